Source: an optimization exercise on an open RTL-to-GDS flow (aim: small area). Production flows keep margins and buffers that such runs may drop. Where RTL was checked, it was by simulation tests only, not by an equivalence proof against the original. Runs are listed by start time; runs that overlapped did not see each other's results, and the first one shown may already differ from the original design. Some runs may be left out. An edit can pass the tests and still lose a function that they never use. No functional check of the RTL was part of run 1.

<file path="flow/config.mk">
export PLATFORM = sky130hd
export DESIGN_NAME = adsb_frontend
export DESIGN_NICKNAME = adsb_frontend
export VERILOG_FILES = /design/flow/design.v
export SDC_FILE = /design/flow/constraint.sdc
export NUM_CORES = 4
export LEC_CHECK = 0
export CAP_MARGIN = 20
export CORE_MARGIN = 2
export CORE_UTILIZATION = 35
export PLACE_DENSITY = 0.45
export SLEW_MARGIN = 20
</file>
<file path="flow/constraint.sdc">
create_clock -name core_clock -period 12.0 [get_ports {clk}]
set_input_delay 2.4000 -clock core_clock [delete_from_list [all_inputs] [get_ports {clk}]]
set_output_delay 2.4000 -clock core_clock [all_outputs]
set_load 0.01 [all_outputs]
</file>
<file path="flow/design.v">
`default_nettype none
`timescale 1 ns / 1 ps
module axis_fir (
    input  wire               clk,
    input  wire               aresetn,
    input  wire               accept,       
    input  wire               upd,          
    input  wire        [75:0] live,         
    input  wire        [15:0] din,
    output logic signed [23:0] acc
);
    logic [15:0] r [0:75];
    always_ff @(posedge clk) begin
        if (accept) begin
            r[0] <= din;
            for (int k = 1; k < 76; k = k + 1) r[k] <= r[k-1];
        end
    end
    wire signed [23:0] m [0:75];
    genvar k;
    generate for (k = 0; k < 76; k = k + 1) begin : mk
        assign m[k] = live[k] ? {{8{r[k][15]}}, r[k]} : 24'sd0;
    end endgenerate
    logic signed [23:0] pos, neg;
    assign pos = m[0] + m[21] + m[23] + m[25] + m[26] + m[27] + m[28] + m[29]
               + m[30] + m[31] + m[33] + m[34] + m[63] + m[67] + m[74];
    assign neg = m[1] + m[8] + m[12] + m[41] + m[42] + m[44] + m[45] + m[46]
               + m[47] + m[48] + m[49] + m[50] + m[52] + m[54] + m[75];
    always_ff @(posedge clk) begin
        if (!aresetn) acc <= 24'sd0;
        else if (upd) acc <= acc + pos - neg;
    end
endmodule
`default_nettype wire
`default_nettype none
`timescale 1 ns / 1 ps
module cordic #(
    parameter integer I = 1
)(
    input  wire               clk,
    input  wire signed [32:0] x,
    input  wire signed [32:0] y,
    output logic signed [32:0] xo,
    output logic signed [32:0] yo
);
    wire s = y[32];
    wire signed [32:0] t = y >>> I;
    wire signed [32:0] u = x >>> I;
    wire nzy = |y[I-1:0];
    wire nzx = |x[I-1:0];
    wire c   = x[32] & nzx;
    always_ff @(posedge clk) begin
        xo <= x + (s ? ~t : t) + {32'd0, s & ~nzy};
        yo <= y + (s ? u : ~u) + {32'd0, s ? c : ~c};
    end
endmodule
`default_nettype wire
`default_nettype none
`timescale 1 ns / 1 ps
module adsb_frontend (
    input  wire         clk,
    input  wire         aresetn,
    input  wire         s_valid,
    input  wire  [31:0] s_data,
    output logic        m_valid,
    output logic [15:0] m_mag
);
    localparam integer NST = 19;    
    wire accept = s_valid & aresetn;
    logic [6:0] cnt;
    always_ff @(posedge clk) begin
        if (!aresetn) cnt <= 7'd0;
        else if (s_valid && cnt != 7'd76) cnt <= cnt + 7'd1;
    end
    wire [75:0] live;
    genvar k;
    generate for (k = 0; k < 76; k = k + 1) begin : lv
        assign live[k] = (cnt > k);
    end endgenerate
    logic [NST:1] vs;
    always_ff @(posedge clk) begin
        if (!aresetn) vs <= '0;
        else vs <= {vs[NST-1:1], s_valid};
    end
    assign m_valid = vs[NST];
    logic signed [23:0] fi, fq;
    axis_fir fir_i (.clk(clk), .aresetn(aresetn), .accept(accept), .upd(vs[1]), .live(live),
                    .din(s_data[31:16]), .acc(fi));
    axis_fir fir_q (.clk(clk), .aresetn(aresetn), .accept(accept), .upd(vs[1]), .live(live),
                    .din(s_data[15:0]), .acc(fq));
    function automatic logic signed [15:0] clip(input logic signed [23:0] v);
        logic signed [16:0] sv;
        sv = v[23:7];
        if (sv > 17'sd32767) clip = 16'sh7fff;
        else if (sv < -17'sd32768) clip = 16'sh8000;
        else clip = sv[15:0];
    endfunction
    wire signed [15:0] si = clip(fi);
    wire signed [15:0] sq = clip(fq);
    wire signed [17:0] ax = (sq[15] && sq != 16'sh8000) ? -{{2{sq[15]}}, sq} : {{2{sq[15]}}, sq};
    wire signed [17:0] ay = si[15] ? -{{2{si[15]}}, si} : {{2{si[15]}}, si};
    logic signed [17:0] sum0, dif0;
    always_ff @(posedge clk) begin
        sum0 <= ay + ax;
        dif0 <= ay - ax;
    end
    function automatic logic signed [32:0] gain(input logic signed [17:0] v);
        logic signed [32:0] w;
        w = v;
        gain = (w <<< 15) + (w <<< 13) - (w <<< 10) - (w <<< 7) - (w <<< 4) + (w <<< 2);
    endfunction
    logic signed [32:0] x1, y1;
    always_ff @(posedge clk) begin
        x1 <= gain(sum0);
        y1 <= gain(dif0);
    end
    wire signed [32:0] xs [1:16];
    wire signed [32:0] ys [1:16];
    assign xs[1] = x1;
    assign ys[1] = y1;
    genvar i;
    generate for (i = 1; i < 16; i = i + 1) begin : it
        cordic #(.I(i)) st (.clk(clk), .x(xs[i]), .y(ys[i]), .xo(xs[i+1]), .yo(ys[i+1]));
    end endgenerate
    assign m_mag = xs[16][31:16];
endmodule
`default_nettype wire
</file>
<file path="flow/run.sh">
#!/bin/bash
# synth_recipe.tcl (not shown) runs the flow's synth.tcl, then flattens the netlist and writes it again
# the make line also repeats each setting of config.mk as NAME=value (left out here)
make -C /OpenROAD-flow-scripts/flow DESIGN_CONFIG=/design/flow/config.mk WORK_HOME=/design/flow/orfs CLKGATE_MAP_FILE= SYNTH_SCRIPT=/design/flow/synth_recipe.tcl finish
</file>
==> flow_summary.toml, run 1 <==
[setup_path]
startpoint = "cnt[2]$_SDFFE_PN0P_"
worstReg2RegEnd = "fir_i.acc[20]$_SDFFE_PN0P_"
cp-end-kind = "register"
r2r_cells = 26
worst_ep_required_time_ns = 12.91
cp_slowest_cell = "dfxtp_1"
slowest_delay_ns = 0.73
crit_fanout = 23
r2r_setup_slack_ns = 2.07
crit_cells = 26
cp-start-kind = "register"
crit_family = "adder cells"
critPathBufInv = 3
worstReg2RegStart = "cnt[2]$_SDFFE_PN0P_"
crit_top_cell = "fa_1"
crit_type = "reg2reg"
worstPathArrival_ns = 10.85
critPathCapture = "fir_i.acc[20]$_SDFFE_PN0P_"

[synthesis]
yosysWarnings = 18
synthesis.area_um2 = 186000
syn_area_per_cell_um2 = 12.4
syn_inst = 15000
synthFlopType = "edfxtp_1"
synth_seq_area_share_pct = 51.1
synth_edf_count = 2432
synth.distinct_cells = 101
synthArstFlopShare_pct = 0
ys_ff_latch = 3539

[grt]
grt_use_met3_pct = 2.04
grt_max_degree = 199
track_usage_pct = 17.4
grt_busiest_layer = "met2"
grt-ovfl-total = 0
use_met1_pct = 24.8
antenna_found_initial = 32
grt_pass1_vias = 112000
grt_pass1_wl_mm = 717
grt.met2_usage_pct = 28.7

[place]
post-place-ws_ns = 1.99
port_buffers = 51
placed_cells = 21900
gp_congestion = 0.814
dp_hpwl_mm = 357

[cts]
cts_buffers = 406
cts-root-buf = "clkbuf_16"
cts_tree = "done"
htree_num_levels = 5
holdBufCountCts = 0
cts_setup_buffers = 0
cts_resized = 0
clk_latency_ns = 1.03
clk_path_buf_depth = 4
clk_pin_slew_ns = 0.06
cts_sinks = 3539

[sta]
final-hold-violation-count = 0
period_needed_ns = 9.93
tightest_slew_ns = 1.30
fmax_ghz = 0.101
period_share_pct = 82.8
layout_setup_ws_ns = 2.07
final_max_slew_viol_count = 0
setup_viol = 0
rsz0062_at_grt = "false"
slew_headroom_pct = 13.2
skew_ns = 0.113
fin_tns_setup_ns = 0

[die]
die_y_um = 733
io_pins = 52
die_w_um = 733
core_area_um2 = 530000
initial_core_util_pct = 35.2
die-area_um2 = 538000
rows = 267

[detailed_routing]
vias_per_cell = 4.85
route.detailed.wl_per_inst_um = 20.9
drtIter0Drc = 7648
ant_nets = 0
drt_wl_total_mm = 473
first_pass_iters = 5
vias = 110000
drc = 0

[finish]
layout.cells.most_common = "edfxtp_1"
final_cell_count_no_fill = 22600
layout_common_cells = "edfxtp_1 (2432), inv_1 (1436), fa_1 (1206)"
area_delta_synth_final_pct = 12.4
nets = 17500
drive_above_1_share_pct = 5.41

[hold_path]
worstHoldPathType = "reg2reg"
worstHoldPathCells = 0

[run_status]
status = "no timing/DRC/antenna violations"

[run]
max_cap_viol_count = 0
## final cells by class
type / count / area (um^2)
clock inverter: 240 / 2850
multi-input combinational: 9747 / 84800
inverter: 1442 / 5410
fill: 50600 / 320000
clock buffer: 507 / 10900
antenna: 7 / 17.5
tap: 6994 / 8750
sequential: 3539 / 95200
timing repair buffer: 148 / 1390
## routing by layer
layer | share of wire [%] | routed length, um | vias up
li1 | - | - | 52700
met1 | 48 | 225000 | 54700
met2 | 47 | 222000 | 1722
met3 | 3.6 | 17100 | 499
met4 | 1.9 | 9130 | 0
met5 | 0 | 0 | -
## Yosys cell counts, types with 213 or more instances
cell      instances  share of area (%)
nand3_1         213               0.57
and2_1          518                1.7
xnor2_1         995                4.7
ha_1           1005                6.8
a21oi_1         754                2.0
nor2_1          696                1.4
nor3_1          220               0.59
a21o_1          332                1.3
edfxtp_1       2432                 39
inv_1          1437                2.9
o21ai_0         292               0.78
xor2_1          600                2.8
clkbuf_1        245               0.49
dfxtp_1        1107                 12
nand2_1         870                1.8
fa_1           1206                 13
## registers in the layout, indices dropped and copies added (netlist names)
register	cells
it.st.yo	461
fir_q.acc	24
y1	31
dif0	18
it.st.xo	476
vs	19
fir_i.r	1216
fir_i.acc	24
x1	30
fir_q.r	1216
sum0	17
cnt	7
## per-stage QoR
stage	cell area (um^2)	hold slack [ns]	utilization [%]
final	209000	0.364	39.5
after global routing	209000	0.378	39.5
after CTS	209000	0.355	39.5
after detailed placement	196000	0.405	36.9
after global placement	196000	0.400	36.9
after floorplan	186000	0.400	-
## worst reg2reg max path: cells and delay by family (launching register included)
| kind | cells | cell delay, ns |
|---|---|---|
| DFF | 1 | 0.73 |
| and+or+nand+nor | 2 | 0.41 |
| muxes | 1 | 0.36 |
| adders and majority gates | 10 | 4.28 |
| AOI/OAI and AO/OA | 10 | 3.45 |
| buffers and inverters | 3 | 0.66 |
## how the worst min path moves through the flow
| stage | from | endpoint | slack [ns] |
|---|---|---|---|
| after floorplan | fir_i.r[9][0]$_DFFE_PP_ | fir_i.r[10][0]$_DFFE_PP_ | 0.40 |
| after global placement | fir_i.r[58][4]$_DFFE_PP_ | fir_i.r[59][4]$_DFFE_PP_ | 0.40 |
| after detailed placement | fir_i.r[9][1]$_DFFE_PP_ | fir_i.r[10][1]$_DFFE_PP_ | 0.40 |
| after CTS | fir_i.r[15][0]$_DFFE_PP_ | fir_i.r[16][0]$_DFFE_PP_ | 0.35 |
| after global routing | fir_i.r[15][0]$_DFFE_PP_ | fir_i.r[16][0]$_DFFE_PP_ | 0.38 |
| final | fir_i.r[15][0]$_DFFE_PP_ | fir_i.r[16][0]$_DFFE_PP_ | 0.36 |
## cell families after synthesis
family          Yosys count  share of synthesized area, %
xor+xnor               1595                          7.50
buf+inv                1741                          3.51
mux                      42                         0.230
other cells               1                       0.00201
simple gates           3325                          8.96
fa+ha+maj              2213                          19.7
flops                  3539                          51.1
compound gates         2570                          8.96
Power of run 1 is not shown: default switching activity piles up to over one toggle a cycle in this logic, so the estimate is an artifact.
==> inputs of run 2 (changes only) <==
==> flow/design.v (replaced) <==
`default_nettype none
`timescale 1 ns / 1 ps
module axis_fir (
    input  wire               clk,
    input  wire               aresetn,
    input  wire               accept,       
    input  wire               upd,          
    input  wire        [75:1] live,         
    input  wire        [15:0] din,
    output logic       [23:0] acc
);
    logic [15:0] r [1:75];
    always_ff @(posedge clk) begin
        if (accept) begin
            r[1] <= din;
            for (int k = 2; k < 76; k = k + 1) r[k] <= r[k-1];
        end
    end
    function automatic [15:0] pm(input logic l, input logic [15:0] v);
        pm = l ? v : 16'd0;
    endfunction
    function automatic [15:0] nm(input logic l, input logic [15:0] v);
        nm = l ? ~v : 16'hffff;
    endfunction
    wire [15:0] p21 = pm(live[21], r[21]), p23 = pm(live[23], r[23]), p25 = pm(live[25], r[25]);
    wire [15:0] p26 = pm(live[26], r[26]), p27 = pm(live[27], r[27]), p28 = pm(live[28], r[28]);
    wire [15:0] p29 = pm(live[29], r[29]), p30 = pm(live[30], r[30]), p31 = pm(live[31], r[31]);
    wire [15:0] p33 = pm(live[33], r[33]), p34 = pm(live[34], r[34]), p63 = pm(live[63], r[63]);
    wire [15:0] p67 = pm(live[67], r[67]), p74 = pm(live[74], r[74]);
    wire [15:0] n1  = nm(live[1],  r[1]),  n8  = nm(live[8],  r[8]),  n12 = nm(live[12], r[12]);
    wire [15:0] n41 = nm(live[41], r[41]), n42 = nm(live[42], r[42]), n44 = nm(live[44], r[44]);
    wire [15:0] n45 = nm(live[45], r[45]), n46 = nm(live[46], r[46]), n47 = nm(live[47], r[47]);
    wire [15:0] n48 = nm(live[48], r[48]), n49 = nm(live[49], r[49]), n50 = nm(live[50], r[50]);
    wire [15:0] n52 = nm(live[52], r[52]), n54 = nm(live[54], r[54]), n75 = nm(live[75], r[75]);
    function automatic [16:0] e17(input logic [15:0] v); e17 = {v[15], v}; endfunction
    function automatic [17:0] e18(input logic [16:0] v); e18 = {v[16], v}; endfunction
    function automatic [18:0] e19(input logic [17:0] v); e19 = {v[17], v}; endfunction
    function automatic [19:0] e20(input logic [18:0] v); e20 = {v[18], v}; endfunction
    function automatic [20:0] e21(input logic [19:0] v); e21 = {v[19], v}; endfunction
    wire [16:0] a1, a2, a3, a4, a5, a6, a7, a8, a9, a10, a11, a12, a13, a14;
    rca #(17) l1a (.a(e17(p21)), .b(e17(n1)),  .ci(1'b1), .s(a1));
    rca #(17) l1b (.a(e17(p23)), .b(e17(n8)),  .ci(1'b1), .s(a2));
    rca #(17) l1c (.a(e17(p25)), .b(e17(n12)), .ci(1'b1), .s(a3));
    rca #(17) l1d (.a(e17(p26)), .b(e17(n41)), .ci(1'b1), .s(a4));
    rca #(17) l1e (.a(e17(p27)), .b(e17(n42)), .ci(1'b1), .s(a5));
    rca #(17) l1f (.a(e17(p28)), .b(e17(n44)), .ci(1'b1), .s(a6));
    rca #(17) l1g (.a(e17(p29)), .b(e17(n45)), .ci(1'b1), .s(a7));
    rca #(17) l1h (.a(e17(p30)), .b(e17(n46)), .ci(1'b1), .s(a8));
    rca #(17) l1i (.a(e17(p31)), .b(e17(n47)), .ci(1'b1), .s(a9));
    rca #(17) l1j (.a(e17(p33)), .b(e17(n48)), .ci(1'b1), .s(a10));
    rca #(17) l1k (.a(e17(p34)), .b(e17(n49)), .ci(1'b1), .s(a11));
    rca #(17) l1l (.a(e17(p63)), .b(e17(n50)), .ci(1'b1), .s(a12));
    rca #(17) l1m (.a(e17(p67)), .b(e17(n52)), .ci(1'b1), .s(a13));
    rca #(17) l1n (.a(e17(p74)), .b(e17(n54)), .ci(1'b1), .s(a14));
    wire [17:0] b1, b2, b3, b4, b5, b6, b7, b8;
    rca #(18) l2a (.a(e18(a1)),  .b(e18(a2)),  .ci(1'b0), .s(b1));
    rca #(18) l2b (.a(e18(a3)),  .b(e18(a4)),  .ci(1'b0), .s(b2));
    rca #(18) l2c (.a(e18(a5)),  .b(e18(a6)),  .ci(1'b0), .s(b3));
    rca #(18) l2d (.a(e18(a7)),  .b(e18(a8)),  .ci(1'b0), .s(b4));
    rca #(18) l2e (.a(e18(a9)),  .b(e18(a10)), .ci(1'b0), .s(b5));
    rca #(18) l2f (.a(e18(a11)), .b(e18(a12)), .ci(1'b0), .s(b6));
    rca #(18) l2g (.a(e18(a13)), .b(e18(a14)), .ci(1'b0), .s(b7));
    assign b8 = {{2{n75[15]}}, n75};
    wire [18:0] c1, c2, c3, c4;
    rca #(19) l3a (.a(e19(b1)), .b(e19(b2)), .ci(1'b0), .s(c1));
    rca #(19) l3b (.a(e19(b3)), .b(e19(b4)), .ci(1'b0), .s(c2));
    rca #(19) l3c (.a(e19(b5)), .b(e19(b6)), .ci(1'b0), .s(c3));
    rca #(19) l3d (.a(e19(b7)), .b(e19(b8)), .ci(1'b1), .s(c4));
    wire [19:0] d1, d2;
    rca #(20) l4a (.a(e20(c1)), .b(e20(c2)), .ci(1'b0), .s(d1));
    rca #(20) l4b (.a(e20(c3)), .b(e20(c4)), .ci(1'b0), .s(d2));
    wire [20:0] f1, dsum;
    rca #(21) l5a (.a(e21(d1)), .b(e21(d2)), .ci(1'b0), .s(f1));
    rca #(21) l6a (.a(f1), .b({{5{din[15]}}, din}), .ci(1'b0), .s(dsum));
    logic [20:0] dreg;
    always_ff @(posedge clk) dreg <= dsum;
    wire [23:0] accn;
    rca #(24) la (.a(acc), .b({{3{dreg[20]}}, dreg}), .ci(1'b0), .s(accn));
    always_ff @(posedge clk) begin
        if (!aresetn) acc <= 24'd0;
        else if (upd) acc <= accn;
    end
endmodule
`default_nettype wire
`default_nettype none
`timescale 1 ns / 1 ps
module rca #(
    parameter integer W = 8
)(
    input  wire [W-1:0] a,
    input  wire [W-1:0] b,
    input  wire         ci,
    output wire [W-1:0] s
);
    wire [W:0] c;
    assign c[0] = ci;
    genvar j;
    generate for (j = 0; j < W; j = j + 1) begin : bit_
        assign s[j]   = a[j] ^ b[j] ^ c[j];
        assign c[j+1] = (a[j] & b[j]) | (c[j] & (a[j] ^ b[j]));
    end endgenerate
endmodule
module cordic #(
    parameter integer I = 2,
    parameter integer W = 33,
    parameter integer WO = W     
)(
    input  wire          clk,
    input  wire [W-1:0]  x,
    input  wire [W-1:0]  y,
    output logic [WO-1:0] xo,
    output logic [WO-1:0] yo
);
    wire s = y[W-1];
    wire [W-1:0] t = $signed(y) >>> I;
    wire [W-1:0] u;
    wire c;
    generate if (W == 33) begin : g_signed
        assign u = $signed(x) >>> I;
        assign c = x[W-1] & (|x[I-1:0]);
    end else begin : g_unsigned
        assign u = x >> I;
        assign c = 1'b0;
    end endgenerate
    wire nzy = |y[I-1:0];
    wire [W-1:0] xn, yn;
    rca #(.W(W)) ax (.a(x), .b(t ^ {W{s}}),  .ci(s & ~nzy),  .s(xn));
    rca #(.W(W)) ay (.a(y), .b(u ^ {W{~s}}), .ci(~(s ^ c)),  .s(yn));
    always_ff @(posedge clk) begin
        xo <= xn[WO-1:0];
        yo <= yn[WO-1:0];
    end
endmodule
`default_nettype wire
`default_nettype none
`timescale 1 ns / 1 ps
module adsb_frontend (
    input  wire         clk,
    input  wire         aresetn,
    input  wire         s_valid,
    input  wire  [31:0] s_data,
    output logic        m_valid,
    output logic [15:0] m_mag
);
    localparam integer NST = 19;    
    wire accept = s_valid & aresetn;
    logic [6:0] cnt;
    always_ff @(posedge clk) begin
        if (!aresetn) cnt <= 7'd0;
        else if (s_valid && cnt != 7'd75) cnt <= cnt + 7'd1;
    end
    wire [75:1] live;
    genvar k;
    generate for (k = 1; k < 76; k = k + 1) begin : lv
        assign live[k] = (cnt >= k);
    end endgenerate
    logic [NST:1] vs;
    always_ff @(posedge clk) begin
        if (!aresetn) vs <= '0;
        else vs <= {vs[NST-1:1], s_valid};
    end
    assign m_valid = vs[NST];
    wire [23:0] fi, fq;
    axis_fir fir_i (.clk(clk), .aresetn(aresetn), .accept(accept), .upd(vs[1]), .live(live),
                    .din(s_data[31:16]), .acc(fi));
    axis_fir fir_q (.clk(clk), .aresetn(aresetn), .accept(accept), .upd(vs[1]), .live(live),
                    .din(s_data[15:0]), .acc(fq));
    function automatic [15:0] clip(input logic [23:0] v);
        if (!v[23] && v[22]) clip = 16'h7fff;
        else if (v[23] && !v[22]) clip = 16'h8000;
        else clip = v[22:7];
    endfunction
    wire [15:0] si = clip(fi);
    wire [15:0] sq = clip(fq);
    wire ni = si[15];
    wire nq = sq[15] & (sq != 16'h8000);
    wire [16:0] ay;
    rca #(17) u_ay (.a({1'b0, si ^ {16{ni}}}), .b(17'd0), .ci(ni), .s(ay));
    wire [17:0] axo = {{2{sq[15]}}, sq} ^ {18{nq}};    
    wire [17:0] s0n, d0n;
    rca #(18) u_s0 (.a({1'b0, ay}), .b(axo),  .ci(nq),  .s(s0n));
    rca #(18) u_d0 (.a({1'b0, ay}), .b(~axo), .ci(~nq), .s(d0n));
    logic [17:0] s0, d0;
    always_ff @(posedge clk) begin
        s0 <= s0n;
        d0 <= d0n;
    end
    wire nd = d0[17];
    wire [18:0] x2n, y2n;
    rca #(19) u_x2 (.a({s0, 1'b0}), .b({1'b0, d0 ^ {18{nd}}}), .ci(nd),  .s(x2n));
    rca #(19) u_y2 (.a({d0, 1'b0}), .b({s0[17], s0} ^ {19{~nd}}),           .ci(~nd), .s(y2n));
    logic [18:0] x2s, y2s;
    always_ff @(posedge clk) begin
        x2s <= x2n;
        y2s <= y2n;
    end
    function automatic signed [32:0] gain(input logic signed [18:0] v);
        logic signed [32:0] w;
        w = v;
        gain = (w <<< 14) + (w <<< 12) - (w <<< 9) - (w <<< 6) - (w <<< 3) + (w <<< 1);
    endfunction
    logic [32:0] x2, y2;
    always_ff @(posedge clk) begin
        x2 <= gain(x2s);
        y2 <= gain(y2s);
    end
    wire [32:0] x3, y3;
    wire [31:0] xs [4:16];
    wire [31:0] ys [4:16];
    cordic #(.I(2), .W(33), .WO(33)) st2 (.clk(clk), .x(x2), .y(y2), .xo(x3), .yo(y3));
    cordic #(.I(3), .W(33), .WO(32)) st3 (.clk(clk), .x(x3), .y(y3), .xo(xs[4]), .yo(ys[4]));
    genvar i;
    generate for (i = 4; i < 16; i = i + 1) begin : it
        cordic #(.I(i), .W(32), .WO(32)) st (.clk(clk), .x(xs[i]), .y(ys[i]), .xo(xs[i+1]), .yo(ys[i+1]));
    end endgenerate
    assign m_mag = xs[16][31:16];
endmodule
`default_nettype wire
==> run 2 against run 1 <==
  * The layout now fails its checks (negative setup slack)
  * Final cell count fell by 24%
  * Flip-flop and latch count decreased by 35
  * Critical path type unchanged
  * Maximum frequency decreased by 17%
  * Worst setup slack got worse by 2.1 ns
  * Global-route usage fell by 2.8 points
  * Non-clock buffer count up 295
  * Synthesized cell count decreased by 32%
  * Sequential share of layout area is 4.6 points higher
  * Routed wire length fell by 30%
  * Register-to-register slack worse by 2.1 ns
  * First-iteration DRC count shrank 44%
  * Area after synthesis is 14% lower
  * Critical endpoint is now st3.yo[31]$_DFF_P_
==> flow_summary.toml, run 2 <==
[setup_path]
worstPathArrival_ns = 12.84
crit_family = "adder cells"
cp-end-kind = "register"
cp_slowest_cell = "dfxtp_4"
worst_ep_required_time_ns = 12.82
crit_type = "reg2reg"
crit_top_cell = "fa_2"
crit_fanout = 2
slowest_delay_ns = 0.37
cp-start-kind = "register"
critPathBufInv = 2

[place]
post-place-ws_ns = -2.63
port_buffers = 51
gp_congestion = 0.782
dp_hpwl_mm = 246

[synthesis]
yosysMostFrequentCell = "edfxtp_1"
synth_top_area_share_pct = 45.2
yosysWarnings = 17
synth_seq_area_share_pct = 59.1
synthesis.area_um2 = 159000
synth.area.mux_share_pct = 0.317
synthArstFlopShare_pct = 0
synth_top_cell_by_area = "edfxtp_1"
syn_inst = 10200
synth_fa_ha_area_share_pct = 26.7
synthTopCellsByCount = "edfxtp_1 (2400), inv_1 (1922), fa_1 (1862), dfxtp_1 (1104), nand2_1 (502)"
synth_edf_count = 2400
ys_ff_latch = 3504
syn_area_per_cell_um2 = 15.7
synth.distinct_cells = 65
synth.top_cells.by_area = "edfxtp_1 (45%), fa_1 (23%), dfxtp_1 (14%)"
synthFlopType = "edfxtp_1"
synth-simple-area-share_pct = 4.16
synth_top_family_by_area = "adder cells"
synth_compound_area_share_pct = 0.976
synth_xor_area_share_pct = 3.73

[cts]
clk_path_buf_depth = 4
clk_pin_slew_ns = 0.06
holdBufCountCts = 0
cts_sinks = 3504
cts-root-buf = "clkbuf_16"
clk_latency_ns = 0.98
cts_buffers = 398
cts_tree = "done"
htree_num_levels = 5

[run_status]
violations = "negative setup slack"
status = "complete, but fails checks"

[detailed_routing]
route.detailed.wl_per_inst_um = 19.4
vias = 73100
ant_nets = 0
first_pass_iters = 5
drtIter0Drc = 4275
drc = 0
drt_wl_total_mm = 333
vias_per_cell = 4.27

[finish]
final-seq-area_um2 = 94300
multi_input_comb_area_um2 = 61000
nets = 13100
layout.cells.most_common = "edfxtp_1"
top_regs = "fir_i.r x1200, fir_q.r x1200, it.st.xo x368"
area_delta_synth_final_pct = 18.0
nFillCells = 40800
drive_above_1_share_pct = 21.4
layout_common_cells = "edfxtp_1 (2400), inv_1 (1890), fa_2 (1172)"

[grt]
grt_pass1_wl_mm = 515
grt_max_degree = 189
antenna_found_initial = 16
track_usage_pct = 14.6
grt_pass1_vias = 82900
grt-ovfl-total = 0

[die]
initial_core_util_pct = 35.2
rows = 247
die_y_um = 679
core_area_um2 = 453000
die_w_um = 679
die-area_um2 = 461000
io_pins = 52

[sta]
fmax_ghz = 0.0832
period_needed_ns = 12.02
hold_slack_ns = 0.368
setup_viol = 2
final_max_slew_viol_count = 0
tightest_slew_ns = 1.12
period_share_pct = 100
skew_ns = 0.0708
slew_headroom_pct = 25.6
layout_setup_ws_ns = -0.0160
final-hold-violation-count = 0
rsz0062_at_grt = "true"
fin_tns_setup_ns = -0.0263

[run]
max_cap_viol_count = 0

[hold_path]
worstHoldPathType = "reg2reg"
run 2: cell count changes in the layout (fill, tap and decap cells not counted), sizes merged, moves of 199 or more:
cell	change
a21o	-305
a21oi	-683
nand2	-368
xnor2	-718
fa	+656
inv	+480
xor2	-199
ha	-581
o21ai	-410
nor2	-620
and2	-318
buf	+289
run 2: final cells by class:
| cell class | count | area share (%) |
|---|---|---|
| inverters | 1923 | 3.84 |
| multi-input cells | 4544 | 32.4 |
| clock buffers | 477 | 5.61 |
| clock inverters | 267 | 1.78 |
| flip-flops and latches | 3504 | 50.1 |
| diodes | 7 | 0.00932 |
| repair buffers | 443 | 2.19 |
| well taps | 5976 | 3.98 |
run 2: routing by layer:
metal  wire [um]  part of all wire (%)  up-vias  track usage, %
li1            -                     -    33500               -
met1      156000                    47    38200            20.9
met2      158000                    47      902            23.7
met3       10300                   3.1      505            1.78
met4        8300                   2.5        4            3.65
met5          22                0.0066        -               0
run 2: final timing paths:
check	slack (ns)	startpoint	cells after the start	to
max	-0.02	st2.yo[32]$_DFF_P_	36	st3.yo[31]$_DFF_P_
min	0.37	fir_q.r[11][12]$_DFFE_PP_	0	fir_q.r[12][12]$_DFFE_PP_
max reg2reg	-0.02	st2.yo[32]$_DFF_P_	36	st3.yo[31]$_DFF_P_
min reg2reg	0.37	fir_q.r[11][12]$_DFFE_PP_	0	fir_q.r[12][12]$_DFFE_PP_
run 2: cells by family after synthesis:
kind of cell	count (synthesis)
XOR/XNOR	678
buffers and inverters	2111
AO/OA/AOI/OAI	236
adder cells (fa/ha/maj)	2287
multiplexers	50
flip-flops	3504
AND/OR/NAND/NOR	1293
run 2: repair_timing:
action	CTS	global route
pin swaps	492	327
gates resized for setup	1191	237
gates cloned	6	0
buffers inserted	46	20
setup endpoints to repair	166	69
run 2: metrics by stage:
stage / util, % / area (um^2) / instances
final: 41.5 / 188000 / 17100
after global routing: 41.5 / 188000 / 17100
after CTS: 41.3 / 187000 / 17100
after detailed placement: 37.4 / 169000 / 16300
after global placement: 37.4 / 169000 / 16300
after floorplan: - / 159000 / 10200
Power of run 2 is left out for the same reason.
==> inputs of run 3 (changes only) <==
==> flow/design.v (replaced) <==
`default_nettype none
`timescale 1 ns / 1 ps
module axis_fir (
    input  wire               clk,
    input  wire               aresetn,
    input  wire               accept,       
    input  wire               upd,          
    input  wire        [75:1] live,         
    input  wire        [15:0] din,
    output logic       [23:0] acc
);
    logic [15:0] r [1:75];
    always_ff @(posedge clk) begin
        if (accept) begin
            r[1] <= din;
            for (int k = 2; k < 76; k = k + 1) r[k] <= r[k-1];
        end
    end
    function automatic [15:0] ob(input logic l, input logic [15:0] v);
        ob = {~(l & v[15]), v[14:0] & {15{l}}};
    endfunction
    wire [15:0] p21 = ob(live[21], r[21]);
    wire [15:0] p23 = ob(live[23], r[23]);
    wire [15:0] p25 = ob(live[25], r[25]);
    wire [15:0] p26 = ob(live[26], r[26]);
    wire [15:0] p27 = ob(live[27], r[27]);
    wire [15:0] p28 = ob(live[28], r[28]);
    wire [15:0] p29 = ob(live[29], r[29]);
    wire [15:0] p30 = ob(live[30], r[30]);
    wire [15:0] p31 = ob(live[31], r[31]);
    wire [15:0] p33 = ob(live[33], r[33]);
    wire [15:0] p34 = ob(live[34], r[34]);
    wire [15:0] p63 = ob(live[63], r[63]);
    wire [15:0] p67 = ob(live[67], r[67]);
    wire [15:0] p74 = ob(live[74], r[74]);
    wire [15:0] n1 = ob(live[1], r[1]);
    wire [15:0] n8 = ob(live[8], r[8]);
    wire [15:0] n12 = ob(live[12], r[12]);
    wire [15:0] n41 = ob(live[41], r[41]);
    wire [15:0] n42 = ob(live[42], r[42]);
    wire [15:0] n44 = ob(live[44], r[44]);
    wire [15:0] n45 = ob(live[45], r[45]);
    wire [15:0] n46 = ob(live[46], r[46]);
    wire [15:0] n47 = ob(live[47], r[47]);
    wire [15:0] n48 = ob(live[48], r[48]);
    wire [15:0] n49 = ob(live[49], r[49]);
    wire [15:0] n50 = ob(live[50], r[50]);
    wire [15:0] n52 = ob(live[52], r[52]);
    wire [15:0] n54 = ob(live[54], r[54]);
    wire [15:0] n75 = ob(live[75], r[75]);
    wire [16:0] tp1_0;
    rca #(16) u_tp1_0 (.a(p21), .b(p23), .ci(1'b0), .s(tp1_0[15:0]), .co(tp1_0[16]));
    wire [16:0] tp1_1;
    rca #(16) u_tp1_1 (.a(p25), .b(p26), .ci(1'b0), .s(tp1_1[15:0]), .co(tp1_1[16]));
    wire [16:0] tp1_2;
    rca #(16) u_tp1_2 (.a(p27), .b(p28), .ci(1'b0), .s(tp1_2[15:0]), .co(tp1_2[16]));
    wire [16:0] tp1_3;
    rca #(16) u_tp1_3 (.a(p29), .b(p30), .ci(1'b0), .s(tp1_3[15:0]), .co(tp1_3[16]));
    wire [16:0] tp1_4;
    rca #(16) u_tp1_4 (.a(p31), .b(p33), .ci(1'b0), .s(tp1_4[15:0]), .co(tp1_4[16]));
    wire [16:0] tp1_5;
    rca #(16) u_tp1_5 (.a(p34), .b(p63), .ci(1'b0), .s(tp1_5[15:0]), .co(tp1_5[16]));
    wire [16:0] tp1_6;
    rca #(16) u_tp1_6 (.a(p67), .b(p74), .ci(1'b0), .s(tp1_6[15:0]), .co(tp1_6[16]));
    wire [17:0] tp2_0;
    rca #(17) u_tp2_0 (.a(tp1_0), .b(tp1_1), .ci(1'b0), .s(tp2_0[16:0]), .co(tp2_0[17]));
    wire [17:0] tp2_1;
    rca #(17) u_tp2_1 (.a(tp1_2), .b(tp1_3), .ci(1'b0), .s(tp2_1[16:0]), .co(tp2_1[17]));
    wire [17:0] tp2_2;
    rca #(17) u_tp2_2 (.a(tp1_4), .b(tp1_5), .ci(1'b0), .s(tp2_2[16:0]), .co(tp2_2[17]));
    wire [18:0] tp3_0;
    rca #(18) u_tp3_0 (.a(tp2_0), .b(tp2_1), .ci(1'b0), .s(tp3_0[17:0]), .co(tp3_0[18]));
    wire [18:0] tp3_1;
    rca #(18) u_tp3_1 (.a(tp2_2), .b({1'd0, tp1_6}), .ci(1'b0), .s(tp3_1[17:0]), .co(tp3_1[18]));
    wire [19:0] tp4_0;
    rca #(19) u_tp4_0 (.a(tp3_0), .b(tp3_1), .ci(1'b0), .s(tp4_0[18:0]), .co(tp4_0[19]));
    wire [16:0] tn1_0;
    rca #(16) u_tn1_0 (.a(n1), .b(n8), .ci(1'b0), .s(tn1_0[15:0]), .co(tn1_0[16]));
    wire [16:0] tn1_1;
    rca #(16) u_tn1_1 (.a(n12), .b(n41), .ci(1'b0), .s(tn1_1[15:0]), .co(tn1_1[16]));
    wire [16:0] tn1_2;
    rca #(16) u_tn1_2 (.a(n42), .b(n44), .ci(1'b0), .s(tn1_2[15:0]), .co(tn1_2[16]));
    wire [16:0] tn1_3;
    rca #(16) u_tn1_3 (.a(n45), .b(n46), .ci(1'b0), .s(tn1_3[15:0]), .co(tn1_3[16]));
    wire [16:0] tn1_4;
    rca #(16) u_tn1_4 (.a(n47), .b(n48), .ci(1'b0), .s(tn1_4[15:0]), .co(tn1_4[16]));
    wire [16:0] tn1_5;
    rca #(16) u_tn1_5 (.a(n49), .b(n50), .ci(1'b0), .s(tn1_5[15:0]), .co(tn1_5[16]));
    wire [16:0] tn1_6;
    rca #(16) u_tn1_6 (.a(n52), .b(n54), .ci(1'b0), .s(tn1_6[15:0]), .co(tn1_6[16]));
    wire [17:0] tn2_0;
    rca #(17) u_tn2_0 (.a(tn1_0), .b(tn1_1), .ci(1'b0), .s(tn2_0[16:0]), .co(tn2_0[17]));
    wire [17:0] tn2_1;
    rca #(17) u_tn2_1 (.a(tn1_2), .b(tn1_3), .ci(1'b0), .s(tn2_1[16:0]), .co(tn2_1[17]));
    wire [17:0] tn2_2;
    rca #(17) u_tn2_2 (.a(tn1_4), .b(tn1_5), .ci(1'b0), .s(tn2_2[16:0]), .co(tn2_2[17]));
    wire [17:0] tn2_3;
    rca #(17) u_tn2_3 (.a(tn1_6), .b({1'd0, n75}), .ci(1'b0), .s(tn2_3[16:0]), .co(tn2_3[17]));
    wire [18:0] tn3_0;
    rca #(18) u_tn3_0 (.a(tn2_0), .b(tn2_1), .ci(1'b0), .s(tn3_0[17:0]), .co(tn3_0[18]));
    wire [18:0] tn3_1;
    rca #(18) u_tn3_1 (.a(tn2_2), .b(tn2_3), .ci(1'b0), .s(tn3_1[17:0]), .co(tn3_1[18]));
    wire [19:0] tn4_0;
    rca #(19) u_tn4_0 (.a(tn3_0), .b(tn3_1), .ci(1'b0), .s(tn4_0[18:0]), .co(tn4_0[19]));
    wire [20:0] dsum;
    rca #(21) u_d (.a({1'b0, tp4_0}), .b(~{1'b0, tn4_0}), .ci(1'b1), .s(dsum), .co());
    logic [20:0] dreg;
    always_ff @(posedge clk) dreg <= dsum;
    wire [23:0] t, accn;
    rca #(24) lt (.a({{3{dreg[20]}}, dreg}), .b({8'd0, ~r[1][15], r[1][14:0]}), .ci(1'b0), .s(t), .co());
    rca #(24) la (.a(acc), .b(t), .ci(1'b0), .s(accn), .co());
    always_ff @(posedge clk) begin
        if (!aresetn) acc <= 24'd0;
        else if (upd) acc <= accn;
    end
endmodule
`default_nettype wire
`default_nettype none
`timescale 1 ns / 1 ps
module rca #(
    parameter integer W = 8
)(
    input  wire [W-1:0] a,
    input  wire [W-1:0] b,
    input  wire         ci,
    output wire [W-1:0] s,
    output wire         co
);
    wire [W:0] c;
    assign c[0] = ci;
    genvar j;
    generate for (j = 0; j < W; j = j + 1) begin : bit_
        assign s[j]   = a[j] ^ b[j] ^ c[j];
        assign c[j+1] = (a[j] & b[j]) | (c[j] & (a[j] ^ b[j]));
    end endgenerate
    assign co = c[W];
endmodule
module cordic #(
    parameter integer I = 2,
    parameter integer W = 33,
    parameter integer WO = W     
)(
    input  wire            clk,
    input  wire [W-1:0]    x,
    input  wire [W-2:0]    m,
    input  wire            s,
    output logic [WO-1:0]  xo,
    output logic [WO-2:0]  mo,
    output logic           so
);
    wire [W-1:0] xn;
    generate if (W == 33) begin : g_xcs
        assign xn = x + ({1'b0, m} >> I) + {32'd0, s & (&m[I-1:0])};
    end else begin : g_xrc
        rca #(.W(W)) ax (.a(x), .b({1'b0, m} >> I), .ci(s & (&m[I-1:0])), .s(xn), .co());
    end endgenerate
    wire [W-1:0] xs;
    wire c;
    generate if (W == 33) begin : g_signed
        assign xs = $signed(x) >>> I;
        assign c  = x[W-1] & (|x[I-1:0]);
    end else begin : g_unsigned
        assign xs = x >> I;
        assign c  = 1'b0;
    end endgenerate
    wire [W-1:0] r;
    generate if (W == 33) begin : g_ycs
        assign r = {1'b0, m} + ~xs + {32'd0, ~c};
    end else begin : g_yrc
        rca #(.W(W)) ay (.a({1'b0, m}), .b(~xs), .ci(~c), .s(r), .co());
    end endgenerate
    wire rs = r[W-1];
    always_ff @(posedge clk) begin
        xo <= xn[WO-1:0];
        mo <= r[WO-2:0] ^ {(WO-1){rs}};
        so <= s ^ rs;
    end
endmodule
`default_nettype wire
`default_nettype none
`timescale 1 ns / 1 ps
module adsb_frontend (
    input  wire         clk,
    input  wire         aresetn,
    input  wire         s_valid,
    input  wire  [31:0] s_data,
    output logic        m_valid,
    output logic [15:0] m_mag
);
    localparam integer NST = 18;    
    wire accept = s_valid & aresetn;
    logic [6:0] cnt;
    wire  [6:0] cnt_n = !aresetn ? 7'd0 : ((s_valid && cnt != 7'd75) ? cnt + 7'd1 : cnt);
    always_ff @(posedge clk) cnt <= cnt_n;
    wire  [75:1] live;
    genvar k;
    generate for (k = 1; k < 76; k = k + 1) begin : lv
        if (k == 1 || k == 8 || k == 12 || k == 21 || k == 23 || (k >= 25 && k <= 31) ||
            k == 33 || k == 34 || k == 41 || k == 42 || (k >= 44 && k <= 50) || k == 52 ||
            k == 54 || k == 63 || k == 67 || k == 74 || k == 75) begin : used
            logic q;
            always_ff @(posedge clk) q <= (cnt_n >= k);
            assign live[k] = q;
        end else begin : unused
            assign live[k] = 1'b0;
        end
    end endgenerate
    logic [NST:1] vs;
    always_ff @(posedge clk) begin
        if (!aresetn) vs <= '0;
        else vs <= {vs[NST-1:1], s_valid};
    end
    assign m_valid = vs[NST];
    wire [23:0] fi, fq;
    axis_fir fir_i (.clk(clk), .aresetn(aresetn), .accept(accept), .upd(vs[1]), .live(live),
                    .din(s_data[31:16]), .acc(fi));
    axis_fir fir_q (.clk(clk), .aresetn(aresetn), .accept(accept), .upd(vs[1]), .live(live),
                    .din(s_data[15:0]), .acc(fq));
    function automatic [15:0] clip(input logic [23:0] v);
        if (!v[23] && v[22]) clip = 16'h7fff;
        else if (v[23] && !v[22]) clip = 16'h8000;
        else clip = v[22:7];
    endfunction
    wire [15:0] si = clip(fi);
    wire [15:0] sq = clip(fq);
    wire ni = si[15];
    wire nq = sq[15] & (sq != 16'h8000);
    wire [16:0] ay;
    rca #(17) u_ay (.a({1'b0, si ^ {16{ni}}}), .b(17'd0), .ci(ni), .s(ay), .co());
    wire [17:0] axo = {{2{sq[15]}}, sq} ^ {18{nq}};    
    wire [17:0] s0n, d0n;
    rca #(18) u_s0 (.a({1'b0, ay}), .b(axo),  .ci(nq),  .s(s0n), .co());
    rca #(18) u_d0 (.a({1'b0, ay}), .b(~axo), .ci(~nq), .s(d0n), .co());
    logic [17:0] s0, d0;
    always_ff @(posedge clk) begin
        s0 <= s0n;
        d0 <= d0n;
    end
    wire nd = d0[17];
    wire [18:0] x2n, y2n;
    rca #(19) u_x2 (.a({s0, 1'b0}), .b({1'b0, d0 ^ {18{nd}}}), .ci(nd),  .s(x2n), .co());
    rca #(19) u_y2 (.a({d0, 1'b0}), .b({s0[17], s0} ^ {19{~nd}}),           .ci(~nd), .s(y2n), .co());
    logic [18:0] x2s, y2s;
    always_ff @(posedge clk) begin
        x2s <= x2n;
        y2s <= y2n;
    end
    function automatic signed [32:0] gain(input logic signed [18:0] v);
        logic signed [32:0] w;
        w = v;
        gain = (w <<< 14) + (w <<< 12) - (w <<< 9) - (w <<< 6) - (w <<< 3) + (w <<< 1);
    endfunction
    wire [32:0] x2 = gain(x2s);
    wire [32:0] y2 = gain(y2s);
    wire        s2 = y2[32];
    wire [31:0] m2 = y2[31:0] ^ {32{s2}};
    wire [32:0] x3n = x2 + ({1'b0, m2} >> 2) + {32'd0, s2 & (&m2[1:0])};
    wire [32:0] xs2 = $signed(x2) >>> 2;
    wire [32:0] r2  = {1'b0, m2} + ~xs2 + {32'd0, ~(x2[32] & (|x2[1:0]))};
    logic [32:0] x3;
    logic [31:0] m3;
    logic        s3;
    always_ff @(posedge clk) begin
        x3 <= x3n;
        m3 <= r2[31:0] ^ {32{r2[32]}};
        s3 <= s2 ^ r2[32];
    end
    wire [31:0] xs [4:16];
    wire [30:0] ms [4:16];
    wire        ss [4:16];
    cordic #(.I(3), .W(33), .WO(32)) st3 (.clk(clk), .x(x3), .m(m3), .s(s3), .xo(xs[4]), .mo(ms[4]), .so(ss[4]));
    genvar i;
    generate for (i = 4; i < 16; i = i + 1) begin : it
        cordic #(.I(i), .W(32), .WO(32)) st (.clk(clk), .x(xs[i]), .m(ms[i]), .s(ss[i]),
                                             .xo(xs[i+1]), .mo(ms[i+1]), .so(ss[i+1]));
    end endgenerate
    assign m_mag = xs[16][31:16];
endmodule
`default_nettype wire
--- a/flow/config.mk
+++ b/flow/config.mk
@@ -8,5 +8,9 @@
 export CAP_MARGIN = 20
 export CORE_MARGIN = 2
-export CORE_UTILIZATION = 35
-export PLACE_DENSITY = 0.45
+export CORE_UTILIZATION = 55
+export CTS_BUF_LIST = sky130_fd_sc_hd__clkbuf_16
+export CTS_CLUSTER_DIAMETER = 80
+export CTS_CLUSTER_SIZE = 25
+export PLACE_DENSITY = 0.65
+export SETUP_SLACK_MARGIN = 0.1
 export SLEW_MARGIN = 20
==> run 3 against run 2 <==
  * The run now finishes clean
  * Flip-flop and latch count shrank 36
  * Final cell count decreased by 20%
  * Core utilization rose by 18 points
  * Critical path depth down 2
  * Global-route usage grew 6.4 points
  * Maximum frequency is 2.8% higher
  * Worst setup slack better by 0.33 ns
  * Non-clock buffer count down 261
  * First-iteration DRC count up 24%
  * Sequential share of layout area is 5.9 points higher
  * Die area down 38%
  * Via count fell by 3.7%
  * Critical path type unchanged
  * Critical endpoint is now it[4].st.xo[31]$_DFF_P_
  * Largest cell class unchanged
==> flow_summary.toml, run 3 <==
[sta]
setup_viol = 0
final_max_slew_viol_count = 0
period_needed_ns = 11.68
period_share_pct = 97.4
fmax_ghz = 0.0856
slew_headroom_pct = 16.2
skew_ns = 0.0583
final-hold-violation-count = 0
tightest_slew_ns = 1.26
rsz0062_at_grt = "true"

[synthesis]
synthArstFlopShare_pct = 0
synth.distinct_cells = 82
yosysMostFrequentCell = "edfxtp_1"
synth.top_cells.by_area = "edfxtp_1 (47%), fa_1 (21%), dfxtp_1 (14%)"
synth_edf_count = 2400
synthTopCellsByCount = "edfxtp_1 (2400), fa_1 (1650), inv_1 (1088), dfxtp_1 (1068), nand2_1 (883)"
synth_top_cell_by_area = "edfxtp_1"
yosysWarnings = 16
syn_area_per_cell_um2 = 16.0
synthesis.area_um2 = 155000
ys_ff_latch = 3468
syn_inst = 9657
synthFlopType = "edfxtp_1"
synth_seq_area_share_pct = 60.4
synth_top_area_share_pct = 46.6

[cts]
holdBufCountCts = 0
cts_buffers = 177
htree_num_levels = 4
cts_sinks = 3468
clk_path_buf_depth = 4
clk_pin_slew_ns = 0.10
clk_latency_ns = 0.90
cts-root-buf = "clkbuf_16"
cts_tree = "done"

[hold_path]
worstHoldPathType = "reg2reg"
worstHoldPathCells = 0
hold_start = "fir_q.r[61][15]$_DFFE_PP_"

[finish]
area_delta_synth_final_pct = 7.87
layout.cells.most_common = "edfxtp_1"
final_cell_count_no_fill = 13700
top_regs = "fir_i.r x1200, fir_q.r x1200, it.st.xo x368"
layout_common_cells = "edfxtp_1 (2400), fa_1 (1425), inv_1 (1150)"
nets = 12100
drive_above_1_share_pct = 6.77

[setup_path]
crit_family = "adder cells"
crit_cells = 34
crit_top_cell = "fa_2"
cp-end-kind = "register"
cp-start-kind = "register"
startpoint = "st3.mo[3]$_DFF_P_"
worstPathArrival_ns = 12.44
r2r_cells = 34
critPathBufInv = 0
crit_fanout = 2
cp_slowest_cell = "fa_2"
crit_type = "reg2reg"
slowest_delay_ns = 0.42
worst_ep_required_time_ns = 12.76
worstReg2RegStart = "st3.mo[3]$_DFF_P_"

[detailed_routing]
drc = 0
vias_per_cell = 5.13
drt_wl_total_mm = 290
first_pass_iters = 5
vias = 70400
route.detailed.wl_per_inst_um = 21.1
drtIter0Drc = 5284
ant_nets = 0

[die]
core_area_um2 = 280000
die_y_um = 534
die_w_um = 534
initial_core_util_pct = 55.3
die-area_um2 = 285000
io_pins = 52
rows = 194

[grt]
antenna_found_initial = 25
track_usage_pct = 21.0
grt_max_degree = 186
grt_pass1_wl_mm = 453
grt-ovfl-total = 0
grt_pass1_vias = 76600

[run]
max_cap_viol_count = 0

[run_status]
status = "no timing/DRC/antenna violations"

[place]
gp_congestion = 0.864
dp_hpwl_mm = 222
port_buffers = 51
placed_cells = 13400
==> run 3: cell types whose count changed in the layout (fill, tap and decap cells not counted), sizes merged, moves of 212 or more <==
| cell | delta |
|---|---|
| xnor2 | +277 |
| inv | -756 |
| nand2 | +381 |
| xor2 | -283 |
| clkbuf | -293 |
| buf | -255 |
| nor2b | -310 |
| fa | -212 |
==> run 3: worst register-to-register path, delay by kind of cell (launching register included) <==
family                     cells  cell delay, ns
and+or+nand+nor                2            0.18
DFF                            1            0.33
xor gates and xnor gates       1            0.15
adders and majority gates     31           10.93
==> run 3: per-layer routing <==
metal  wire (um)  vias to the layer above  GRT usage [%]  part of all wire (%)
met5          23                        -              0                0.0079
met2      140000                     1072           34.4                    48
met4        6150                        4           4.45                   2.1
li1            -                    32400              -                     -
met3       11400                      310           2.54                   3.9
met1      132000                    36700           30.5                    46
==> run 3: layout make-up <==
class                   count  area (um^2)
fillers                 21100       113000
flip-flops and latches   3468        93500
multi-input cells        4933        57400
well taps                3724         4660
clock buffers             184         4600
inverters                1088         4080
repair buffers            182         1720
clock inverters           122          917
diodes                     12         30.0
==> run 3: stage by stage <==
| stage | setup WS [ns] | TNS (ns) | utilization [%] | cell area, um^2 | hold slack (ns) |
|---|---|---|---|---|---|
| 2_1_floorplan | -7.62 | - | - | 155000 | 0.400 |
| 3_3_place_gp | -2.16 | -51.27 | 57.3 | 160000 | 0.400 |
| 3_5_place_dp | -2.18 | -58.64 | 57.3 | 160000 | 0.405 |
| 4_1_cts | 0.0523 | 0 | 59.5 | 166000 | 0.401 |
| 5_1_grt | 0.0464 | 0 | 59.7 | 167000 | 0.408 |
| 6_report | 0.315 | 0 | 59.7 | 167000 | 0.401 |
==> run 3: kinds of logic (layout without fill, tap and decap cells) <==
group	count (synthesis)	after routing	synth area share (%)
buffers and inverters	1269	1576	3.12
other	0	12	0
AND/OR/NAND/NOR	1449	1462	4.19
flip-flops	3468	3468	60.4
adder cells (fa/ha/maj)	2203	2203	25.8
XOR/XNOR	673	673	3.86
AO/OA/AOI/OAI	585	585	2.52
multiplexers	10	10	0.0679
==> run 3: path summary, 6_finish.rpt <==
check | end | slack (ns)
min | fir_q.r[62][15]$_DFFE_PP_ | 0.40
max reg2reg | it[4].st.xo[31]$_DFF_P_ | 0.32
max | it[4].st.xo[31]$_DFF_P_ | 0.32
min reg2reg | fir_q.r[62][15]$_DFFE_PP_ | 0.40
==> run 3: timing repair <==
item / 4_1_cts / 5_1_grt
resized for setup: 183 / 80
gates cloned: 9 / 4
endpoints found under the setup margin: 150 / 170
pin swaps: 37 / 98
setup buffers: 0 / 3
Power of run 3 is left out for the same reason.
==> inputs of run 4 (changes only) <==
--- a/flow/design.v
+++ b/flow/design.v
@@ -11,4 +11,5 @@
 );
     logic [15:0] r [1:75];
+    logic [19:0] q;
     always_ff @(posedge clk) begin
         if (accept) begin
@@ -20,13 +21,18 @@
         ob = {~(l & v[15]), v[14:0] & {15{l}}};
     endfunction
+    wire [15:0] q24 = ob(live[24], r[24]), q31 = ob(live[31], r[31]);
+    wire [15:0] q43 = ob(live[43], r[43]), q50 = ob(live[50], r[50]);
+    wire [16:0] qa, qb;
+    wire [19:0] qt, qn;
+    rca #(16) u_qa (.a(q24), .b(q50), .ci(1'b0), .s(qa[15:0]), .co(qa[16]));
+    rca #(16) u_qb (.a(q31), .b(q43), .ci(1'b0), .s(qb[15:0]), .co(qb[16]));
+    rca #(20) u_qt (.a(q), .b({3'd0, qa}), .ci(1'b0), .s(qt), .co());
+    rca #(20) u_qn (.a(qt), .b(~{3'd0, qb}), .ci(1'b1), .s(qn), .co());
+    always_ff @(posedge clk) begin
+        if (!aresetn) q <= 20'd0;
+        else if (accept) q <= qn;
+    end
     wire [15:0] p21 = ob(live[21], r[21]);
     wire [15:0] p23 = ob(live[23], r[23]);
-    wire [15:0] p25 = ob(live[25], r[25]);
-    wire [15:0] p26 = ob(live[26], r[26]);
-    wire [15:0] p27 = ob(live[27], r[27]);
-    wire [15:0] p28 = ob(live[28], r[28]);
-    wire [15:0] p29 = ob(live[29], r[29]);
-    wire [15:0] p30 = ob(live[30], r[30]);
-    wire [15:0] p31 = ob(live[31], r[31]);
     wire [15:0] p33 = ob(live[33], r[33]);
     wire [15:0] p34 = ob(live[34], r[34]);
@@ -39,11 +45,4 @@
     wire [15:0] n41 = ob(live[41], r[41]);
     wire [15:0] n42 = ob(live[42], r[42]);
-    wire [15:0] n44 = ob(live[44], r[44]);
-    wire [15:0] n45 = ob(live[45], r[45]);
-    wire [15:0] n46 = ob(live[46], r[46]);
-    wire [15:0] n47 = ob(live[47], r[47]);
-    wire [15:0] n48 = ob(live[48], r[48]);
-    wire [15:0] n49 = ob(live[49], r[49]);
-    wire [15:0] n50 = ob(live[50], r[50]);
     wire [15:0] n52 = ob(live[52], r[52]);
     wire [15:0] n54 = ob(live[54], r[54]);
@@ -52,27 +51,13 @@
     rca #(16) u_tp1_0 (.a(p21), .b(p23), .ci(1'b0), .s(tp1_0[15:0]), .co(tp1_0[16]));
     wire [16:0] tp1_1;
-    rca #(16) u_tp1_1 (.a(p25), .b(p26), .ci(1'b0), .s(tp1_1[15:0]), .co(tp1_1[16]));
+    rca #(16) u_tp1_1 (.a(p33), .b(p34), .ci(1'b0), .s(tp1_1[15:0]), .co(tp1_1[16]));
     wire [16:0] tp1_2;
-    rca #(16) u_tp1_2 (.a(p27), .b(p28), .ci(1'b0), .s(tp1_2[15:0]), .co(tp1_2[16]));
-    wire [16:0] tp1_3;
-    rca #(16) u_tp1_3 (.a(p29), .b(p30), .ci(1'b0), .s(tp1_3[15:0]), .co(tp1_3[16]));
-    wire [16:0] tp1_4;
-    rca #(16) u_tp1_4 (.a(p31), .b(p33), .ci(1'b0), .s(tp1_4[15:0]), .co(tp1_4[16]));
-    wire [16:0] tp1_5;
-    rca #(16) u_tp1_5 (.a(p34), .b(p63), .ci(1'b0), .s(tp1_5[15:0]), .co(tp1_5[16]));
-    wire [16:0] tp1_6;
-    rca #(16) u_tp1_6 (.a(p67), .b(p74), .ci(1'b0), .s(tp1_6[15:0]), .co(tp1_6[16]));
+    rca #(16) u_tp1_2 (.a(p63), .b(p67), .ci(1'b0), .s(tp1_2[15:0]), .co(tp1_2[16]));
     wire [17:0] tp2_0;
     rca #(17) u_tp2_0 (.a(tp1_0), .b(tp1_1), .ci(1'b0), .s(tp2_0[16:0]), .co(tp2_0[17]));
     wire [17:0] tp2_1;
-    rca #(17) u_tp2_1 (.a(tp1_2), .b(tp1_3), .ci(1'b0), .s(tp2_1[16:0]), .co(tp2_1[17]));
-    wire [17:0] tp2_2;
-    rca #(17) u_tp2_2 (.a(tp1_4), .b(tp1_5), .ci(1'b0), .s(tp2_2[16:0]), .co(tp2_2[17]));
+    rca #(17) u_tp2_1 (.a(tp1_2), .b({1'd0, p74}), .ci(1'b0), .s(tp2_1[16:0]), .co(tp2_1[17]));
     wire [18:0] tp3_0;
     rca #(18) u_tp3_0 (.a(tp2_0), .b(tp2_1), .ci(1'b0), .s(tp3_0[17:0]), .co(tp3_0[18]));
-    wire [18:0] tp3_1;
-    rca #(18) u_tp3_1 (.a(tp2_2), .b({1'd0, tp1_6}), .ci(1'b0), .s(tp3_1[17:0]), .co(tp3_1[18]));
-    wire [19:0] tp4_0;
-    rca #(19) u_tp4_0 (.a(tp3_0), .b(tp3_1), .ci(1'b0), .s(tp4_0[18:0]), .co(tp4_0[19]));
     wire [16:0] tn1_0;
     rca #(16) u_tn1_0 (.a(n1), .b(n8), .ci(1'b0), .s(tn1_0[15:0]), .co(tn1_0[16]));
@@ -80,29 +65,16 @@
     rca #(16) u_tn1_1 (.a(n12), .b(n41), .ci(1'b0), .s(tn1_1[15:0]), .co(tn1_1[16]));
     wire [16:0] tn1_2;
-    rca #(16) u_tn1_2 (.a(n42), .b(n44), .ci(1'b0), .s(tn1_2[15:0]), .co(tn1_2[16]));
+    rca #(16) u_tn1_2 (.a(n42), .b(n52), .ci(1'b0), .s(tn1_2[15:0]), .co(tn1_2[16]));
     wire [16:0] tn1_3;
-    rca #(16) u_tn1_3 (.a(n45), .b(n46), .ci(1'b0), .s(tn1_3[15:0]), .co(tn1_3[16]));
-    wire [16:0] tn1_4;
-    rca #(16) u_tn1_4 (.a(n47), .b(n48), .ci(1'b0), .s(tn1_4[15:0]), .co(tn1_4[16]));
-    wire [16:0] tn1_5;
-    rca #(16) u_tn1_5 (.a(n49), .b(n50), .ci(1'b0), .s(tn1_5[15:0]), .co(tn1_5[16]));
-    wire [16:0] tn1_6;
-    rca #(16) u_tn1_6 (.a(n52), .b(n54), .ci(1'b0), .s(tn1_6[15:0]), .co(tn1_6[16]));
+    rca #(16) u_tn1_3 (.a(n54), .b(n75), .ci(1'b0), .s(tn1_3[15:0]), .co(tn1_3[16]));
     wire [17:0] tn2_0;
     rca #(17) u_tn2_0 (.a(tn1_0), .b(tn1_1), .ci(1'b0), .s(tn2_0[16:0]), .co(tn2_0[17]));
     wire [17:0] tn2_1;
     rca #(17) u_tn2_1 (.a(tn1_2), .b(tn1_3), .ci(1'b0), .s(tn2_1[16:0]), .co(tn2_1[17]));
-    wire [17:0] tn2_2;
-    rca #(17) u_tn2_2 (.a(tn1_4), .b(tn1_5), .ci(1'b0), .s(tn2_2[16:0]), .co(tn2_2[17]));
-    wire [17:0] tn2_3;
-    rca #(17) u_tn2_3 (.a(tn1_6), .b({1'd0, n75}), .ci(1'b0), .s(tn2_3[16:0]), .co(tn2_3[17]));
     wire [18:0] tn3_0;
     rca #(18) u_tn3_0 (.a(tn2_0), .b(tn2_1), .ci(1'b0), .s(tn3_0[17:0]), .co(tn3_0[18]));
-    wire [18:0] tn3_1;
-    rca #(18) u_tn3_1 (.a(tn2_2), .b(tn2_3), .ci(1'b0), .s(tn3_1[17:0]), .co(tn3_1[18]));
-    wire [19:0] tn4_0;
-    rca #(19) u_tn4_0 (.a(tn3_0), .b(tn3_1), .ci(1'b0), .s(tn4_0[18:0]), .co(tn4_0[19]));
-    wire [20:0] dsum;
-    rca #(21) u_d (.a({1'b0, tp4_0}), .b(~{1'b0, tn4_0}), .ci(1'b1), .s(dsum), .co());
+    wire [20:0] pq, dsum;
+    rca #(21) u_pq (.a({2'd0, tp3_0}), .b({q[19], q}), .ci(1'b0), .s(pq), .co());
+    rca #(21) u_d (.a(pq), .b(~{2'd0, tn3_0}), .ci(1'b1), .s(dsum), .co());
     logic [20:0] dreg;
     always_ff @(posedge clk) dreg <= dsum;
@@ -196,6 +168,6 @@
     genvar k;
     generate for (k = 1; k < 76; k = k + 1) begin : lv
-        if (k == 1 || k == 8 || k == 12 || k == 21 || k == 23 || (k >= 25 && k <= 31) ||
-            k == 33 || k == 34 || k == 41 || k == 42 || (k >= 44 && k <= 50) || k == 52 ||
+        if (k == 1 || k == 8 || k == 12 || k == 21 || k == 23 || k == 24 || k == 31 ||
+            k == 33 || k == 34 || k == 41 || k == 42 || k == 43 || k == 50 || k == 52 ||
             k == 54 || k == 63 || k == 67 || k == 74 || k == 75) begin : used
             logic q;
==> run 4 against run 3 <==
  * Worst setup slack got worse by 0.029 ns
  * Cell area fell by 3.6%
  * Sequential share of layout area rose by 2.5 points
  * Area after synthesis fell by 3.7%
  * Critical endpoint unchanged
==> flow_summary.toml, run 4 <==
[run_status]
status = "no timing/DRC/antenna violations"

[die]
die_y_um = 524
rows = 191
core_area_um2 = 270000
initial_core_util_pct = 55.2
io_pins = 52
die-area_um2 = 275000
die_w_um = 524

[synthesis]
synth_seq_area_share_pct = 63.1
synth.distinct_cells = 82
synth.top_cells.by_area = "edfxtp_1 (48%), fa_1 (18%), dfxtp_1 (15%)"
synth_edf_count = 2400
synthTopCellsByCount = "edfxtp_1 (2400), fa_1 (1366), inv_1 (1208), dfxtp_1 (1098), nand2_1 (653)"
synthArstFlopShare_pct = 0
syn_area_per_cell_um2 = 16.1
synth_top_area_share_pct = 48.4
ys_ff_latch = 3498
syn_inst = 9236
yosysWarnings = 16
synth_top_cell_by_area = "edfxtp_1"
synthFlopType = "edfxtp_1"
synthesis.area_um2 = 149000
yosysMostFrequentCell = "edfxtp_1"

[sta]
rsz0062_at_grt = "true"
period_share_pct = 97.6
period_needed_ns = 11.71
slew_headroom_pct = 27.7
hold_slack_ns = 0.383
setup_viol = 0
final-hold-violation-count = 0
final_max_slew_viol_count = 0
skew_ns = 0.0760
fmax_ghz = 0.0854
tightest_slew_ns = 1.08

[detailed_routing]
drtIter0Drc = 5839
ant_nets = 0
drc = 0
vias_per_cell = 5.17
route.detailed.wl_per_inst_um = 21.1
first_pass_iters = 5
drt_wl_total_mm = 277
vias = 67800

[finish]
nFillCells = 20400
final_cell_count_no_fill = 13100
nets = 11400
top_regs = "fir_i.r x1200, fir_q.r x1200, it.st.xo x368"
drive_above_1_share_pct = 7.06
stdcell_area_um2 = 161000
final_util_pct = 59.6
layout.cells.most_common = "edfxtp_1"
layout_common_cells = "edfxtp_1 (2400), inv_1 (1285), fa_1 (1117)"
area_delta_synth_final_pct = 8.00

[place]
postPlaceCellArea_um2 = 154000
gp_congestion = 0.881
port_buffers = 51
placed_cells = 12800
dp_hpwl_mm = 207

[grt]
grt-ovfl-total = 0
track_usage_pct = 20.6
grt_pass1_vias = 72400
grt_pass1_wl_mm = 432
grt_max_degree = 207
antenna_found_initial = 19

[run]
max_cap_viol_count = 0

[setup_path]
cp-start-kind = "register"
crit_family = "adder cells"
critPathBufInv = 0
crit_type = "reg2reg"
worst_ep_required_time_ns = 12.76
cp-end-kind = "register"
crit_top_cell = "fa_2"
crit_fanout = 2
cp_slowest_cell = "fa_2"
slowest_delay_ns = 0.42
worstPathArrival_ns = 12.47

[cts]
cts_tree = "done"
cts_sinks = 3498
htree_num_levels = 4
cts-root-buf = "clkbuf_16"
clk_pin_slew_ns = 0.10
clk_latency_ns = 0.91
cts_buffers = 179
clk_path_buf_depth = 4

[hold_path]
worstHoldPathType = "reg2reg"
[run 4: cell types whose count changed after synthesis, sizes merged, moves of 15 or more]
| cell | previous run | this run |
|---|---|---|
| inv | 1088 | 1209 |
| o211a | 45 | 81 |
| xnor2 | 554 | 572 |
| and2 | 220 | 165 |
| clkbuf | 148 | 122 |
| o21bai | 34 | 18 |
| nand2 | 883 | 653 |
| and3 | 9 | 32 |
| o21ai | 128 | 94 |
| dfxtp | 1068 | 1098 |
| xor2 | 118 | 103 |
| fa | 1650 | 1366 |
[run 4: repair_timing]
item,in CTS,in global routing
buffers inserted,0,4
gates resized for setup,194,121
gates cloned,9,2
endpoints found under the setup margin,154,190
pin swaps,43,98
hold endpoints to repair,0,0
hold buffers,0,0
[run 4: cell families (layout without fill, tap and decap cells)]
logic type / Yosys count / after routing / share of synthesized area (%)
AOI/OAI and AO/OA: 568 / 568 / 2.69
xor gates and xnor gates: 677 / 677 / 4.04
adders and majority gates: 1907 / 1907 / 22.9
buffers and inverters: 1372 / 1669 / 3.47
DFF: 3498 / 3498 / 63.1
muxes: 10 / 10 / 0.0705
other: 0 / 2 / 0
and+or+nand+nor: 1204 / 1215 / 3.72
[run 4: layout make-up]
type,count,area (um^2),area share [%]
flip-flops and latches,3498,94100,58.5
multi-input cells,4377,50900,31.6
inverters,1209,4540,2.82
clock buffers,181,4530,2.81
well taps,3570,4470,2.78
repair buffers,152,1570,0.974
clock inverters,127,848,0.527
diodes,2,5.00,0.00311
[run 4: final timing paths]
check                           cells after the start  slack (ns)                      start                        end
worst max register to register                     34        0.29          st3.mo[3]$_DFF_P_    it[4].st.xo[31]$_DFF_P_
worst min register to register                      0        0.38  fir_i.r[22][13]$_DFFE_PP_  fir_i.r[23][13]$_DFFE_PP_
worst max-delay path                               34        0.29          st3.mo[3]$_DFF_P_    it[4].st.xo[31]$_DFF_P_
worst min-delay path                                0        0.38  fir_i.r[22][13]$_DFFE_PP_  fir_i.r[23][13]$_DFFE_PP_
[run 4: stage by stage]
step	setup WS (ns)	TNS (ns)
after floorplan	-7.80	-
after global placement	-2.20	-51.97
after detailed placement	-2.16	-57.26
after CTS	0.0676	0
after global routing	0.0174	0
final	0.286	0
[run 4: metal layers]
layer | share of wire, % | GRT usage, %
met5 | 0.0079 | 0
met4 | 2.7 | 5.09
met3 | 5.3 | 2.86
met2 | 46 | 32.2
met1 | 46 | 31.0
Power of run 4 is left out for the same reason.
==> inputs of run 5 (changes only) <==
--- a/flow/design.v
+++ b/flow/design.v
@@ -11,5 +11,5 @@
 );
     logic [15:0] r [1:75];
-    logic [19:0] q;
+    logic [20:0] q;
     always_ff @(posedge clk) begin
         if (accept) begin
@@ -21,20 +21,19 @@
         ob = {~(l & v[15]), v[14:0] & {15{l}}};
     endfunction
-    wire [15:0] q24 = ob(live[24], r[24]), q31 = ob(live[31], r[31]);
-    wire [15:0] q43 = ob(live[43], r[43]), q50 = ob(live[50], r[50]);
+    wire [15:0] q24 = ob(live[24], r[24]), q34 = ob(live[34], r[34]);
+    wire [15:0] q40 = ob(live[40], r[40]), q50 = ob(live[50], r[50]);
     wire [16:0] qa, qb;
-    wire [19:0] qt, qn;
+    wire [20:0] qt, qn;
     rca #(16) u_qa (.a(q24), .b(q50), .ci(1'b0), .s(qa[15:0]), .co(qa[16]));
-    rca #(16) u_qb (.a(q31), .b(q43), .ci(1'b0), .s(qb[15:0]), .co(qb[16]));
-    rca #(20) u_qt (.a(q), .b({3'd0, qa}), .ci(1'b0), .s(qt), .co());
-    rca #(20) u_qn (.a(qt), .b(~{3'd0, qb}), .ci(1'b1), .s(qn), .co());
-    always_ff @(posedge clk) begin
-        if (!aresetn) q <= 20'd0;
+    rca #(16) u_qb (.a(q34), .b(q40), .ci(1'b0), .s(qb[15:0]), .co(qb[16]));
+    rca #(21) u_qt (.a(q), .b({4'd0, qa}), .ci(1'b0), .s(qt), .co());
+    rca #(21) u_qn (.a(qt), .b(~{4'd0, qb}), .ci(1'b1), .s(qn), .co());
+    always_ff @(posedge clk) begin
+        if (!aresetn) q <= 21'd0;
         else if (accept) q <= qn;
     end
     wire [15:0] p21 = ob(live[21], r[21]);
     wire [15:0] p23 = ob(live[23], r[23]);
-    wire [15:0] p33 = ob(live[33], r[33]);
-    wire [15:0] p34 = ob(live[34], r[34]);
+    wire [15:0] p43 = ob(live[43], r[43]);
     wire [15:0] p63 = ob(live[63], r[63]);
     wire [15:0] p67 = ob(live[67], r[67]);
@@ -43,6 +42,5 @@
     wire [15:0] n8 = ob(live[8], r[8]);
     wire [15:0] n12 = ob(live[12], r[12]);
-    wire [15:0] n41 = ob(live[41], r[41]);
-    wire [15:0] n42 = ob(live[42], r[42]);
+    wire [15:0] n32 = ob(live[32], r[32]);
     wire [15:0] n52 = ob(live[52], r[52]);
     wire [15:0] n54 = ob(live[54], r[54]);
@@ -51,29 +49,25 @@
     rca #(16) u_tp1_0 (.a(p21), .b(p23), .ci(1'b0), .s(tp1_0[15:0]), .co(tp1_0[16]));
     wire [16:0] tp1_1;
-    rca #(16) u_tp1_1 (.a(p33), .b(p34), .ci(1'b0), .s(tp1_1[15:0]), .co(tp1_1[16]));
+    rca #(16) u_tp1_1 (.a(p43), .b(p63), .ci(1'b0), .s(tp1_1[15:0]), .co(tp1_1[16]));
     wire [16:0] tp1_2;
-    rca #(16) u_tp1_2 (.a(p63), .b(p67), .ci(1'b0), .s(tp1_2[15:0]), .co(tp1_2[16]));
+    rca #(16) u_tp1_2 (.a(p67), .b(p74), .ci(1'b0), .s(tp1_2[15:0]), .co(tp1_2[16]));
     wire [17:0] tp2_0;
     rca #(17) u_tp2_0 (.a(tp1_0), .b(tp1_1), .ci(1'b0), .s(tp2_0[16:0]), .co(tp2_0[17]));
-    wire [17:0] tp2_1;
-    rca #(17) u_tp2_1 (.a(tp1_2), .b({1'd0, p74}), .ci(1'b0), .s(tp2_1[16:0]), .co(tp2_1[17]));
     wire [18:0] tp3_0;
-    rca #(18) u_tp3_0 (.a(tp2_0), .b(tp2_1), .ci(1'b0), .s(tp3_0[17:0]), .co(tp3_0[18]));
+    rca #(18) u_tp3_0 (.a(tp2_0), .b({1'd0, tp1_2}), .ci(1'b0), .s(tp3_0[17:0]), .co(tp3_0[18]));
     wire [16:0] tn1_0;
     rca #(16) u_tn1_0 (.a(n1), .b(n8), .ci(1'b0), .s(tn1_0[15:0]), .co(tn1_0[16]));
     wire [16:0] tn1_1;
-    rca #(16) u_tn1_1 (.a(n12), .b(n41), .ci(1'b0), .s(tn1_1[15:0]), .co(tn1_1[16]));
+    rca #(16) u_tn1_1 (.a(n12), .b(n32), .ci(1'b0), .s(tn1_1[15:0]), .co(tn1_1[16]));
     wire [16:0] tn1_2;
-    rca #(16) u_tn1_2 (.a(n42), .b(n52), .ci(1'b0), .s(tn1_2[15:0]), .co(tn1_2[16]));
-    wire [16:0] tn1_3;
-    rca #(16) u_tn1_3 (.a(n54), .b(n75), .ci(1'b0), .s(tn1_3[15:0]), .co(tn1_3[16]));
+    rca #(16) u_tn1_2 (.a(n52), .b(n54), .ci(1'b0), .s(tn1_2[15:0]), .co(tn1_2[16]));
     wire [17:0] tn2_0;
     rca #(17) u_tn2_0 (.a(tn1_0), .b(tn1_1), .ci(1'b0), .s(tn2_0[16:0]), .co(tn2_0[17]));
     wire [17:0] tn2_1;
-    rca #(17) u_tn2_1 (.a(tn1_2), .b(tn1_3), .ci(1'b0), .s(tn2_1[16:0]), .co(tn2_1[17]));
+    rca #(17) u_tn2_1 (.a(tn1_2), .b({1'd0, n75}), .ci(1'b0), .s(tn2_1[16:0]), .co(tn2_1[17]));
     wire [18:0] tn3_0;
     rca #(18) u_tn3_0 (.a(tn2_0), .b(tn2_1), .ci(1'b0), .s(tn3_0[17:0]), .co(tn3_0[18]));
     wire [20:0] pq, dsum;
-    rca #(21) u_pq (.a({2'd0, tp3_0}), .b({q[19], q}), .ci(1'b0), .s(pq), .co());
+    rca #(21) u_pq (.a({2'd0, tp3_0}), .b(q), .ci(1'b0), .s(pq), .co());
     rca #(21) u_d (.a(pq), .b(~{2'd0, tn3_0}), .ci(1'b1), .s(dsum), .co());
     logic [20:0] dreg;
@@ -168,7 +162,7 @@
     genvar k;
     generate for (k = 1; k < 76; k = k + 1) begin : lv
-        if (k == 1 || k == 8 || k == 12 || k == 21 || k == 23 || k == 24 || k == 31 ||
-            k == 33 || k == 34 || k == 41 || k == 42 || k == 43 || k == 50 || k == 52 ||
-            k == 54 || k == 63 || k == 67 || k == 74 || k == 75) begin : used
+        if (k == 1 || k == 8 || k == 12 || k == 21 || k == 23 || k == 24 || k == 32 ||
+            k == 34 || k == 40 || k == 43 || k == 50 || k == 52 || k == 54 || k == 63 ||
+            k == 67 || k == 74 || k == 75) begin : used
             logic q;
             always_ff @(posedge clk) q <= (cnt_n >= k);
==> run 5 against run 4 <==
  * Clock skew down 0.035 ns
  * Core utilization up 0.098 points
  * First-iteration DRC count down 7.2%
  * Still clean on timing, DRC and antenna
  * Global-route usage up 0.14 points
  * Register-to-register slack better by 0.04 ns
==> flow_summary.toml, run 5 <==
[grt]
grt_max_degree = 218
track_usage_pct = 20.8
grt-ovfl-total = 0
antenna_found_initial = 11
grt_pass1_vias = 71200
grt_pass1_wl_mm = 425

[die]
initial_core_util_pct = 55.2
die-area_um2 = 272000
die_w_um = 522
io_pins = 52
rows = 190
core_area_um2 = 267000
die_y_um = 522

[finish]
multi_input_comb_area_um2 = 49300
drive_above_1_share_pct = 7.29
final-seq-area_um2 = 94100
area_delta_synth_final_pct = 8.20
nFillCells = 20000
final_cell_count_no_fill = 13000
layout_common_cells = "edfxtp_1 (2400), inv_1 (1306), dfxtp_1 (1075)"
nets = 11200
stdcell_area_um2 = 160000
layout.cells.most_common = "edfxtp_1"
top_regs = "fir_i.r x1200, fir_q.r x1200, it.st.xo x368"

[detailed_routing]
drt_wl_total_mm = 276
met3WireLength_mm = 11.3
ant_nets = 0
route.detailed.wl_per_inst_um = 21.1
drc = 0
vias_per_cell = 5.13
first_pass_iters = 6
vias = 66900
top_layer_used = "met5"
wl_met1_mm = 124
dr_wl_met2_mm = 134
drtIter0Drc = 5419

[setup_path]
critPathBufInv = 0
slowest_delay_ns = 0.41
worst_ep_required_time_ns = 12.73
crit_fanout = 2
crit_cells = 34
crit_top_cell = "fa_2"
cp_slowest_cell = "fa_2"
crit_family = "adder cells"
r2r_cells = 34
cp-end-kind = "register"
crit_type = "reg2reg"
cp-start-kind = "register"
worstPathArrival_ns = 12.40

[sta]
setup_viol = 0
final-hold-violation-count = 0
tightest_slew_ns = 1.19
period_share_pct = 97.3
rsz0062_at_grt = "true"
period_needed_ns = 11.68
skew_ns = 0.0410
slew_headroom_pct = 20.4
fmax_ghz = 0.0856
final_max_slew_viol_count = 0

[synthesis]
synth_edf_count = 2400
synth.top_cells.by_area = "edfxtp_1 (49%), fa_1 (18%), dfxtp_1 (15%)"
synth_seq_area_share_pct = 63.8
synthFlopType = "edfxtp_1"
syn_inst = 9148
synth_top_cell_by_area = "edfxtp_1"
ys_ff_latch = 3498
synth.distinct_cells = 72
synth_top_area_share_pct = 48.9
synthesis.area_um2 = 148000
synthArstFlopShare_pct = 0
syn_area_per_cell_um2 = 16.1
yosysWarnings = 16
synthTopCellsByCount = "edfxtp_1 (2400), fa_1 (1300), inv_1 (1225), dfxtp_1 (1098), nand2_1 (606)"
yosysMostFrequentCell = "edfxtp_1"

[cts]
clk_path_buf_depth = 3
htree_num_levels = 4
clk_pin_slew_ns = 0.10
cts-root-buf = "clkbuf_16"
clk_latency_ns = 0.86
cts_sinks = 3498
cts_buffers = 173
holdBufCountCts = 0
cts_setup_buffers = 0
cts_tree = "done"

[place]
port_buffers = 51
postPlaceCellArea_um2 = 153000
placed_cells = 12700
dp_hpwl_mm = 204
gp_congestion = 0.871

[hold_path]
worstHoldPathCells = 0
worstHoldPathType = "reg2reg"

[run]
max_cap_viol_count = 0

[run_status]
status = "no timing/DRC/antenna violations"
-- run 5: cell types whose count changed after synthesis, sizes merged, moves of 9 or more --
cell    before   now
a21o        90    65
and2       165   152
xnor2      572   581
o21ai       94   111
o21bai      18    29
nand2      653   606
nand2b      20    32
a21oi      143   156
inv       1209  1225
fa        1366  1300
-- run 5: cells by family (layout without fill, tap and decap cells) --
logic type | after synthesis | in the layout | synth area share [%]
mux | 10 | 10 | 0.0704
simple gates | 1153 | 1165 | 3.61
flops | 3498 | 3498 | 63.8
fa+ha+maj | 1845 | 1845 | 22.3
buf+inv | 1380 | 1707 | 3.53
xor+xnor | 682 | 682 | 4.09
other cells | 0 | 4 | 0
compound gates | 580 | 580 | 2.68
-- run 5: area by class of cell --
class                           count  share of cell area (%)
Timing Repair Buffer              167                    1.00
Clock inverter                    139                   0.735
Multi-Input combinational cell   4282                    30.9
Tap cell                         3552                    2.78
Sequential cell                  3498                    58.9
Clock buffer                      176                    2.76
Inverter                         1225                    2.88
Antenna cell                        4                 0.00627
-- run 5: metrics by stage --
step	setup WS [ns]	hold slack (ns)	utilization, %	setup TNS (ns)
2_1_floorplan	-7.76	0.400	-	-
3_5_place_dp	-2.12	0.405	57.2	-63.28
5_1_grt	0.0540	0.409	59.7	0
6_report	0.322	0.406	59.7	0
3_3_place_gp	-2.18	0.400	57.2	-54.99
4_1_cts	0.0481	0.411	59.5	0
-- run 5: repair_timing --
action	CTS	global route
cloned	10	2
endpoints found under the setup margin	184	177
pin swaps	41	89
resized for setup	192	107
-- run 5: final timing paths --
| path | from | end | slack (ns) |
|---|---|---|---|
| hold / removal | fir_i.r[49][10]$_DFFE_PP_ | fir_i.r[50][10]$_DFFE_PP_ | 0.41 |
| setup reg to reg | it[4].st.mo[2]$_DFF_P_ | it[5].st.xo[31]$_DFF_P_ | 0.32 |
| setup / recovery | it[4].st.mo[2]$_DFF_P_ | it[5].st.xo[31]$_DFF_P_ | 0.32 |
| hold reg to reg | fir_i.r[49][10]$_DFFE_PP_ | fir_i.r[50][10]$_DFFE_PP_ | 0.41 |
-- run 5: layer usage --
layer  vias to the layer above  GRT usage [%]
met5                         -              0
li1                      30800              -
met4                         2           4.78
met1                     34600           30.1
met2                      1214           34.1
met3                       317           2.46
Power of run 5 is left out for the same reason.
==> inputs of run 6 (changes only) <==
--- a/flow/config.mk
+++ b/flow/config.mk
@@ -6,11 +6,11 @@
 export NUM_CORES = 4
 export LEC_CHECK = 0
-export CAP_MARGIN = 20
+export CAP_MARGIN = 10
 export CORE_MARGIN = 2
 export CORE_UTILIZATION = 55
 export CTS_BUF_LIST = sky130_fd_sc_hd__clkbuf_16
 export CTS_CLUSTER_DIAMETER = 80
-export CTS_CLUSTER_SIZE = 25
+export CTS_CLUSTER_SIZE = 28
 export PLACE_DENSITY = 0.65
-export SETUP_SLACK_MARGIN = 0.1
-export SLEW_MARGIN = 20
+export SETUP_SLACK_MARGIN = 0.05
+export SLEW_MARGIN = 10
==> run 6 against run 5 <==
  * Critical endpoint unchanged
  * Sequential share of layout area grew 0.14 points
  * Cell area shrank 0.24%
  * Non-clock buffer count shrank 6
  * First-iteration DRC count shrank 2.9%
  * Routed wire length is essentially flat
  * Core utilization shrank 0.14 points
  * Flip-flop and latch count is the same
  * Synthesized cell count is the same
  * Final cell count shrank 0.18%
  * Register-to-register slack lost 0.02 ns
  * Critical path depth is the same
  * Hold slack gained 0.0042 ns
==> flow_summary.toml, run 6 <==
[run_status]
status = "no timing/DRC/antenna violations"

[detailed_routing]
drc = 0
ant_nets = 0
vias_per_cell = 5.14
route.detailed.wl_per_inst_um = 21.2
drtIter0Drc = 5260
met3WireLength_mm = 11.2
wl_met1_mm = 124
top_layer_used = "met4"
dr_wl_met2_mm = 134
vias = 66900
drt_wl_total_mm = 276
first_pass_iters = 6

[finish]
layout_common_cells = "edfxtp_1 (2400), inv_1 (1280), dfxtp_1 (1075)"
final-seq-area_um2 = 94100
layout.cells.most_common = "edfxtp_1"
multi_input_comb_area_um2 = 49300
nFillCells = 20000
stdcell_area_um2 = 159000
drive_above_1_share_pct = 7.21
area_delta_synth_final_pct = 7.94
nets = 11200
final_cell_count_no_fill = 13000
top_regs = "fir_i.r x1200, fir_q.r x1200, it.st.xo x368"

[die]
die_y_um = 522
rows = 190
die_w_um = 522
initial_core_util_pct = 55.2
die-area_um2 = 272000
io_pins = 52
core_area_um2 = 267000

[setup_path]
cp_slowest_cell = "fa_2"
worst_ep_required_time_ns = 12.72
r2r_setup_slack_ns = 0.30
slowest_delay_ns = 0.41
cp-start-kind = "register"
r2r_cells = 34
cp-end-kind = "register"
startpoint = "it[4].st.mo[2]$_DFF_P_"
worstReg2RegEnd = "it[5].st.xo[31]$_DFF_P_"
worstReg2RegStart = "it[4].st.mo[2]$_DFF_P_"
crit_top_cell = "fa_2"
worstPathArrival_ns = 12.42
crit_type = "reg2reg"
crit_fanout = 2

[cts]
clk_path_buf_depth = 3
htree_num_levels = 4
clk_latency_ns = 0.84
clk_pin_slew_ns = 0.10
cts_buffers = 162
cts_tree = "done"
cts-root-buf = "clkbuf_16"
cts_setup_buffers = 0
cts_sinks = 3498

[sta]
final_max_slew_viol_count = 0
setup_viol = 0
period_share_pct = 97.5
tightest_slew_ns = 1.21
slew_headroom_pct = 19.3
fin_tns_setup_ns = 0
fmax_ghz = 0.0855
final-hold-violation-count = 0
rsz0062_at_grt = "false"
period_needed_ns = 11.70
skew_ns = 0.0408

[grt]
grt-ovfl-total = 0
track_usage_pct = 20.8
grt_pass1_wl_mm = 425
grt_max_degree = 218
grt_pass1_vias = 70900
antenna_found_initial = 9

[synthesis]
synth_seq_area_share_pct = 63.8
synthFlopType = "edfxtp_1"
synth.area.mux_share_pct = 0.0704
yosysWarnings = 16
synth_top_area_share_pct = 48.9
synthesis.area_um2 = 148000
synth.top_cells.by_area = "edfxtp_1 (49%), fa_1 (18%), dfxtp_1 (15%)"
synth_top_cell_by_area = "edfxtp_1"
synth_edf_count = 2400
synth-simple-area-share_pct = 3.61
synth_compound_area_share_pct = 2.68
synthTopCellsByCount = "edfxtp_1 (2400), fa_1 (1300), inv_1 (1225), dfxtp_1 (1098), nand2_1 (606)"
synthArstFlopShare_pct = 0
yosysMostFrequentCell = "edfxtp_1"
ys_ff_latch = 3498
syn_inst = 9148
synth_fa_ha_area_share_pct = 22.3
synth_xor_area_share_pct = 4.09
synth_top_family_by_area = "adder cells"
syn_area_per_cell_um2 = 16.1
synth.distinct_cells = 72

[hold_path]
worstHoldPathType = "reg2reg"
worstHoldPathCells = 0
hold_start = "fir_i.r[57][12]$_DFFE_PP_"
min_delay_worst_endpoint = "fir_i.r[58][12]$_DFFE_PP_"

[place]
placed_cells = 12700
dp_hpwl_mm = 204
postPlaceCellArea_um2 = 153000
port_buffers = 51
gp_congestion = 0.871

[run]
max_cap_viol_count = 0
-- run 6: per-stage QoR --
step	setup slack, ns	hold slack, ns	util [%]
after CTS	0.0502	0.405	59.4
after global placement	-2.18	0.400	57.2
after global routing	0.0523	0.405	59.5
final	0.300	0.410	59.5
after detailed placement	-2.12	0.405	57.2
after floorplan	-7.76	0.400	-
-- run 6: kinds of logic after synthesis --
family | Yosys count
multiplexers | 10
AO/OA/AOI/OAI | 580
flip-flops | 3498
AND/OR/NAND/NOR | 1153
buffers and inverters | 1380
XOR/XNOR | 682
adder cells (fa/ha/maj) | 1845
-- run 6: cell type report --
cell class / count / area share [%]
diodes: 5 / 0.00786
clock buffers: 165 / 2.59
clock inverters: 128 / 0.769
inverters: 1225 / 2.89
multi-input cells: 4285 / 30.9
flip-flops and latches: 3498 / 59.1
well taps: 3552 / 2.79
repair buffers: 161 / 0.915
-- run 6: timing repair --
| item | in CTS | in global routing |
|---|---|---|
| pin swaps | 39 | 86 |
| gates cloned | 10 | 5 |
| gates resized for setup | 185 | 103 |
| hold buffers | 0 | 0 |
| endpoints found under the setup margin | 173 | 185 |
-- run 6: critical path, delay by kind of cell, from the launching register on --
kind | cells | cell delay [ns]
xor+xnor | 1 | 0.15
simple gates | 2 | 0.17
flops | 1 | 0.33
fa+ha+maj | 31 | 10.93
-- run 6: worst max path at each step --
stage | to | cells after the start | slack (ns)
2_1_floorplan | fir_i.r[10][0]$_DFFE_PP_ | 4 | -7.76
4_1_cts | it[6].st.so$_DFF_P_ | 34 | 0.05
6_report | it[5].st.xo[31]$_DFF_P_ | 34 | 0.30
3_3_place_gp | it[4].st.xo[31]$_DFF_P_ | 34 | -2.18
5_1_grt | fir_q.acc[23]$_SDFFE_PN0P_ | 29 | 0.05
3_5_place_dp | it[4].st.xo[31]$_DFF_P_ | 34 | -2.12
-- run 6: per-layer routing --
layer  vias up  GRT usage, %
met1     34500          30.2
met4         0          4.70
met2      1290          34.1
met5         -             0
li1      30800             -
met3       298          2.34
Power of run 6 is left out for the same reason.

## separate check: timing with driven ports
The results above use ideal ports. As a check the final layouts listed here were re-extracted and re-timed, cells and wires unchanged. Step 1 sets driving cells, clkbuf_16 on the clock port and buf_2 on the other inputs (assumed; they add their load-dependent delay and slew). Step 2 moves the port delays by t, midway between the first and last clock arrival at a register: inputs arrive t later, outputs are due t later. That takes back most of the time a late clock gives input paths. Slacks: no drivers / after step 1 / after step 2; pairs: no drivers / after step 1.
run | shift t [ns] | setup WS [ns] | hold slack, ns | clock arrival spread, ns | cell pins on the clock port's net
run 1 | 1.086 | 2.068 / 2.068 / 2.068 | 0.364 / 0.364 / 0.364 | 0.124 / 0.124 | 1
run 2 | 1.054 | -0.016 / -0.016 / -0.016 | 0.368 / 0.368 / 0.368 | 0.077 / 0.077 | 1
run 3 | 0.968 | 0.315 / 0.315 / 0.315 | 0.401 / 0.401 / 0.401 | 0.071 / 0.071 | 1
run 4 | 0.962 | 0.286 / 0.286 / 0.286 | 0.383 / 0.383 / 0.383 | 0.088 / 0.088 | 1
run 5 | 0.933 | 0.322 / 0.322 / 0.322 | 0.406 / 0.406 / 0.406 | 0.049 / 0.049 | 1
run 6 | 0.922 | 0.300 / 0.300 / 0.300 | 0.410 / 0.410 / 0.410 | 0.060 / 0.061 | 1
